This is an optimization exercise on Yosys and OpenROAD, whose aim is small area, a short achievable clock period and few clock cycles per item, not a production implementation.
RTL that was checked went through simulation tests only; none was proved equivalent to the original.
The runs stand in the order in which they began. Some may have run side by side, so a run need not build on the results above it, and the first need not be the original design.
Not every run is shown, and edits may drop behaviour that the tests do not exercise.
The RTL of runs 2 to 6 was laid out without a check of its function.

$ cat design.v
module matvec8_part3(clk, reset, input_valid, input_ready, input_data, new_matrix, output_valid, output_ready, output_data);
parameter INPUT_LENGTH = 14;
parameter OUTPUT_LENGTH = 28;
parameter MATRIX_LENGTH = 8;
parameter VECTOR_SIZE = MATRIX_LENGTH;
parameter MATRIX_SIZE = MATRIX_LENGTH * MATRIX_LENGTH;
input clk, reset, input_valid, output_ready,new_matrix;
input signed [INPUT_LENGTH-1:0] input_data;
output signed [OUTPUT_LENGTH-1:0] output_data;
output output_valid, input_ready;
wire [$clog2(VECTOR_SIZE)-1:0]wire_addr_x;
wire wire_wr_en_x;
wire [$clog2(MATRIX_SIZE)-1:0]wire_addr_w;
wire wire_wr_en_w;
wire wire_clear_acc;
wire wire_en_acc;
control control_inst(.clk(clk), .reset(reset), .new_matrix(new_matrix), .input_valid(input_valid), .addr_x(wire_addr_x), .wr_en_x(wire_wr_en_x), .addr_w(wire_addr_w), .wr_en_w(wire_wr_en_w), .clear_acc(wire_clear_acc), .en_acc(wire_en_acc), .input_ready(input_ready), .output_valid(output_valid), .output_ready(output_ready));
datapath datapath_inst(.clk(clk), .input_data(input_data), .addr_x(wire_addr_x), .wr_en_x(wire_wr_en_x), .addr_w(wire_addr_w), .wr_en_w(wire_wr_en_w), .clear_acc(wire_clear_acc), .en_acc(wire_en_acc), .output_data(output_data));
endmodule
module datapath(clk, input_data, addr_x, wr_en_x, addr_w, wr_en_w, clear_acc, en_acc, output_data);
parameter INPUT_LENGTH = 14;
parameter OUTPUT_LENGTH = 28;
parameter MATRIX_LENGTH = 8;
parameter MATRIX_SIZE = MATRIX_LENGTH * MATRIX_LENGTH;
parameter VECTOR_SIZE = MATRIX_LENGTH;
input clk, wr_en_x, wr_en_w, clear_acc, en_acc;
input signed [INPUT_LENGTH-1:0] input_data;
input [$clog2(VECTOR_SIZE)-1:0] addr_x ;
input [$clog2(MATRIX_SIZE)-1:0] addr_w;
output logic signed [OUTPUT_LENGTH-1:0] output_data;
   logic [INPUT_LENGTH-1: 0]input_data_holder;                                       
wire [INPUT_LENGTH-1:0] wire_mem_x_data_out;
wire [INPUT_LENGTH-1:0] wire_mem_w_data_out;
wire [OUTPUT_LENGTH-1:0] wire_mult_to_add;
wire [OUTPUT_LENGTH-1:0] wire_add_to_reg28b;
always_ff @(posedge clk)begin
   input_data_holder <= input_data ;
end
memory #(INPUT_LENGTH,MATRIX_SIZE) memoryWInst(.clk(clk), .data_in(input_data_holder), .data_out(wire_mem_w_data_out), .addr(addr_w), .wr_en(wr_en_w));
memory #(INPUT_LENGTH,VECTOR_SIZE) memoryXInst(.clk(clk), .data_in(input_data_holder), .data_out(wire_mem_x_data_out), .addr(addr_x), .wr_en(wr_en_x));
multiplier multiplier_inst(.a_in(wire_mem_x_data_out), .b_in(wire_mem_w_data_out), .mult_out(wire_mult_to_add));
adder adder_inst(.productAB(wire_mult_to_add), .preSum(output_data), .out(wire_add_to_reg28b));
register28b reg28b_add_to_out_inst(.clk(clk), .reset(clear_acc), .en(en_acc), .data(wire_add_to_reg28b), .out(output_data));
endmodule
module control(clk, reset,new_matrix, input_valid, input_ready, output_valid, output_ready, addr_x, wr_en_x, addr_w, wr_en_w, clear_acc, en_acc);
parameter MATRIX_LENGTH = 8;
parameter MATRIX_SIZE = MATRIX_LENGTH * MATRIX_LENGTH;
parameter VECTOR_SIZE = MATRIX_LENGTH;
parameter DATA_SIZE = MATRIX_SIZE + VECTOR_SIZE;
input clk, reset, input_valid, output_ready,new_matrix;
output logic [$clog2(VECTOR_SIZE)-1:0] addr_x;
output logic [$clog2(MATRIX_SIZE)-1:0] addr_w;
output logic wr_en_x, wr_en_w, clear_acc, en_acc, input_ready, output_valid;
logic local_valid, temp_valid, temp_valid2, local_ready,local_wr_en_x, local_wr_en_w; 
logic start_computing,temp_en_acc,temp_clear_acc,continue_next,reset_x_addr,from_loading;          
logic temp_en_accp,temp_en_acc2,came3;
logic unsigned [$clog2(DATA_SIZE)-1:0]count_input_data;                                     
logic unsigned [$clog2(MATRIX_SIZE)-1:0]count_w_addr;
logic unsigned [$clog2(VECTOR_SIZE)-1:0]count_x_addr;
logic unsigned [$clog2(MATRIX_SIZE):0]count_compute;
always_ff @(posedge clk) begin 
    if(reset)begin                                                                          
        local_ready <= 1;                                                                   
        input_ready <= 1;
        local_valid <= 0;
        output_valid <= 0;
        count_input_data <= 0;
        count_w_addr <= 0;
        count_x_addr <= 0;
        count_compute <= 0;
        addr_x <=0;
        addr_w <=0 ;
        local_wr_en_w <= 0;
        local_wr_en_x <= 0;
        wr_en_w <= 0;
        wr_en_x <= 0;
        en_acc <= 0;
        clear_acc <= 1;
        start_computing <= 0;    
        temp_valid <= 0;
        temp_valid2 <= 0;
        temp_en_acc <= 0;
        temp_clear_acc <= 1;
        continue_next <= 0;
        reset_x_addr <= 0;
        from_loading <= 0;
        came3 <= 0;
        temp_en_accp <= 0;
   end 
    else begin
        if(count_input_data != DATA_SIZE &&(!input_valid && !start_computing))begin                 
            if(local_wr_en_w == 1)begin 
                local_wr_en_w <= 0;
                wr_en_w <= 0;
            end
            else if (local_wr_en_x == 1) begin
                local_wr_en_x <= 0;
                wr_en_x <= 0;
            end
        end
        else if((input_valid && local_ready)||count_input_data == DATA_SIZE) begin                  
            if(count_input_data < MATRIX_SIZE) begin                                          
                if(count_input_data == 0)begin
                    if(new_matrix == 1)begin
                        local_wr_en_w <= 1;
                        local_wr_en_x <= 0;
                        wr_en_w <= 1;                                                                 
                        wr_en_x <= 0;
                        count_input_data <= count_input_data +1;
                    end
                    else begin
                        count_input_data <= MATRIX_SIZE+1;
                        local_wr_en_w <= 0;
                        local_wr_en_x <= 1;
                        wr_en_w <= 0;
                        wr_en_x <= 1;
                    end
                end
                else begin
                    local_wr_en_w <= 1;
                    local_wr_en_x <= 0;
                    wr_en_w <= 1;                                                                 
                    wr_en_x <= 0;
                    count_input_data <= count_input_data +1;
                    if(count_input_data != 0 )begin
                        count_w_addr <= count_w_addr +1;
                        addr_w <= count_w_addr +1 ;
                    end
                end
            end
        else if(count_input_data >= MATRIX_SIZE && count_input_data < DATA_SIZE) begin             
            local_wr_en_w <= 0;
            local_wr_en_x <= 1;
            wr_en_w <= 0;
            wr_en_x <= 1;
            count_input_data <= count_input_data +1;                                                
            if(count_input_data != MATRIX_SIZE)begin                                                                  
                count_x_addr <= count_x_addr +1;
                addr_x <= count_x_addr +1 ;
                end
        end                                                                          
	    else if(count_input_data == DATA_SIZE) begin                                                        
            start_computing <= 1;                                                                    
            count_w_addr <= 0;                                                                       
            addr_w <=  0 ;                                                                           
            addr_x <= 0;
            count_x_addr <= 0;
            count_input_data <= 0;
            local_wr_en_x <= 0;
            wr_en_x <= 0;
            temp_en_acc <= 1;
            en_acc <= temp_en_acc ;
            temp_clear_acc <= 0;
            clear_acc <= temp_clear_acc ;
            temp_valid <= 0;
            temp_valid2 <= temp_valid;
            local_valid <= temp_valid2;
            output_valid <= temp_valid2;
            count_compute <= count_compute+1;
		    from_loading <=1;
        end   
	    if(count_input_data +1 == DATA_SIZE)begin                                                               
		    local_ready <= 0 ;                                                                           
            input_ready <= 0;
        end
        end
        else if(start_computing) begin                                                                   
            if( count_compute%MATRIX_LENGTH != 0 || continue_next)begin                                              
		        reset_x_addr <= 0;                                                                       
                continue_next <= 0;
                count_w_addr <= count_w_addr +1;
                addr_w <= count_w_addr +1 ;
                if(reset_x_addr != 1 || from_loading) begin                                              
                    count_x_addr <= count_x_addr +1;
                    addr_x <= count_x_addr +1 ;
		            from_loading <= 0;
                end
                count_compute <= count_compute +1;
                temp_en_acc <= 1;
                en_acc <= temp_en_acc ;
                temp_clear_acc <= 0;
                clear_acc <= temp_clear_acc ;
                if((count_compute +1)%MATRIX_LENGTH == 0)begin                                                           
                    temp_valid <= 1;                                                                         
                    temp_valid2 <= temp_valid;
                    local_valid <= temp_valid2;
                    output_valid <= temp_valid2;
		            temp_en_accp <= 0;
		            came3 <= 1;                                                                             
                end
                else begin                                                                                       
                    temp_valid <= 0;
                    temp_valid2 <= temp_valid;
                    local_valid <= temp_valid2;
                    output_valid <= temp_valid2;
                end
            end
            else if(count_compute%MATRIX_LENGTH == 0) begin                                                                      
                if(count_compute != MATRIX_SIZE) begin 
                    if(output_ready && local_valid)begin                                                               
                        clear_acc <= 1;                                                                                
                        output_valid <= 0;
                        local_valid <= 0;
		                temp_valid <= 0;
		                temp_valid2 <= 0;
		                temp_en_acc <= 0;
                        count_x_addr <= 0;
		                reset_x_addr <= 1;
                        addr_x <= 0 ;
                        continue_next <= 1;
		                en_acc <= 0;
                    end
                    else if(!output_ready && local_valid )begin                                                      
                        en_acc <= 0;
                    end 
                    else if(!local_valid)begin                                                                       
		                if(came3) begin                                                                              
		                    en_acc <= 1;
                            came3<= 0;
                        end
		                 else begin
		                    en_acc <= 0;
                        end
                        temp_valid2 <= temp_valid;                                                                       
                        local_valid <= temp_valid2;
                        output_valid <= temp_valid2;
                    end
                end
                else begin                                                                                               
                    if(output_ready && local_valid)begin                                                                 
                        start_computing <= 0;
                        en_acc <= 0;
                        clear_acc <= 1;
                        local_valid <= 0;
                        output_valid <= 0;
			            temp_valid <= 0;
                        temp_valid2 <= 0;
                        temp_en_acc <= 0;
                        count_compute <= 0;
                        count_w_addr <= 0;
                        count_x_addr <= 0;
                        addr_w <= 0;
                        addr_x <= 0;
                        local_ready <= 1;
                        input_ready<=1;   
                    end
                    else if(!output_ready && local_valid )begin                                                          
                        en_acc <= 0;
                    end 
                    else if(!local_valid)begin                                                                           
		                if(came3) begin
		                    en_acc <= 1;
                            came3<= 0;
                        end
		                else begin
		                    en_acc <= 0;
                        end	
                        temp_valid2 <= temp_valid;
                        local_valid <= temp_valid2;
                        output_valid <= temp_valid2;
                    end
                end
            end
        end
    end
end  
endmodule
module memory(clk, data_in, data_out, addr, wr_en);
parameter WIDTH = 16, SIZE = 64;
localparam LOGSIZE = $clog2(SIZE);
input [WIDTH-1:0] data_in;
output logic [WIDTH-1:0] data_out;
input [LOGSIZE-1:0] addr;
input clk, wr_en;
logic [SIZE-1:0][WIDTH-1:0] mem;
always_ff @(posedge clk) begin
    data_out <= mem[addr];
if (wr_en)
    mem[addr] <= data_in;
end
endmodule
module adder(preSum, productAB, out);
parameter WIDTH = 28;
input signed[WIDTH-1:0] preSum, productAB;
output logic signed[WIDTH-1:0] out;
always_comb begin
    out = productAB + preSum;
    if(preSum>0 && productAB >0 && out<0) begin
        out = signed'(28'b0111111111111111111111111111);
    end
    else if(preSum <0 && productAB <0 && out>0) begin
        out = signed'(28'b1000000000000000000000000000);
    end
end
endmodule
module multiplier(a_in, b_in, mult_out);
parameter WIDTH = 14;
parameter WIDTH2 = 28;
input signed [WIDTH-1:0] a_in, b_in;
output logic signed [WIDTH2-1:0] mult_out;
always_comb begin
    mult_out = a_in * b_in;
end   
endmodule
module register28b(data, en, clk, reset, out);
parameter WIDTH = 28;
input logic signed [WIDTH-1:0] data;
input en, reset, clk ;
output logic signed [WIDTH-1:0] out;
always_ff @(posedge clk) begin
    if (reset) begin
        out <= 0;
    end
    else if (en) begin
        out <= data;
    end
end
endmodule
$ cat run.sh
#!/bin/bash
# synth_recipe.tcl (not shown) runs the flow's synth.tcl, then flattens the netlist and writes it again
# the make line also repeats each setting of config.mk as NAME=value (left out here)
make -C /OpenROAD-flow-scripts/flow DESIGN_CONFIG=/design/flow/config.mk WORK_HOME=/design/flow/orfs CLKGATE_MAP_FILE= SYNTH_SCRIPT=/design/flow/synth_recipe.tcl finish
$ cat config.mk
export PLATFORM = sky130hd
export DESIGN_NAME = matvec8_part3
export DESIGN_NICKNAME = matvec8_part3
export VERILOG_FILES = /design/flow/design.v
export SDC_FILE = /design/flow/constraint.sdc
export NUM_CORES = 4
export LEC_CHECK = 0
export CAP_MARGIN = 20
export CORE_MARGIN = 2
export CORE_UTILIZATION = 40
export SLEW_MARGIN = 20
$ cat constraint.sdc
create_clock -name core_clock -period 10.0 [get_ports {clk}]
set_input_delay 2.0000 -clock core_clock [delete_from_list [all_inputs] [get_ports {clk}]]
set_output_delay 2.0000 -clock core_clock [all_outputs]
set_load 0.01 [all_outputs]
==> flow_summary.toml, run 1 <==
[job]
cap_violations = 0

[layout]
multi_input_area_sq_um = 33600
seqCellArea_sq_um = 32500
synthToLayoutAreaGrowth_pct = 11.8
drive_above_1_share_pct = 14.6
n_fill_cell = 15400
fin_nets = 5998

[floorplan]
dieWidth_um = 416
dieArea_sq_um = 173000
std_cell_rows = 151
core_sq_um = 169000
fp.dieH_um = 416
initial_core_util_pct = 40.2
io_pins = 49

[synth]
syn_area_per_cell_sq_um = 12.0
yosys.area.top_type_share_pct = 44.5
synth_ff_type = "edfxtp_1"
yosysMostFrequentCell = "edfxtp_1"
synth_cells = 5691
seq_area_frac_synth_pct = 47.7
synthTopCellsByArea = "edfxtp_1, mux4_2, a22o_1"
synth_warnings = 7
synth_seq_cells = 1118
yosys-top-cells-count = "edfxtp_1, nand2_1, a22o_1"
synthDistinctLibCells = 96
synth_nets = 6035
syn_area_sq_um = 68100
synth_top_cell_by_area = "edfxtp_1"
synth_edf_count = 1008
async_reset_ff_share_pct = 0

[worst_setup_path]
timing.reg2reg.worst_path_depth = 30
crit_type = "flip-flop to flip-flop"
cp_slowest_cell = "fa_1"
worst-endpoint-arrival_ns = 9.85
reg2reg_from = "datapath_inst.memoryWInst.data_out[2]"
reg2reg_slack_ns = 0.82
cp-startpoint = "datapath_inst.memoryWInst.data_out[2]"
r2r-end = "datapath_inst.reg28b_add_to_out_inst.out[1]"
critPathLaunchType = "flip-flop"
cp_max_fo = 18
end_kind = "flip-flop"
crit_end = "datapath_inst.reg28b_add_to_out_inst.out[1]"
worstPathRequired_ns = 10.67
cp_common_cell = "fa_1"
max_stage_delay_ns = 0.66

[grt]
grt_remaining_overflow = 0
grt_pass1_vias = 50700
busiest_layer = "met2"
grt_first_pass_wirelength_mm = 380
use_met3_pct = 8.97
gr-usage-met1_pct = 40.3
grt_use_total_pct = 30.5
grt_max_degree = 181
grtUsageMet2_pct = 44.7
grt_antenna_before_repair = 15

[status]
status = "complete, no violations"

[timing]
fin_crit_ns = 9.18
slew_viol_final = 0
rsz0062_at_grt = "no"
max_freq_mhz = 109
setup_violations = 0
relSlewSlack_pct = 12.4
tns_ns = 0
post-route-period-util_pct = 91.8
hold_viol_final = 0
worst_pin_slew_ns = 1.31
skew_ns = 0.0588

[routing]
ant_nets = 0
vias = 54300
drc = 0
wl_per_cell_um = 33.8
viasPerCell = 6.81
first_iter_violations = 8873
drt-total-wl_mm = 270
first_pass_iters = 6

[min_path]
holdCritStartpoint = "control_inst.temp_clear_acc"
hold_path.class = "flip-flop to flip-flop"

[clocking]
post-cts-setup-buffers = 0
cts_tree = "built"
path_clk_slew_ns = 0.06
hold_buffers = 0
clockBufferDepth = 3
clkSinkCount = 1118
worstSkewPairLatency_ns = 0.81
numCtsBuffers = 131
cts.repair.resized = 0
cts_max_level = 4
cts-root-buf = "clkbuf_16"

[placed_design]
place.gp.congestion = 0.993
dp_hpwl_mm = 180
port_buffers = 48
-- worst max-delay path, delay by kind of cell (launching register included) --
family	cells	cell delay, ns
adders and majority gates	8	3.85
and+or+nand+nor	11	2.93
AOI/OAI and AO/OA	4	0.98
DFF	1	0.64
buffers and inverters	5	0.36
xor gates and xnor gates	2	0.32
-- per-layer routing --
layer	vias to the layer above	wire, um
li1	22000	-
met1	27500	99100
met3	788	36500
met2	4039	116000
met5	-	129
met4	18	18800
-- metrics by stage --
step           util, %  setup slack [ns]  cell area, sq um  hold slack (ns)  std cells
2_1_floorplan        -              1.80             68100            0.427       5691
3_3_place_gp      42.3             0.951             71600            0.434       7733
3_5_place_dp      42.3             0.778             71700            0.445       7736
4_1_cts           44.9             0.688             76000            0.458       7972
5_1_grt           44.9             0.223             76100            0.479       7975
6_report          44.9             0.822             76100            0.456       7984
-- flip-flops by register name, summed over array words and instances (netlist names), 3 cells and up --
register and cells:
control_inst.count_compute 7, control_inst.count_input_data 7, control_inst.count_w_addr 6, control_inst.count_x_addr 3, datapath_inst.input_data_holder 14, datapath_inst.memoryWInst.data_out 14
datapath_inst.memoryWInst.mem 896, datapath_inst.memoryXInst.data_out 14, datapath_inst.memoryXInst.mem 112, datapath_inst.reg28b_add_to_out_inst.out 28
-- cells in the final DEF (no fill, tap or decap), types with 14 or more instances in the layout --
cell             netlist  layout
ha_1                 120     120
a22o_1               691     691
mux2i_1               20      18
edfxtp_1            1008    1008
nand4_1               15      15
a221o_1               34      34
clkdlybuf4s50_1        0      48
o2bb2ai_1             98      98
o21a_1                15      15
nand2b_1              26      26
a21o_1                31      31
nand2_1              866     864
a311oi_1              14      14
nand3_1               80      80
clkinv_1               3      27
clkbuf_1             347      23
o21ai_0              360     358
mux4_2               338     338
a22oi_1               23      21
a21oi_1              130     127
dfxtp_1              110     104
clkinv_2               0      16
or3_1                 15      15
nor2_1               268     243
a31oi_1               24      20
nor4_1                16      16
and3_1                14      14
xnor2_1               48      45
xor2_1                29      29
nor3_1                55      50
clkbuf_16              0     134
fa_1                 205     205
and2_1                96      96
buf_4                  4     175
mux2_2                17      17
o22ai_1               82      63
inv_1                236     236
a211oi_1              21      17
-- cell type report --
class | count | area share, %
clock buffers | 167 | 4.70
clock inverters | 69 | 0.934
inverters | 240 | 1.19
well taps | 2218 | 3.65
flip-flops and latches | 1118 | 42.7
multi-input cells | 3929 | 44.2
repair buffers | 234 | 2.61
diodes | 9 | 0.0296
-- cell families (layout without fill, tap and decap cells) --
group,after synthesis,after routing,synth area share (%)
XOR/XNOR,81,81,1.12
multiplexers,375,375,11.8
AO/OA/AOI/OAI,1630,1630,17.8
flip-flops,1118,1118,47.7
other,0,9,0
adder cells (fa/ha/maj),325,325,8.24
buffers and inverters,644,710,3.68
AND/OR/NAND/NOR,1518,1518,9.69
-- worst min-delay path by stage --
stage | endpoint | slack [ns] | cells past startpoint
after floorplan | control_inst.temp_clear_acc | 0.43 | 1
after global placement | control_inst.temp_clear_acc | 0.43 | 1
after detailed placement | control_inst.temp_clear_acc | 0.45 | 1
after CTS | control_inst.temp_en_acc | 0.46 | 2
after global routing | control_inst.temp_en_acc | 0.48 | 2
final | control_inst.temp_clear_acc | 0.46 | 1
Testbench counts, summed over its fixed seeds: cycles 34,816, vectors 320.
Power of run 1 is not shown: the default activity estimate is doubtful for this run.
==> inputs of run 2 (changes only) <==
==> design.v (replaced) <==
module matvec8_part3(clk, reset, input_valid, input_ready, input_data, new_matrix, output_valid, output_ready, output_data);
input clk, reset, input_valid, output_ready, new_matrix;
input signed [13:0] input_data;
output signed [27:0] output_data;
output output_valid, input_ready;
reg [2:0] ph;
always @(posedge clk) ph <= reset ? 3'd0 : ph + 3'd1;
reg rdy;
assign input_ready = rdy;
wire xfer = input_valid & rdy;
reg [13:0] in_r;
always @(posedge clk) in_r <= input_data;
reg mid;             
reg isW;             
reg [2:0] row;       
reg [2:0] col;       
wire eW   = mid ? isW : new_matrix;         
wire [2:0] erow = mid ? row : 3'd0;
reg vld;             
reg ldd;             
reg p0d, p1d;        
reg spec;            
reg pvalid;          
reg hfull;           
reg hcap;            
reg hwr;             
reg x0d;             
reg [13:0] H;
reg run, psel, run_a, cmpv, accpend;
reg [2:0] cnt;       
reg ov;
reg [7:0] wW;        
reg wX;              
wire is_x   = xfer & ~eW;
wire x_last = is_x & (col == 3'd7);
wire x0_dir = is_x & (col == 3'd0) & (mid | ~vld);
wire x0_toH = is_x & ~mid & vld;
wire slot_ok = (cnt == 3'd0) & ~accpend;
wire x1_now  = is_x & (col == 3'd1);
wire go_spec = (ph == 3'd1) & slot_ok & (x0d | hwr) & x1_now;
wire go0     = (ph == 3'd1) & slot_ok & vld & ldd & ~p0d & ~spec;
wire go1     = (ph == 3'd1) & slot_ok & vld & ldd & p0d & ~p1d;
reg        mid_n, isW_n, vld_n, ldd_n, p0d_n, p1d_n, spec_n, pvalid_n, hfull_n;
reg [2:0]  row_n, col_n;
always @* begin
  mid_n = mid; isW_n = isW; row_n = row; col_n = col;
  vld_n = vld; ldd_n = ldd; p0d_n = p0d; p1d_n = p1d; spec_n = spec;
  pvalid_n = pvalid; hfull_n = hfull;
  if (xfer) begin
    col_n = col + 3'd1;
    if (!mid) begin
      mid_n = 1'b1;
      isW_n = new_matrix;
    end
    if (eW && col == 3'd7) begin
      row_n = erow + 3'd1;
      if (erow == 3'd7) isW_n = 1'b0;
    end
    if (x_last) mid_n = 1'b0;
  end
  if (x0_toH) hfull_n = 1'b1;
  if (x0_dir || hwr) begin
    vld_n = 1'b1; ldd_n = 1'b0; p0d_n = 1'b0; p1d_n = 1'b0;
  end
  if (hwr) hfull_n = 1'b0;
  if (x_last) ldd_n = 1'b1;
  if (go_spec) begin spec_n = 1'b1; pvalid_n = 1'b1; end
  if (go0) begin p0d_n = 1'b1; pvalid_n = 1'b1; end
  if (go1) begin p1d_n = 1'b1; vld_n = 1'b0; pvalid_n = 1'b1; end
  if (spec && ph != 3'd1) begin
    if (!xfer) pvalid_n = 1'b0;
    if (ph == 3'd7) begin
      spec_n = 1'b0;
      p0d_n = pvalid & xfer;
    end
  end
end
wire [2:0] ph_n = ph + 3'd1;
wire accept_ok =
    !mid_n ? ~(vld_n & ~p0d_n) :
    isW_n  ? (~row_n[2] | ~vld_n) :
    ((col_n == 3'd0) | hfull_n) ? ~vld_n : 1'b1;
always @(posedge clk) begin
  if (reset) begin
    rdy <= 1'b1; mid <= 1'b0; isW <= 1'b0; row <= 3'd0; col <= 3'd0;
    vld <= 1'b0; ldd <= 1'b0; p0d <= 1'b0; p1d <= 1'b0; spec <= 1'b0;
    pvalid <= 1'b0; hfull <= 1'b0; hcap <= 1'b0; hwr <= 1'b0; x0d <= 1'b0;
    wW <= 8'd0; wX <= 1'b0;
    run <= 1'b0; psel <= 1'b0; run_a <= 1'b0; cmpv <= 1'b0;
  end else begin
    mid <= mid_n; isW <= isW_n; row <= row_n; col <= col_n;
    vld <= vld_n; ldd <= ldd_n; p0d <= p0d_n; p1d <= p1d_n; spec <= spec_n;
    pvalid <= pvalid_n; hfull <= hfull_n;
    rdy <= accept_ok & (ph_n == col_n);
    hcap <= x0_toH;
    hwr  <= hfull_n & ~vld_n & (ph_n == 3'd1);
    x0d  <= x0_dir;
    wW   <= (xfer & eW) ? (8'd1 << erow) : 8'd0;
    wX   <= is_x & ~x0_toH;
    if (ph == 3'd1) begin
      run  <= go_spec | go0 | go1;
      psel <= go1;
      cmpv <= run & pvalid;
    end
    run_a <= run;
  end
end
always @(posedge clk) if (hcap) H <= in_r;
reg [7:0][7:0][13:0] R;     
reg [7:0][13:0] X;          
genvar r, j;
generate for (r = 0; r < 8; r = r + 1) begin : wring
  always @(posedge clk) R[r][0] <= wW[r] ? in_r : R[r][7];
  for (j = 1; j < 8; j = j + 1) begin : sh
    always @(posedge clk) R[r][j] <= R[r][j-1];
  end
end endgenerate
always @(posedge clk) X[0] <= hwr ? H : (wX ? in_r : X[7]);
generate for (j = 1; j < 8; j = j + 1) begin : xring
  always @(posedge clk) X[j] <= X[j-1];
end endgenerate
wire signed [13:0] x_op = run ? X[0] : 14'sd0;
wire first = run_a & (ph == 3'd3);
wire cmp   = cmpv & (ph == 3'd3);
reg [3:0][27:0] P;
reg [3:0][27:0] acc;
reg [3:0][27:0] res;
genvar k;
generate for (k = 0; k < 4; k = k + 1) begin : mac
  wire signed [13:0] w_op = psel ? R[k+4][0] : R[k][0];
  wire [27:0] base = first ? 28'd0 : acc[k];
  wire [28:0] s = {base[27], base} + {P[k][27], P[k]};
  wire [27:0] sat = (s[28] != s[27]) ? {s[28], {27{~s[28]}}} : s[27:0];
  always @(posedge clk) begin
    P[k]   <= $signed(w_op) * $signed(x_op);
    acc[k] <= sat;
  end
end endgenerate
wire avail = cmp | accpend;
wire ld    = avail & (cnt == 3'd0);
wire shift = ov & output_ready;
always @(posedge clk) begin
  if (reset) begin
    cnt <= 3'd0; ov <= 1'b0; accpend <= 1'b0;
  end else begin
    accpend <= avail & ~ld;
    if (ld) begin
      cnt <= 3'd4; ov <= 1'b1;
    end else if (shift) begin
      cnt <= cnt - 3'd1; ov <= (cnt != 3'd1);
    end
  end
end
always @(posedge clk) begin
  if (ld) res <= acc;
  else if (shift) res <= {28'd0, res[3:1]};
end
assign output_data  = res[0];
assign output_valid = ov;
endmodule
==> flow_summary.toml, run 2 <==
[status]
status = "complete, no violations"

[floorplan]
fp.dieH_um = 425
dieArea_sq_um = 181000
std_cell_rows = 154
core_sq_um = 176000
io_pins = 49
dieWidth_um = 425
initial_core_util_pct = 40.2

[min_path]
hold_path.class = "flip-flop to flip-flop"
holdCritStartpoint = "R[384]"

[clocking]
cts_tree = "built"
clockBufferDepth = 3
clkSinkCount = 1412
post-cts-setup-buffers = 0
cts_max_level = 4
worstSkewPairLatency_ns = 0.79
numCtsBuffers = 141
cts-root-buf = "clkbuf_16"
hold_buffers = 0
path_clk_slew_ns = 0.06
cts.repair.resized = 0

[worst_setup_path]
end_kind = "flip-flop"
max_stage_delay_ns = 0.91
crit_type = "flip-flop to flip-flop"
cp_slowest_cell = "mux2i_1"
reg2reg_from = "psel"
critPathLaunchType = "flip-flop"
cp_max_fo = 60
worstPathRequired_ns = 10.69
worst-endpoint-arrival_ns = 8.74
cp-startpoint = "psel"

[timing]
tns_ns = 0
fin_crit_ns = 8.04
relSlewSlack_pct = 21.0
hold_viol_final = 0
setup_violations = 0
worst_pin_slew_ns = 1.15
rsz0062_at_grt = "no"
post-route-period-util_pct = 80.4
slew_viol_final = 0
max_freq_mhz = 124
skew_ns = 0.0467

[placed_design]
dp_hpwl_mm = 126
port_buffers = 48
place.gp.congestion = 0.908

[routing]
drt-total-wl_mm = 169
first_iter_violations = 2630
ant_nets = 0
first_pass_iters = 6
drc = 0
wl_per_cell_um = 18.7
viasPerCell = 4.85
vias = 43800

[grt]
busiest_layer = "met2"
grt_use_total_pct = 19.2
grt_pass1_vias = 46700
grt_max_degree = 86
grt_first_pass_wirelength_mm = 267
gr-usage-met1_pct = 25.2
grt_antenna_before_repair = 8
grtUsageMet2_pct = 32.1
grt_remaining_overflow = 0
use_met3_pct = 3.04

[layout]
drive_above_1_share_pct = 8.22
synthToLayoutAreaGrowth_pct = 11.6
final_common_cell = "dfxtp_1"
top_register = "R"
n_fill_cell = 16600
largest_reg_flops = 896
layout_common_cells = "dfxtp_1, inv_1, fa_1, nand2_1, nor2_1"
fin_nets = 7777
utilization_pct = 44.9

[synth]
synthDistinctLibCells = 88
synth_top_cell_by_area = "dfxtp_1"
seq_area_frac_synth_pct = 41.7
synth_warnings = 1
syn_area_per_cell_sq_um = 10.9
yosys-top-cells-count = "dfxtp_1, inv_1, fa_1"
synth_cells = 6520
yosysMostFrequentCell = "dfxtp_1"
synthTopCellsByArea = "dfxtp_1, fa_1, ha_1"
syn_area_sq_um = 70900
synth_ff_type = "dfxtp_1"
synth_seq_cells = 1412
synth_nets = 7720
async_reset_ff_share_pct = 0
synth_edf_count = 126
yosys.area.top_type_share_pct = 36.3

[job]
cap_violations = 0
run 2: cell types whose count changed in the layout (fill, tap and decap cells not counted), moves of 234 or more:
cell / change
edfxtp_1: -882
fa_1: +579
ha_1: +277
a22o_1: -691
nor2_1: +355
inv_1: +719
mux4_2: -338
o21ai_0: -234
dfxtp_1: +1178
run 2: final timing paths:
path / depth (start not counted) / slack (ns) / end
hold / removal: 0 / 0.30 / R[398]
hold reg to reg: 0 / 0.30 / R[398]
setup reg to reg: 25 / 1.96 / P[83]
setup / recovery: 25 / 1.96 / P[83]
run 2: worst max-delay path, delay by kind of cell, from the launching register on:
kind	cells	cell delay (ns)
DFF	1	0.75
adders and majority gates	7	3.21
muxes	1	0.91
buffers and inverters	7	0.72
xor gates and xnor gates	1	0.13
and+or+nand+nor	2	0.24
AOI/OAI and AO/OA	7	1.95
run 2: logic make-up (layout without fill, tap and decap cells):
group,after synthesis,in the layout,synth area share (%)
and+or+nand+nor,1667,1667,10.1
other,0,2,0
DFF,1412,1412,41.7
AOI/OAI and AO/OA,604,604,5.65
muxes,243,243,3.73
adders and majority gates,1223,1223,29.8
xor gates and xnor gates,217,217,2.70
buffers and inverters,1154,1325,6.32
run 2: through the flow:
stage                     hold slack [ns]  area [sq um]  cells  setup slack (ns)
after floorplan                     0.310         70900   6520              2.64
after global placement              0.310         73900   8773              1.64
after detailed placement            0.312         74000   8774              1.64
after CTS                           0.298         79000   9031              1.58
after global routing                0.302         79000   9031              1.50
final                               0.302         79100   9033              1.96
run 2: final cells by class:
type / count / area [sq um] / share of cell area (%)
tap: 2340 / 2930 / 3.70
sequential: 1412 / 29500 / 37.4
antenna: 2 / 5.00 / 0.00633
timing repair buffer: 113 / 981 / 1.24
multi-input combinational: 3954 / 36900 / 46.7
inverter: 955 / 3580 / 4.53
clock buffer: 192 / 4070 / 5.15
clock inverter: 65 / 1000 / 1.27
run 2: routing by layer:
layer / wire, um / vias up
met4: 5950 / 0
met1: 74400 / 21800
met2: 79900 / 1030
met5: 0 / -
li1: - / 20600
met3: 8200 / 319
Power of run 2 is not shown: the default activity estimate is doubtful for this run.
==> inputs of run 3 (changes only) <==
--- a/design.v
+++ b/design.v
@@ -28,3 +28,3 @@
 reg [13:0] H;
-reg run, psel, run_a, cmpv, accpend;
+reg run, psel, ran, cmpv, accpend;
 reg [2:0] cnt;       
@@ -39,3 +39,3 @@
 wire x1_now  = is_x & (col == 3'd1);
-wire go_spec = (ph == 3'd1) & slot_ok & (x0d | hwr) & x1_now;
+wire go_spec = (ph == 3'd1) & slot_ok & (x0d | hwr);
 wire go0     = (ph == 3'd1) & slot_ok & vld & ldd & ~p0d & ~spec;
@@ -66,3 +66,3 @@
   if (x_last) ldd_n = 1'b1;
-  if (go_spec) begin spec_n = 1'b1; pvalid_n = 1'b1; end
+  if (go_spec) begin spec_n = x1_now; pvalid_n = x1_now; end
   if (go0) begin p0d_n = 1'b1; pvalid_n = 1'b1; end
@@ -88,3 +88,3 @@
     wW <= 8'd0; wX <= 1'b0;
-    run <= 1'b0; psel <= 1'b0; run_a <= 1'b0; cmpv <= 1'b0;
+    run <= 1'b0; psel <= 1'b0; ran <= 1'b0; cmpv <= 1'b0;
   end else begin
@@ -103,4 +103,4 @@
       cmpv <= run & pvalid;
+      ran  <= run;
     end
-    run_a <= run;
   end
@@ -121,6 +121,18 @@
 end endgenerate
-wire signed [13:0] x_op = run ? X[0] : 14'sd0;
-wire first = run_a & (ph == 3'd3);
-wire cmp   = cmpv & (ph == 3'd3);
-reg [3:0][27:0] P;
+wire run_n = ~reset & ((ph == 3'd1) ? (go_spec | go0 | go1) : run);
+wire [13:0] x0_n = hwr ? H : (wX ? in_r : X[7]);
+wire [13:0] xg_n = run_n ? x0_n : 14'd0;
+wire [14:0] xe_n = {xg_n, 1'b0};
+reg [6:0] b_one, b_two, b_neg;
+integer d;
+always @(posedge clk) begin
+  for (d = 0; d < 7; d = d + 1) begin
+    b_one[d] <= xe_n[2*d+1] ^ xe_n[2*d];
+    b_two[d] <= (xe_n[2*d+2] & ~xe_n[2*d+1] & ~xe_n[2*d]) | (~xe_n[2*d+2] & xe_n[2*d+1] & xe_n[2*d]);
+    b_neg[d] <= xe_n[2*d+2] & ~(xe_n[2*d+1] & xe_n[2*d]);
+  end
+end
+wire cmp  = cmpv & (ph == 3'd2);
+wire drop = ran & ~cmpv & (ph == 3'd2);    
+reg [3:0][28:0] PS, PC;      
 reg [3:0][27:0] acc;
@@ -129,14 +141,23 @@
 generate for (k = 0; k < 4; k = k + 1) begin : mac
-  wire signed [13:0] w_op = psel ? R[k+4][0] : R[k][0];
-  wire [27:0] base = first ? 28'd0 : acc[k];
-  wire [28:0] s = {base[27], base} + {P[k][27], P[k]};
+  wire [13:0] w_op = psel ? R[k+4][0] : R[k][0];
+  wire [28:0] ps, pc;
+  booth_cs mul(.w(w_op), .one(b_one), .two(b_two), .neg(b_neg), .s(ps), .c(pc));
+  wire [28:0] b29 = {acc[k][27], acc[k]};
+  wire [28:0] u = b29 ^ PS[k] ^ PC[k];
+  wire [28:0] v = {(b29[27:0] & PS[k][27:0]) | (b29[27:0] & PC[k][27:0]) | (PS[k][27:0] & PC[k][27:0]), 1'b0};
+  wire [28:0] s = u + v;
   wire [27:0] sat = (s[28] != s[27]) ? {s[28], {27{~s[28]}}} : s[27:0];
   always @(posedge clk) begin
-    P[k]   <= $signed(w_op) * $signed(x_op);
-    acc[k] <= sat;
+    PS[k]  <= ps;
+    PC[k]  <= pc;
+    acc[k] <= clr ? 28'd0 : sat;
   end
 end endgenerate
-wire avail = cmp | accpend;
-wire ld    = avail & (cnt == 3'd0);
-wire shift = ov & output_ready;
+wire empty  = (cnt == 3'd0);
+wire ld_now  = cmp & empty;
+wire ldp     = accpend & empty;
+reg rst_d;
+always @(posedge clk) rst_d <= reset;
+wire clr     = ld_now | ldp | drop | reset | rst_d;
+wire shift   = ov & output_ready;
 always @(posedge clk) begin
@@ -145,4 +166,4 @@
   end else begin
-    accpend <= avail & ~ld;
-    if (ld) begin
+    accpend <= (cmp | accpend) & ~empty;
+    if (ld_now | ldp) begin
       cnt <= 3'd4; ov <= 1'b1;
@@ -154,3 +175,4 @@
 always @(posedge clk) begin
-  if (ld) res <= acc;
+  if (ld_now) res <= {mac[3].sat, mac[2].sat, mac[1].sat, mac[0].sat};
+  else if (ldp) res <= acc;
   else if (shift) res <= {28'd0, res[3:1]};
@@ -160 +182,589 @@
 endmodule
+module booth_cs(input [13:0] w, input [6:0] one, input [6:0] two, input [6:0] neg, output [28:0] s, output [28:0] c);
+  wire pp0_0;
+  wire pp0_1;
+  wire pp0_2;
+  wire pp0_3;
+  wire pp0_4;
+  wire pp0_5;
+  wire pp0_6;
+  wire pp0_7;
+  wire pp0_8;
+  wire pp0_9;
+  wire pp0_10;
+  wire pp0_11;
+  wire pp0_12;
+  wire pp0_13;
+  wire pp0_14;
+  wire pp0_15;
+  wire pp1_0;
+  wire pp1_1;
+  wire pp1_2;
+  wire pp1_3;
+  wire pp1_4;
+  wire pp1_5;
+  wire pp1_6;
+  wire pp1_7;
+  wire pp1_8;
+  wire pp1_9;
+  wire pp1_10;
+  wire pp1_11;
+  wire pp1_12;
+  wire pp1_13;
+  wire pp1_14;
+  wire pp1_15;
+  wire pp2_0;
+  wire pp2_1;
+  wire pp2_2;
+  wire pp2_3;
+  wire pp2_4;
+  wire pp2_5;
+  wire pp2_6;
+  wire pp2_7;
+  wire pp2_8;
+  wire pp2_9;
+  wire pp2_10;
+  wire pp2_11;
+  wire pp2_12;
+  wire pp2_13;
+  wire pp2_14;
+  wire pp2_15;
+  wire pp3_0;
+  wire pp3_1;
+  wire pp3_2;
+  wire pp3_3;
+  wire pp3_4;
+  wire pp3_5;
+  wire pp3_6;
+  wire pp3_7;
+  wire pp3_8;
+  wire pp3_9;
+  wire pp3_10;
+  wire pp3_11;
+  wire pp3_12;
+  wire pp3_13;
+  wire pp3_14;
+  wire pp3_15;
+  wire pp4_0;
+  wire pp4_1;
+  wire pp4_2;
+  wire pp4_3;
+  wire pp4_4;
+  wire pp4_5;
+  wire pp4_6;
+  wire pp4_7;
+  wire pp4_8;
+  wire pp4_9;
+  wire pp4_10;
+  wire pp4_11;
+  wire pp4_12;
+  wire pp4_13;
+  wire pp4_14;
+  wire pp4_15;
+  wire pp5_0;
+  wire pp5_1;
+  wire pp5_2;
+  wire pp5_3;
+  wire pp5_4;
+  wire pp5_5;
+  wire pp5_6;
+  wire pp5_7;
+  wire pp5_8;
+  wire pp5_9;
+  wire pp5_10;
+  wire pp5_11;
+  wire pp5_12;
+  wire pp5_13;
+  wire pp5_14;
+  wire pp5_15;
+  wire pp6_0;
+  wire pp6_1;
+  wire pp6_2;
+  wire pp6_3;
+  wire pp6_4;
+  wire pp6_5;
+  wire pp6_6;
+  wire pp6_7;
+  wire pp6_8;
+  wire pp6_9;
+  wire pp6_10;
+  wire pp6_11;
+  wire pp6_12;
+  wire pp6_13;
+  wire pp6_14;
+  wire pp6_15;
+  wire hs1;
+  wire hc2;
+  wire hs3;
+  wire hc4;
+  wire fs5;
+  wire fc6;
+  wire hs7;
+  wire hc8;
+  wire fs9;
+  wire fc10;
+  wire hs11;
+  wire hc12;
+  wire fs13;
+  wire fc14;
+  wire hs15;
+  wire hc16;
+  wire fs17;
+  wire fc18;
+  wire fs19;
+  wire fc20;
+  wire fs21;
+  wire fc22;
+  wire hs23;
+  wire hc24;
+  wire fs25;
+  wire fc26;
+  wire hs27;
+  wire hc28;
+  wire hs29;
+  wire hc30;
+  wire hs31;
+  wire hc32;
+  wire fs33;
+  wire fc34;
+  wire hs35;
+  wire hc36;
+  wire fs37;
+  wire fc38;
+  wire hs39;
+  wire hc40;
+  wire fs41;
+  wire fc42;
+  wire fs43;
+  wire fc44;
+  wire fs45;
+  wire fc46;
+  wire fs47;
+  wire fc48;
+  wire fs49;
+  wire fc50;
+  wire fs51;
+  wire fc52;
+  wire fs53;
+  wire fc54;
+  wire fs55;
+  wire fc56;
+  wire fs57;
+  wire fc58;
+  wire fs59;
+  wire fc60;
+  wire fs61;
+  wire fc62;
+  wire fs63;
+  wire fc64;
+  wire fs65;
+  wire fc66;
+  wire fs67;
+  wire fc68;
+  wire fs69;
+  wire fc70;
+  wire fs71;
+  wire fc72;
+  wire fs73;
+  wire fc74;
+  wire fs75;
+  wire fc76;
+  wire fs77;
+  wire fc78;
+  wire fs79;
+  wire fc80;
+  wire fs81;
+  wire fc82;
+  wire hs83;
+  wire hc84;
+  wire fs85;
+  wire fc86;
+  wire hs87;
+  wire hc88;
+  wire hs89;
+  wire hc90;
+  wire hs91;
+  wire hc92;
+  wire fs93;
+  wire fc94;
+  wire fs95;
+  wire fc96;
+  wire fs97;
+  wire fc98;
+  wire fs99;
+  wire fc100;
+  wire fs101;
+  wire fc102;
+  wire fs103;
+  wire fc104;
+  wire fs105;
+  wire fc106;
+  wire fs107;
+  wire fc108;
+  wire fs109;
+  wire fc110;
+  wire fs111;
+  wire fc112;
+  wire fs113;
+  wire fc114;
+  wire fs115;
+  wire fc116;
+  wire fs117;
+  wire fc118;
+  wire fs119;
+  wire fc120;
+  wire fs121;
+  wire fc122;
+  wire fs123;
+  wire fc124;
+  wire fs125;
+  wire fc126;
+  wire fs127;
+  wire fc128;
+  wire hs129;
+  wire hc130;
+  wire hs131;
+  wire hc132;
+  wire hs133;
+  wire hc134;
+  wire fs135;
+  wire fc136;
+  wire fs137;
+  wire fc138;
+  wire fs139;
+  wire fc140;
+  wire fs141;
+  wire fc142;
+  wire fs143;
+  wire fc144;
+  wire fs145;
+  wire fc146;
+  wire fs147;
+  wire fc148;
+  wire fs149;
+  wire fc150;
+  wire fs151;
+  wire fc152;
+  wire fs153;
+  wire fc154;
+  wire fs155;
+  wire fc156;
+  wire fs157;
+  wire fc158;
+  wire fs159;
+  wire fc160;
+  wire fs161;
+  wire fc162;
+  wire fs163;
+  wire fc164;
+  wire fs165;
+  wire fc166;
+  wire fs167;
+  wire fc168;
+  wire fs169;
+  wire fc170;
+  wire fs171;
+  wire fc172;
+  wire fs173;
+  wire fc174;
+  wire fs175;
+  wire fc176;
+  wire fs177;
+  wire fc178;
+  wire hs179;
+  wire hc180;
+  assign pp0_0 = ((one[0] & w[0])) ^ neg[0];
+  assign pp0_1 = ((one[0] & w[1]) | (two[0] & w[0])) ^ neg[0];
+  assign pp0_2 = ((one[0] & w[2]) | (two[0] & w[1])) ^ neg[0];
+  assign pp0_3 = ((one[0] & w[3]) | (two[0] & w[2])) ^ neg[0];
+  assign pp0_4 = ((one[0] & w[4]) | (two[0] & w[3])) ^ neg[0];
+  assign pp0_5 = ((one[0] & w[5]) | (two[0] & w[4])) ^ neg[0];
+  assign pp0_6 = ((one[0] & w[6]) | (two[0] & w[5])) ^ neg[0];
+  assign pp0_7 = ((one[0] & w[7]) | (two[0] & w[6])) ^ neg[0];
+  assign pp0_8 = ((one[0] & w[8]) | (two[0] & w[7])) ^ neg[0];
+  assign pp0_9 = ((one[0] & w[9]) | (two[0] & w[8])) ^ neg[0];
+  assign pp0_10 = ((one[0] & w[10]) | (two[0] & w[9])) ^ neg[0];
+  assign pp0_11 = ((one[0] & w[11]) | (two[0] & w[10])) ^ neg[0];
+  assign pp0_12 = ((one[0] & w[12]) | (two[0] & w[11])) ^ neg[0];
+  assign pp0_13 = ((one[0] & w[13]) | (two[0] & w[12])) ^ neg[0];
+  assign pp0_14 = ((one[0] & w[13]) | (two[0] & w[13])) ^ neg[0];
+  assign pp0_15 = ~(((one[0] & w[13]) | (two[0] & w[13])) ^ neg[0]);
+  assign pp1_0 = ((one[1] & w[0])) ^ neg[1];
+  assign pp1_1 = ((one[1] & w[1]) | (two[1] & w[0])) ^ neg[1];
+  assign pp1_2 = ((one[1] & w[2]) | (two[1] & w[1])) ^ neg[1];
+  assign pp1_3 = ((one[1] & w[3]) | (two[1] & w[2])) ^ neg[1];
+  assign pp1_4 = ((one[1] & w[4]) | (two[1] & w[3])) ^ neg[1];
+  assign pp1_5 = ((one[1] & w[5]) | (two[1] & w[4])) ^ neg[1];
+  assign pp1_6 = ((one[1] & w[6]) | (two[1] & w[5])) ^ neg[1];
+  assign pp1_7 = ((one[1] & w[7]) | (two[1] & w[6])) ^ neg[1];
+  assign pp1_8 = ((one[1] & w[8]) | (two[1] & w[7])) ^ neg[1];
+  assign pp1_9 = ((one[1] & w[9]) | (two[1] & w[8])) ^ neg[1];
+  assign pp1_10 = ((one[1] & w[10]) | (two[1] & w[9])) ^ neg[1];
+  assign pp1_11 = ((one[1] & w[11]) | (two[1] & w[10])) ^ neg[1];
+  assign pp1_12 = ((one[1] & w[12]) | (two[1] & w[11])) ^ neg[1];
+  assign pp1_13 = ((one[1] & w[13]) | (two[1] & w[12])) ^ neg[1];
+  assign pp1_14 = ((one[1] & w[13]) | (two[1] & w[13])) ^ neg[1];
+  assign pp1_15 = ~(((one[1] & w[13]) | (two[1] & w[13])) ^ neg[1]);
+  assign pp2_0 = ((one[2] & w[0])) ^ neg[2];
+  assign pp2_1 = ((one[2] & w[1]) | (two[2] & w[0])) ^ neg[2];
+  assign pp2_2 = ((one[2] & w[2]) | (two[2] & w[1])) ^ neg[2];
+  assign pp2_3 = ((one[2] & w[3]) | (two[2] & w[2])) ^ neg[2];
+  assign pp2_4 = ((one[2] & w[4]) | (two[2] & w[3])) ^ neg[2];
+  assign pp2_5 = ((one[2] & w[5]) | (two[2] & w[4])) ^ neg[2];
+  assign pp2_6 = ((one[2] & w[6]) | (two[2] & w[5])) ^ neg[2];
+  assign pp2_7 = ((one[2] & w[7]) | (two[2] & w[6])) ^ neg[2];
+  assign pp2_8 = ((one[2] & w[8]) | (two[2] & w[7])) ^ neg[2];
+  assign pp2_9 = ((one[2] & w[9]) | (two[2] & w[8])) ^ neg[2];
+  assign pp2_10 = ((one[2] & w[10]) | (two[2] & w[9])) ^ neg[2];
+  assign pp2_11 = ((one[2] & w[11]) | (two[2] & w[10])) ^ neg[2];
+  assign pp2_12 = ((one[2] & w[12]) | (two[2] & w[11])) ^ neg[2];
+  assign pp2_13 = ((one[2] & w[13]) | (two[2] & w[12])) ^ neg[2];
+  assign pp2_14 = ((one[2] & w[13]) | (two[2] & w[13])) ^ neg[2];
+  assign pp2_15 = ~(((one[2] & w[13]) | (two[2] & w[13])) ^ neg[2]);
+  assign pp3_0 = ((one[3] & w[0])) ^ neg[3];
+  assign pp3_1 = ((one[3] & w[1]) | (two[3] & w[0])) ^ neg[3];
+  assign pp3_2 = ((one[3] & w[2]) | (two[3] & w[1])) ^ neg[3];
+  assign pp3_3 = ((one[3] & w[3]) | (two[3] & w[2])) ^ neg[3];
+  assign pp3_4 = ((one[3] & w[4]) | (two[3] & w[3])) ^ neg[3];
+  assign pp3_5 = ((one[3] & w[5]) | (two[3] & w[4])) ^ neg[3];
+  assign pp3_6 = ((one[3] & w[6]) | (two[3] & w[5])) ^ neg[3];
+  assign pp3_7 = ((one[3] & w[7]) | (two[3] & w[6])) ^ neg[3];
+  assign pp3_8 = ((one[3] & w[8]) | (two[3] & w[7])) ^ neg[3];
+  assign pp3_9 = ((one[3] & w[9]) | (two[3] & w[8])) ^ neg[3];
+  assign pp3_10 = ((one[3] & w[10]) | (two[3] & w[9])) ^ neg[3];
+  assign pp3_11 = ((one[3] & w[11]) | (two[3] & w[10])) ^ neg[3];
+  assign pp3_12 = ((one[3] & w[12]) | (two[3] & w[11])) ^ neg[3];
+  assign pp3_13 = ((one[3] & w[13]) | (two[3] & w[12])) ^ neg[3];
+  assign pp3_14 = ((one[3] & w[13]) | (two[3] & w[13])) ^ neg[3];
+  assign pp3_15 = ~(((one[3] & w[13]) | (two[3] & w[13])) ^ neg[3]);
+  assign pp4_0 = ((one[4] & w[0])) ^ neg[4];
+  assign pp4_1 = ((one[4] & w[1]) | (two[4] & w[0])) ^ neg[4];
+  assign pp4_2 = ((one[4] & w[2]) | (two[4] & w[1])) ^ neg[4];
+  assign pp4_3 = ((one[4] & w[3]) | (two[4] & w[2])) ^ neg[4];
+  assign pp4_4 = ((one[4] & w[4]) | (two[4] & w[3])) ^ neg[4];
+  assign pp4_5 = ((one[4] & w[5]) | (two[4] & w[4])) ^ neg[4];
+  assign pp4_6 = ((one[4] & w[6]) | (two[4] & w[5])) ^ neg[4];
+  assign pp4_7 = ((one[4] & w[7]) | (two[4] & w[6])) ^ neg[4];
+  assign pp4_8 = ((one[4] & w[8]) | (two[4] & w[7])) ^ neg[4];
+  assign pp4_9 = ((one[4] & w[9]) | (two[4] & w[8])) ^ neg[4];
+  assign pp4_10 = ((one[4] & w[10]) | (two[4] & w[9])) ^ neg[4];
+  assign pp4_11 = ((one[4] & w[11]) | (two[4] & w[10])) ^ neg[4];
+  assign pp4_12 = ((one[4] & w[12]) | (two[4] & w[11])) ^ neg[4];
+  assign pp4_13 = ((one[4] & w[13]) | (two[4] & w[12])) ^ neg[4];
+  assign pp4_14 = ((one[4] & w[13]) | (two[4] & w[13])) ^ neg[4];
+  assign pp4_15 = ~(((one[4] & w[13]) | (two[4] & w[13])) ^ neg[4]);
+  assign pp5_0 = ((one[5] & w[0])) ^ neg[5];
+  assign pp5_1 = ((one[5] & w[1]) | (two[5] & w[0])) ^ neg[5];
+  assign pp5_2 = ((one[5] & w[2]) | (two[5] & w[1])) ^ neg[5];
+  assign pp5_3 = ((one[5] & w[3]) | (two[5] & w[2])) ^ neg[5];
+  assign pp5_4 = ((one[5] & w[4]) | (two[5] & w[3])) ^ neg[5];
+  assign pp5_5 = ((one[5] & w[5]) | (two[5] & w[4])) ^ neg[5];
+  assign pp5_6 = ((one[5] & w[6]) | (two[5] & w[5])) ^ neg[5];
+  assign pp5_7 = ((one[5] & w[7]) | (two[5] & w[6])) ^ neg[5];
+  assign pp5_8 = ((one[5] & w[8]) | (two[5] & w[7])) ^ neg[5];
+  assign pp5_9 = ((one[5] & w[9]) | (two[5] & w[8])) ^ neg[5];
+  assign pp5_10 = ((one[5] & w[10]) | (two[5] & w[9])) ^ neg[5];
+  assign pp5_11 = ((one[5] & w[11]) | (two[5] & w[10])) ^ neg[5];
+  assign pp5_12 = ((one[5] & w[12]) | (two[5] & w[11])) ^ neg[5];
+  assign pp5_13 = ((one[5] & w[13]) | (two[5] & w[12])) ^ neg[5];
+  assign pp5_14 = ((one[5] & w[13]) | (two[5] & w[13])) ^ neg[5];
+  assign pp5_15 = ~(((one[5] & w[13]) | (two[5] & w[13])) ^ neg[5]);
+  assign pp6_0 = ((one[6] & w[0])) ^ neg[6];
+  assign pp6_1 = ((one[6] & w[1]) | (two[6] & w[0])) ^ neg[6];
+  assign pp6_2 = ((one[6] & w[2]) | (two[6] & w[1])) ^ neg[6];
+  assign pp6_3 = ((one[6] & w[3]) | (two[6] & w[2])) ^ neg[6];
+  assign pp6_4 = ((one[6] & w[4]) | (two[6] & w[3])) ^ neg[6];
+  assign pp6_5 = ((one[6] & w[5]) | (two[6] & w[4])) ^ neg[6];
+  assign pp6_6 = ((one[6] & w[6]) | (two[6] & w[5])) ^ neg[6];
+  assign pp6_7 = ((one[6] & w[7]) | (two[6] & w[6])) ^ neg[6];
+  assign pp6_8 = ((one[6] & w[8]) | (two[6] & w[7])) ^ neg[6];
+  assign pp6_9 = ((one[6] & w[9]) | (two[6] & w[8])) ^ neg[6];
+  assign pp6_10 = ((one[6] & w[10]) | (two[6] & w[9])) ^ neg[6];
+  assign pp6_11 = ((one[6] & w[11]) | (two[6] & w[10])) ^ neg[6];
+  assign pp6_12 = ((one[6] & w[12]) | (two[6] & w[11])) ^ neg[6];
+  assign pp6_13 = ((one[6] & w[13]) | (two[6] & w[12])) ^ neg[6];
+  assign pp6_14 = ((one[6] & w[13]) | (two[6] & w[13])) ^ neg[6];
+  assign pp6_15 = ~(((one[6] & w[13]) | (two[6] & w[13])) ^ neg[6]);
+  assign hs1 = pp0_10 ^ pp1_8;
+  assign hc2 = pp0_10 & pp1_8;
+  assign hs3 = pp0_11 ^ pp1_9;
+  assign hc4 = pp0_11 & pp1_9;
+  assign fs5 = pp0_12 ^ pp1_10 ^ pp2_8;
+  assign fc6 = (pp0_12 & pp1_10) | (pp0_12 & pp2_8) | (pp1_10 & pp2_8);
+  assign hs7 = pp3_6 ^ pp4_4;
+  assign hc8 = pp3_6 & pp4_4;
+  assign fs9 = pp0_13 ^ pp1_11 ^ pp2_9;
+  assign fc10 = (pp0_13 & pp1_11) | (pp0_13 & pp2_9) | (pp1_11 & pp2_9);
+  assign hs11 = pp3_7 ^ pp4_5;
+  assign hc12 = pp3_7 & pp4_5;
+  assign fs13 = pp0_14 ^ pp1_12 ^ pp2_10;
+  assign fc14 = (pp0_14 & pp1_12) | (pp0_14 & pp2_10) | (pp1_12 & pp2_10);
+  assign hs15 = pp3_8 ^ pp4_6;
+  assign hc16 = pp3_8 & pp4_6;
+  assign fs17 = pp0_15 ^ pp1_13 ^ pp2_11;
+  assign fc18 = (pp0_15 & pp1_13) | (pp0_15 & pp2_11) | (pp1_13 & pp2_11);
+  assign fs19 = pp3_9 ^ pp4_7 ^ pp5_5;
+  assign fc20 = (pp3_9 & pp4_7) | (pp3_9 & pp5_5) | (pp4_7 & pp5_5);
+  assign fs21 = pp1_14 ^ pp2_12 ^ pp3_10;
+  assign fc22 = (pp1_14 & pp2_12) | (pp1_14 & pp3_10) | (pp2_12 & pp3_10);
+  assign hs23 = pp4_8 ^ pp5_6;
+  assign hc24 = pp4_8 & pp5_6;
+  assign fs25 = pp1_15 ^ pp2_13 ^ pp3_11;
+  assign fc26 = (pp1_15 & pp2_13) | (pp1_15 & pp3_11) | (pp2_13 & pp3_11);
+  assign hs27 = pp2_14 ^ pp3_12;
+  assign hc28 = pp2_14 & pp3_12;
+  assign hs29 = pp0_6 ^ pp1_4;
+  assign hc30 = pp0_6 & pp1_4;
+  assign hs31 = pp0_7 ^ pp1_5;
+  assign hc32 = pp0_7 & pp1_5;
+  assign fs33 = pp0_8 ^ pp1_6 ^ pp2_4;
+  assign fc34 = (pp0_8 & pp1_6) | (pp0_8 & pp2_4) | (pp1_6 & pp2_4);
+  assign hs35 = pp3_2 ^ pp4_0;
+  assign hc36 = pp3_2 & pp4_0;
+  assign fs37 = pp0_9 ^ pp1_7 ^ pp2_5;
+  assign fc38 = (pp0_9 & pp1_7) | (pp0_9 & pp2_5) | (pp1_7 & pp2_5);
+  assign hs39 = pp3_3 ^ pp4_1;
+  assign hc40 = pp3_3 & pp4_1;
+  assign fs41 = pp2_6 ^ pp3_4 ^ pp4_2;
+  assign fc42 = (pp2_6 & pp3_4) | (pp2_6 & pp4_2) | (pp3_4 & pp4_2);
+  assign fs43 = pp5_0 ^ neg[5] ^ hs1;
+  assign fc44 = (pp5_0 & neg[5]) | (pp5_0 & hs1) | (neg[5] & hs1);
+  assign fs45 = pp2_7 ^ pp3_5 ^ pp4_3;
+  assign fc46 = (pp2_7 & pp3_5) | (pp2_7 & pp4_3) | (pp3_5 & pp4_3);
+  assign fs47 = pp5_1 ^ hc2 ^ hs3;
+  assign fc48 = (pp5_1 & hc2) | (pp5_1 & hs3) | (hc2 & hs3);
+  assign fs49 = pp5_2 ^ pp6_0 ^ neg[6];
+  assign fc50 = (pp5_2 & pp6_0) | (pp5_2 & neg[6]) | (pp6_0 & neg[6]);
+  assign fs51 = hc4 ^ fs5 ^ hs7;
+  assign fc52 = (hc4 & fs5) | (hc4 & hs7) | (fs5 & hs7);
+  assign fs53 = pp5_3 ^ pp6_1 ^ fc6;
+  assign fc54 = (pp5_3 & pp6_1) | (pp5_3 & fc6) | (pp6_1 & fc6);
+  assign fs55 = hc8 ^ fs9 ^ hs11;
+  assign fc56 = (hc8 & fs9) | (hc8 & hs11) | (fs9 & hs11);
+  assign fs57 = pp5_4 ^ pp6_2 ^ fc10;
+  assign fc58 = (pp5_4 & pp6_2) | (pp5_4 & fc10) | (pp6_2 & fc10);
+  assign fs59 = hc12 ^ fs13 ^ hs15;
+  assign fc60 = (hc12 & fs13) | (hc12 & hs15) | (fs13 & hs15);
+  assign fs61 = pp6_3 ^ 1'b1 ^ fc14;
+  assign fc62 = (pp6_3 & 1'b1) | (pp6_3 & fc14) | (1'b1 & fc14);
+  assign fs63 = hc16 ^ fs17 ^ fs19;
+  assign fc64 = (hc16 & fs17) | (hc16 & fs19) | (fs17 & fs19);
+  assign fs65 = pp6_4 ^ 1'b1 ^ fc18;
+  assign fc66 = (pp6_4 & 1'b1) | (pp6_4 & fc18) | (1'b1 & fc18);
+  assign fs67 = fc20 ^ fs21 ^ hs23;
+  assign fc68 = (fc20 & fs21) | (fc20 & hs23) | (fs21 & hs23);
+  assign fs69 = pp4_9 ^ pp5_7 ^ pp6_5;
+  assign fc70 = (pp4_9 & pp5_7) | (pp4_9 & pp6_5) | (pp5_7 & pp6_5);
+  assign fs71 = fc22 ^ hc24 ^ fs25;
+  assign fc72 = (fc22 & hc24) | (fc22 & fs25) | (hc24 & fs25);
+  assign fs73 = pp4_10 ^ pp5_8 ^ pp6_6;
+  assign fc74 = (pp4_10 & pp5_8) | (pp4_10 & pp6_6) | (pp5_8 & pp6_6);
+  assign fs75 = 1'b1 ^ fc26 ^ hs27;
+  assign fc76 = (1'b1 & fc26) | (1'b1 & hs27) | (fc26 & hs27);
+  assign fs77 = pp2_15 ^ pp3_13 ^ pp4_11;
+  assign fc78 = (pp2_15 & pp3_13) | (pp2_15 & pp4_11) | (pp3_13 & pp4_11);
+  assign fs79 = pp5_9 ^ pp6_7 ^ hc28;
+  assign fc80 = (pp5_9 & pp6_7) | (pp5_9 & hc28) | (pp6_7 & hc28);
+  assign fs81 = pp3_14 ^ pp4_12 ^ pp5_10;
+  assign fc82 = (pp3_14 & pp4_12) | (pp3_14 & pp5_10) | (pp4_12 & pp5_10);
+  assign hs83 = pp6_8 ^ 1'b1;
+  assign hc84 = pp6_8 & 1'b1;
+  assign fs85 = pp3_15 ^ pp4_13 ^ pp5_11;
+  assign fc86 = (pp3_15 & pp4_13) | (pp3_15 & pp5_11) | (pp4_13 & pp5_11);
+  assign hs87 = pp4_14 ^ pp5_12;
+  assign hc88 = pp4_14 & pp5_12;
+  assign hs89 = pp0_4 ^ pp1_2;
+  assign hc90 = pp0_4 & pp1_2;
+  assign hs91 = pp0_5 ^ pp1_3;
+  assign hc92 = pp0_5 & pp1_3;
+  assign fs93 = pp2_2 ^ pp3_0 ^ neg[3];
+  assign fc94 = (pp2_2 & pp3_0) | (pp2_2 & neg[3]) | (pp3_0 & neg[3]);
+  assign fs95 = pp2_3 ^ pp3_1 ^ hc30;
+  assign fc96 = (pp2_3 & pp3_1) | (pp2_3 & hc30) | (pp3_1 & hc30);
+  assign fs97 = neg[4] ^ hc32 ^ fs33;
+  assign fc98 = (neg[4] & hc32) | (neg[4] & fs33) | (hc32 & fs33);
+  assign fs99 = fc34 ^ hc36 ^ fs37;
+  assign fc100 = (fc34 & hc36) | (fc34 & fs37) | (hc36 & fs37);
+  assign fs101 = fc38 ^ hc40 ^ fs41;
+  assign fc102 = (fc38 & hc40) | (fc38 & fs41) | (hc40 & fs41);
+  assign fs103 = fc42 ^ fc44 ^ fs45;
+  assign fc104 = (fc42 & fc44) | (fc42 & fs45) | (fc44 & fs45);
+  assign fs105 = fc46 ^ fc48 ^ fs49;
+  assign fc106 = (fc46 & fc48) | (fc46 & fs49) | (fc48 & fs49);
+  assign fs107 = fc50 ^ fc52 ^ fs53;
+  assign fc108 = (fc50 & fc52) | (fc50 & fs53) | (fc52 & fs53);
+  assign fs109 = fc54 ^ fc56 ^ fs57;
+  assign fc110 = (fc54 & fc56) | (fc54 & fs57) | (fc56 & fs57);
+  assign fs111 = fc58 ^ fc60 ^ fs61;
+  assign fc112 = (fc58 & fc60) | (fc58 & fs61) | (fc60 & fs61);
+  assign fs113 = fc62 ^ fc64 ^ fs65;
+  assign fc114 = (fc62 & fc64) | (fc62 & fs65) | (fc64 & fs65);
+  assign fs115 = fc66 ^ fc68 ^ fs69;
+  assign fc116 = (fc66 & fc68) | (fc66 & fs69) | (fc68 & fs69);
+  assign fs117 = fc70 ^ fc72 ^ fs73;
+  assign fc118 = (fc70 & fc72) | (fc70 & fs73) | (fc72 & fs73);
+  assign fs119 = fc74 ^ fc76 ^ fs77;
+  assign fc120 = (fc74 & fc76) | (fc74 & fs77) | (fc76 & fs77);
+  assign fs121 = fc78 ^ fc80 ^ fs81;
+  assign fc122 = (fc78 & fc80) | (fc78 & fs81) | (fc80 & fs81);
+  assign fs123 = pp6_9 ^ fc82 ^ hc84;
+  assign fc124 = (pp6_9 & fc82) | (pp6_9 & hc84) | (fc82 & hc84);
+  assign fs125 = pp6_10 ^ 1'b1 ^ fc86;
+  assign fc126 = (pp6_10 & 1'b1) | (pp6_10 & fc86) | (1'b1 & fc86);
+  assign fs127 = pp4_15 ^ pp5_13 ^ pp6_11;
+  assign fc128 = (pp4_15 & pp5_13) | (pp4_15 & pp6_11) | (pp5_13 & pp6_11);
+  assign hs129 = pp5_14 ^ pp6_12;
+  assign hc130 = pp5_14 & pp6_12;
+  assign hs131 = pp0_2 ^ pp1_0;
+  assign hc132 = pp0_2 & pp1_0;
+  assign hs133 = pp0_3 ^ pp1_1;
+  assign hc134 = pp0_3 & pp1_1;
+  assign fs135 = pp2_0 ^ neg[2] ^ hs89;
+  assign fc136 = (pp2_0 & neg[2]) | (pp2_0 & hs89) | (neg[2] & hs89);
+  assign fs137 = pp2_1 ^ hc90 ^ hs91;
+  assign fc138 = (pp2_1 & hc90) | (pp2_1 & hs91) | (hc90 & hs91);
+  assign fs139 = hs29 ^ hc92 ^ fs93;
+  assign fc140 = (hs29 & hc92) | (hs29 & fs93) | (hc92 & fs93);
+  assign fs141 = hs31 ^ fc94 ^ fs95;
+  assign fc142 = (hs31 & fc94) | (hs31 & fs95) | (fc94 & fs95);
+  assign fs143 = hs35 ^ fc96 ^ fs97;
+  assign fc144 = (hs35 & fc96) | (hs35 & fs97) | (fc96 & fs97);
+  assign fs145 = hs39 ^ fc98 ^ fs99;
+  assign fc146 = (hs39 & fc98) | (hs39 & fs99) | (fc98 & fs99);
+  assign fs147 = fs43 ^ fc100 ^ fs101;
+  assign fc148 = (fs43 & fc100) | (fs43 & fs101) | (fc100 & fs101);
+  assign fs149 = fs47 ^ fc102 ^ fs103;
+  assign fc150 = (fs47 & fc102) | (fs47 & fs103) | (fc102 & fs103);
+  assign fs151 = fs51 ^ fc104 ^ fs105;
+  assign fc152 = (fs51 & fc104) | (fs51 & fs105) | (fc104 & fs105);
+  assign fs153 = fs55 ^ fc106 ^ fs107;
+  assign fc154 = (fs55 & fc106) | (fs55 & fs107) | (fc106 & fs107);
+  assign fs155 = fs59 ^ fc108 ^ fs109;
+  assign fc156 = (fs59 & fc108) | (fs59 & fs109) | (fc108 & fs109);
+  assign fs157 = fs63 ^ fc110 ^ fs111;
+  assign fc158 = (fs63 & fc110) | (fs63 & fs111) | (fc110 & fs111);
+  assign fs159 = fs67 ^ fc112 ^ fs113;
+  assign fc160 = (fs67 & fc112) | (fs67 & fs113) | (fc112 & fs113);
+  assign fs161 = fs71 ^ fc114 ^ fs115;
+  assign fc162 = (fs71 & fc114) | (fs71 & fs115) | (fc114 & fs115);
+  assign fs163 = fs75 ^ fc116 ^ fs117;
+  assign fc164 = (fs75 & fc116) | (fs75 & fs117) | (fc116 & fs117);
+  assign fs165 = fs79 ^ fc118 ^ fs119;
+  assign fc166 = (fs79 & fc118) | (fs79 & fs119) | (fc118 & fs119);
+  assign fs167 = hs83 ^ fc120 ^ fs121;
+  assign fc168 = (hs83 & fc120) | (hs83 & fs121) | (fc120 & fs121);
+  assign fs169 = fs85 ^ fc122 ^ fs123;
+  assign fc170 = (fs85 & fc122) | (fs85 & fs123) | (fc122 & fs123);
+  assign fs171 = hs87 ^ fc124 ^ fs125;
+  assign fc172 = (hs87 & fc124) | (hs87 & fs125) | (fc124 & fs125);
+  assign fs173 = hc88 ^ fc126 ^ fs127;
+  assign fc174 = (hc88 & fc126) | (hc88 & fs127) | (fc126 & fs127);
+  assign fs175 = 1'b1 ^ fc128 ^ hs129;
+  assign fc176 = (1'b1 & fc128) | (1'b1 & hs129) | (fc128 & hs129);
+  assign fs177 = pp5_15 ^ pp6_13 ^ hc130;
+  assign fc178 = (pp5_15 & pp6_13) | (pp5_15 & hc130) | (pp6_13 & hc130);
+  assign hs179 = pp6_14 ^ 1'b1;
+  assign hc180 = pp6_14 & 1'b1;
+  assign s = {1'b1, pp6_15, fc178, fc176, fc174, fc172, fc170, fc168, fc166, fc164, fc162, fc160, fc158, fc156, fc154, fc152, fc150, fc148, fc146, fc144, fc142, fc140, fc138, fc136, hc134, hc132, neg[1], pp0_1, pp0_0};
+  assign c = {1'b0, hc180, hs179, fs177, fs175, fs173, fs171, fs169, fs167, fs165, fs163, fs161, fs159, fs157, fs155, fs153, fs151, fs149, fs147, fs145, fs143, fs141, fs139, fs137, fs135, hs133, hs131, 1'b0, neg[0]};
+endmodule
--- a/config.mk
+++ b/config.mk
@@ -9,3 +9,4 @@
 export CORE_MARGIN = 2
-export CORE_UTILIZATION = 40
+export CORE_UTILIZATION = 60
+export SETUP_SLACK_MARGIN = 5
 export SLEW_MARGIN = 20
==> flow_summary.toml, run 3 <==
[grt]
grt_pass1_vias = 39600
grt_use_total_pct = 30.1
grtUsageMet2_pct = 49.2
gr-usage-met1_pct = 40.6
use_met3_pct = 4.80
grt_antenna_before_repair = 3
grt_max_degree = 77
grt_first_pass_wirelength_mm = 243
busiest_layer = "met2"
grt_remaining_overflow = 0

[layout]
layout_common_cells = "dfxtp_1, a22oi_1, fa_1, inv_1, xnor2_1"
largest_reg_flops = 896
top_register = "R"
fin_area_sq_um = 69100
drive_above_1_share_pct = 11.7
final_common_cell = "dfxtp_1"
synthToLayoutAreaGrowth_pct = 11.3
utilization_pct = 67.1
fin_nets = 5793

[timing]
skew_ns = 0.0359
fin_crit_ns = 4.86
tns_ns = 0
worst_pin_slew_ns = 1.10
layout_setup_ws_ns = 5.14
setup_violations = 0
rsz0062_at_grt = "no"
post-route-period-util_pct = 48.6
max_freq_mhz = 206
slew_viol_final = 0
hold_viol_final = 0
relSlewSlack_pct = 27.0

[worst_setup_path]
crit_type = "flip-flop to flip-flop"
end_kind = "flip-flop"
reg2reg_from = "PC[0]"
path_cells = "inv_4, fa_1, inv_2, ha_4, inv_1, fa_2, nand2b_4, a21oi_4, o41ai_4, nor2b_4, o21a_1, o21ai_2, a21oi_1, o21bai_1, xor2_1, ha_4, clkinvlp_4, nor3_1, nand2_1, o221ai_4, or3_4, a21o_1, a21o_1"
timing.reg2reg.worst_path_depth = 23
cp_max_fo = 6
cp_slowest_cell = "or3_4"
worst-endpoint-arrival_ns = 5.36
crit_cells = 23
worstPathRequired_ns = 10.51
path_delay_family = "compound AO/OA/AOI/OAI gates"
crit_buf_inv = 4
critPathLaunchType = "flip-flop"
cp-startpoint = "PC[0]"
max_stage_delay_ns = 0.50

[status]
status = "complete, no violations"

[synth]
syn_area_per_cell_sq_um = 11.8
async_reset_ff_share_pct = 0
synth_nets = 5847
synth_seq_cells = 1532
synth_ff_type = "dfxtp_1"
synthDistinctLibCells = 81
synth_warnings = 1
synth_edf_count = 126
synth_top_cell_by_area = "dfxtp_1"
yosys-top-cells-count = "dfxtp_1, a22oi_1, fa_1, inv_1, xnor2_1"
yosysMostFrequentCell = "dfxtp_1"
synth_cells = 5243
synthTopCellsByArea = "dfxtp_1, fa_1, edfxtp_1"
yosys.area.top_type_share_pct = 45.3
seq_area_frac_synth_pct = 51.4
syn_area_sq_um = 62100

[clocking]
cts_max_level = 4
worstSkewPairLatency_ns = 0.76
cts-root-buf = "clkbuf_16"
clockBufferDepth = 3
path_clk_slew_ns = 0.06
clkSinkCount = 1532
cts_tree = "built"
numCtsBuffers = 150

[routing]
vias = 38600
first_pass_iters = 6
first_iter_violations = 2967
ant_nets = 0
viasPerCell = 5.76
drc = 0
drt-total-wl_mm = 158
wl_per_cell_um = 23.7

[placed_design]
port_buffers = 48
dp_hpwl_mm = 105
place.gp.congestion = 0.923
place_area_sq_um = 63400
post-place-ws_ns = 3.41

[job]
cap_violations = 0

[floorplan]
std_cell_rows = 118
initial_core_util_pct = 60.3
dieWidth_um = 326
fp.dieH_um = 326
io_pins = 49
dieArea_sq_um = 106000
core_sq_um = 103000

[min_path]
holdCritStartpoint = "R[73]"
whs_path_depth = 0
hold_path.class = "flip-flop to flip-flop"
[run 3: changes by cell type in the layout (fill, tap and decap cells not counted), sizes merged, moves of 162 or more]
| cell | previous run | this run |
|---|---|---|
| fa | 784 | 352 |
| nor2 | 600 | 217 |
| xor2 | 57 | 219 |
| a22oi | 3 | 370 |
| ha | 397 | 233 |
| nand2 | 681 | 134 |
| inv | 971 | 361 |
[run 3: layout make-up]
| type | count | area [sq um] |
|---|---|---|
| clock buffer | 207 | 4260 |
| inverter | 354 | 1360 |
| fill | 7862 | 33900 |
| timing repair buffer | 132 | 1150 |
| clock inverter | 70 | 885 |
| antenna | 2 | 5.00 |
| tap | 1380 | 1730 |
| multi-input combinational | 3018 | 27800 |
| sequential | 1532 | 32000 |
| timing repair inverter | 1 | 5.00 |
[run 3: worst paths after layout]
path,slack (ns),to
min,0.31,R[87]
max reg2reg,5.14,res[38]
min reg2reg,0.31,R[87]
max,5.14,res[38]
[run 3: metal layers]
layer | wire [um] | vias to the layer above
met2 | 74700 | 1329
met3 | 9400 | 335
met4 | 5790 | 0
met5 | 0 | -
li1 | - | 17700
met1 | 68500 | 19200
[run 3: cells by family (layout without fill, tap and decap cells)]
logic type,count (synthesis),in the layout,share of synthesized area [%]
buf+inv,697,764,4.43
other cells,0,2,0
xor+xnor,534,534,7.53
simple gates,642,646,5.00
flops,1532,1532,51.4
fa+ha+maj,610,610,16.4
compound gates,997,997,11.1
mux,231,231,4.09
[run 3: what timing repair did]
item / CTS / global route
resized for setup: 26 / 37
pin swaps: 5 / 17
hold buffers: 0 / 0
hold endpoints to repair: 0 / 0
buffers inserted: 13 / 13
setup endpoints to repair: 159 / 146
gates cloned: 4 / 1
[run 3: metrics by stage]
stage	cells	hold WS [ns]
final	6696	0.306
after global routing	6694	0.311
after CTS	6680	0.301
after detailed placement	6386	0.312
after global placement	6386	0.310
after floorplan	5243	0.310
Power of run 3 is not shown: the default activity estimate is doubtful for this run.
==> inputs of run 4 (changes only) <==
--- a/config.mk
+++ b/config.mk
@@ -7,5 +7,6 @@
 export LEC_CHECK = 0
+export ABC_CLOCK_PERIOD_IN_PS = 4000
 export CAP_MARGIN = 20
 export CORE_MARGIN = 2
-export CORE_UTILIZATION = 60
+export CORE_UTILIZATION = 40
 export SETUP_SLACK_MARGIN = 5
==> flow_summary.toml, run 4 <==
[status]
status = "complete, no violations"

[layout]
top_register = "R"
synthToLayoutAreaGrowth_pct = 13.2
largest_reg_flops = 896
utilization_pct = 45.6
fin_nets = 5817
n_fill_cell = 14000
fin_area_sq_um = 70300
drive_above_1_share_pct = 12.5
layout_common_cells = "dfxtp_1, a22oi_1, fa_1, inv_1, xnor2_1"
final_common_cell = "dfxtp_1"

[grt]
grt_pass1_vias = 40200
grt_max_degree = 80
grt_use_total_pct = 20.6
grt_antenna_before_repair = 7
grt_remaining_overflow = 0
grt_first_pass_wirelength_mm = 248

[synth]
synth_nets = 5847
seq_area_frac_synth_pct = 51.4
synth_ff_type = "dfxtp_1"
yosys.area.top_type_share_pct = 45.3
yosys-top-cells-count = "dfxtp_1, a22oi_1, fa_1, inv_1, xnor2_1"
syn_area_per_cell_sq_um = 11.8
synth_cells = 5243
synth_seq_cells = 1532
synth_edf_count = 126
synthDistinctLibCells = 81
synth_warnings = 1
syn_area_sq_um = 62100
synthTopCellsByArea = "dfxtp_1, fa_1, edfxtp_1"
async_reset_ff_share_pct = 0
synth_top_cell_by_area = "dfxtp_1"
yosysMostFrequentCell = "dfxtp_1"

[clocking]
worstSkewPairLatency_ns = 0.81
clockBufferDepth = 3
cts_tree = "built"
path_clk_slew_ns = 0.06
numCtsBuffers = 151
cts-root-buf = "clkbuf_16"
clkSinkCount = 1532
hold_buffers = 0
cts_max_level = 4

[routing]
first_iter_violations = 3168
vias = 38900
met1_length_mm = 74.3
wl_met2_mm = 73.9
drt-total-wl_mm = 163
ant_nets = 0
wl_per_cell_um = 22.1
drc = 0
top_layer = "met5"
first_pass_iters = 6
route.met3.wl_mm = 10.2
viasPerCell = 5.26

[timing]
worst_pin_slew_ns = 1.15
hold_viol_final = 0
fin_crit_ns = 5.01
rsz0062_at_grt = "yes"
slew_viol_final = 0
tns_ns = 0
setup_violations = 0
whs_ns = 0.301
post-route-period-util_pct = 50.1
skew_ns = 0.0678
max_freq_mhz = 200
relSlewSlack_pct = 23.5

[worst_setup_path]
worst-endpoint-arrival_ns = 5.58
crit_buf_inv = 5
path_delay_family = "compound AO/OA/AOI/OAI gates"
end_kind = "flip-flop"
cp_max_fo = 6
critPathLaunchType = "flip-flop"
path_cells = "clkinvlp_4, buf_4, fa_2, inv_2, ha_4, inv_1, fa_2, nand2b_4, a21oi_4, o41ai_4, nor2b_4, o21a_2, o21ai_2, a21oi_1, o21bai_1, xor2_1, ha_4, clkinvlp_4, nor3_1, nand2_1, o221ai_4, or3_4, a21o_1, a21o_1"
cp_slowest_cell = "or3_4"
worstPathRequired_ns = 10.56
crit_type = "flip-flop to flip-flop"
max_stage_delay_ns = 0.50
reg2reg_slack_ns = 4.99

[floorplan]
std_cell_rows = 144
io_pins = 49
dieArea_sq_um = 158000
initial_core_util_pct = 40.3
dieWidth_um = 398
core_sq_um = 154000
fp.dieH_um = 398

[job]
cap_violations = 0

[placed_design]
dp_hpwl_mm = 108
place.gp.congestion = 0.901
port_buffers = 48
place_area_sq_um = 64300

[min_path]
hold_path.class = "flip-flop to flip-flop"
-- run 4: routing by layer --
metal / global-route usage (%) / up-vias
met5: 0 / -
met4: 6.99 / 2
met3: 3.38 / 294
met2: 32.5 / 1319
met1: 28.7 / 19500
li1: - / 17700
-- run 4: stage by stage --
stage / setup slack [ns] / std cells
floorplan: 5.06 / 5243
global placement: 3.65 / 7055
detailed placement: 3.51 / 7055
CTS: 5.01 / 7356
global route: 4.79 / 7381
finish: 4.99 / 7383
-- run 4: path summary, 6_finish.rpt --
kind / start / end / cells past startpoint
min reg2reg: X[11] / X[25] / 0
min: X[11] / X[25] / 0
max: PC[0] / res[38] / 24
max reg2reg: PC[0] / res[38] / 24
-- run 4: worst reg2reg max path: cells and delay by family, from the launching register on --
kind | cells | cell delay [ns]
DFF | 1 | 0.34
AOI/OAI and AO/OA | 9 | 1.56
and+or+nand+nor | 5 | 1.02
adders and majority gates | 4 | 1.07
buffers and inverters | 5 | 0.55
xor gates and xnor gates | 1 | 0.25
-- run 4: cell type report --
cell class                      count  area [sq um]  share of cell area, %
Antenna cell                        2          5.00                0.00712
Multi-Input combinational cell   3017         27900                   39.7
Timing Repair Buffer              154          1300                   1.86
Timing Repair inverter              3          25.0                 0.0356
Clock buffer                      224          4350                   6.18
Inverter                          354          1360                   1.94
Tap cell                         2044          2560                   3.64
Clock inverter                     53           788                   1.12
Sequential cell                  1532         32000                   45.5
-- run 4: kinds of logic after synthesis --
| group | count (synthesis) | share of synthesized area [%] |
|---|---|---|
| adders and majority gates | 610 | 16.4 |
| buffers and inverters | 697 | 4.43 |
| and+or+nand+nor | 642 | 5.00 |
| muxes | 231 | 4.09 |
| DFF | 1532 | 51.4 |
| AOI/OAI and AO/OA | 997 | 11.1 |
| xor gates and xnor gates | 534 | 7.53 |
-- run 4: timing repair --
item | in CTS | in global routing
setup endpoints to repair | 160 | 149
buffers inserted | 21 | 20
resized for setup | 40 | 68
pin swaps | 12 | 27
cloned | 3 | 5
Power of run 4 is not shown: the default activity estimate is doubtful for this run.
==> inputs of run 5 (changes only) <==
--- a/design.v
+++ b/design.v
@@ -16,4 +16,2 @@
 reg [2:0] col;       
-wire eW   = mid ? isW : new_matrix;         
-wire [2:0] erow = mid ? row : 3'd0;
 reg vld;             
@@ -28,3 +26,3 @@
 reg [13:0] H;
-reg run, psel, ran, cmpv, accpend;
+reg run, psel, run_a, cmpv, accpend;
 reg [2:0] cnt;       
@@ -33,8 +31,3 @@
 reg wX;              
-wire is_x   = xfer & ~eW;
-wire x_last = is_x & (col == 3'd7);
-wire x0_dir = is_x & (col == 3'd0) & (mid | ~vld);
-wire x0_toH = is_x & ~mid & vld;
 wire slot_ok = (cnt == 3'd0) & ~accpend;
-wire x1_now  = is_x & (col == 3'd1);
 wire go_spec = (ph == 3'd1) & slot_ok & (x0d | hwr);
@@ -42,42 +35,19 @@
 wire go1     = (ph == 3'd1) & slot_ok & vld & ldd & p0d & ~p1d;
-reg        mid_n, isW_n, vld_n, ldd_n, p0d_n, p1d_n, spec_n, pvalid_n, hfull_n;
-reg [2:0]  row_n, col_n;
-always @* begin
-  mid_n = mid; isW_n = isW; row_n = row; col_n = col;
-  vld_n = vld; ldd_n = ldd; p0d_n = p0d; p1d_n = p1d; spec_n = spec;
-  pvalid_n = pvalid; hfull_n = hfull;
-  if (xfer) begin
-    col_n = col + 3'd1;
-    if (!mid) begin
-      mid_n = 1'b1;
-      isW_n = new_matrix;
-    end
-    if (eW && col == 3'd7) begin
-      row_n = erow + 3'd1;
-      if (erow == 3'd7) isW_n = 1'b0;
-    end
-    if (x_last) mid_n = 1'b0;
-  end
-  if (x0_toH) hfull_n = 1'b1;
-  if (x0_dir || hwr) begin
-    vld_n = 1'b1; ldd_n = 1'b0; p0d_n = 1'b0; p1d_n = 1'b0;
-  end
-  if (hwr) hfull_n = 1'b0;
-  if (x_last) ldd_n = 1'b1;
-  if (go_spec) begin spec_n = x1_now; pvalid_n = x1_now; end
-  if (go0) begin p0d_n = 1'b1; pvalid_n = 1'b1; end
-  if (go1) begin p1d_n = 1'b1; vld_n = 1'b0; pvalid_n = 1'b1; end
-  if (spec && ph != 3'd1) begin
-    if (!xfer) pvalid_n = 1'b0;
-    if (ph == 3'd7) begin
-      spec_n = 1'b0;
-      p0d_n = pvalid & xfer;
-    end
-  end
-end
-wire [2:0] ph_n = ph + 3'd1;
-wire accept_ok =
-    !mid_n ? ~(vld_n & ~p0d_n) :
-    isW_n  ? (~row_n[2] | ~vld_n) :
-    ((col_n == 3'd0) | hfull_n) ? ~vld_n : 1'b1;
+localparam NXW = 35;
+wire [NXW-1:0] nx0, nx1v, nx1w;
+ctl_nx cn0 (.ph(ph), .mid(mid), .isW(isW), .row(row), .col(col), .vld(vld), .ldd(ldd), .p0d(p0d), .p1d(p1d),
+            .spec(spec), .pvalid(pvalid), .hfull(hfull), .x0d(x0d), .hwr(hwr), .go_spec(go_spec), .go0(go0), .go1(go1),
+            .xf(1'b0), .nm(1'b0), .nx(nx0));
+ctl_nx cn1v(.ph(ph), .mid(mid), .isW(isW), .row(row), .col(col), .vld(vld), .ldd(ldd), .p0d(p0d), .p1d(p1d),
+            .spec(spec), .pvalid(pvalid), .hfull(hfull), .x0d(x0d), .hwr(hwr), .go_spec(go_spec), .go0(go0), .go1(go1),
+            .xf(1'b1), .nm(1'b0), .nx(nx1v));
+ctl_nx cn1w(.ph(ph), .mid(mid), .isW(isW), .row(row), .col(col), .vld(vld), .ldd(ldd), .p0d(p0d), .p1d(p1d),
+            .spec(spec), .pvalid(pvalid), .hfull(hfull), .x0d(x0d), .hwr(hwr), .go_spec(go_spec), .go0(go0), .go1(go1),
+            .xf(1'b1), .nm(1'b1), .nx(nx1w));
+wire [NXW-1:0] nx = ~xfer ? nx0 : (new_matrix ? nx1w : nx1v);
+wire        mid_n, isW_n, vld_n, ldd_n, p0d_n, p1d_n, spec_n, pvalid_n, hfull_n, rdy_n, hcap_n, hwr_n, x0d_n, wX_n;
+wire [2:0]  row_n, col_n;
+wire [7:0]  wW_n;
+assign {mid_n, isW_n, row_n, col_n, vld_n, ldd_n, p0d_n, p1d_n, spec_n, pvalid_n, hfull_n,
+        rdy_n, hcap_n, hwr_n, x0d_n, wW_n, wX_n} = nx;
 always @(posedge clk) begin
@@ -88,3 +58,3 @@
     wW <= 8'd0; wX <= 1'b0;
-    run <= 1'b0; psel <= 1'b0; ran <= 1'b0; cmpv <= 1'b0;
+    run <= 1'b0; psel <= 1'b0; run_a <= 1'b0; cmpv <= 1'b0;
   end else begin
@@ -93,8 +63,3 @@
     pvalid <= pvalid_n; hfull <= hfull_n;
-    rdy <= accept_ok & (ph_n == col_n);
-    hcap <= x0_toH;
-    hwr  <= hfull_n & ~vld_n & (ph_n == 3'd1);
-    x0d  <= x0_dir;
-    wW   <= (xfer & eW) ? (8'd1 << erow) : 8'd0;
-    wX   <= is_x & ~x0_toH;
+    rdy <= rdy_n; hcap <= hcap_n; hwr <= hwr_n; x0d <= x0d_n; wW <= wW_n; wX <= wX_n;
     if (ph == 3'd1) begin
@@ -103,4 +68,4 @@
       cmpv <= run & pvalid;
-      ran  <= run;
     end
+    run_a <= run;
   end
@@ -134,4 +99,4 @@
 end
-wire cmp  = cmpv & (ph == 3'd2);
-wire drop = ran & ~cmpv & (ph == 3'd2);    
+wire first = run_a & (ph == 3'd3);
+wire cmp   = cmpv & (ph == 3'd3);
 reg [3:0][28:0] PS, PC;      
@@ -144,3 +109,4 @@
   booth_cs mul(.w(w_op), .one(b_one), .two(b_two), .neg(b_neg), .s(ps), .c(pc));
-  wire [28:0] b29 = {acc[k][27], acc[k]};
+  wire [27:0] base = first ? 28'd0 : acc[k];
+  wire [28:0] b29 = {base[27], base};
   wire [28:0] u = b29 ^ PS[k] ^ PC[k];
@@ -152,12 +118,8 @@
     PC[k]  <= pc;
-    acc[k] <= clr ? 28'd0 : sat;
+    acc[k] <= sat;
   end
 end endgenerate
-wire empty  = (cnt == 3'd0);
-wire ld_now  = cmp & empty;
-wire ldp     = accpend & empty;
-reg rst_d;
-always @(posedge clk) rst_d <= reset;
-wire clr     = ld_now | ldp | drop | reset | rst_d;
-wire shift   = ov & output_ready;
+wire avail = cmp | accpend;
+wire ld    = avail & (cnt == 3'd0);
+wire shift = ov & output_ready;
 always @(posedge clk) begin
@@ -166,4 +128,4 @@
   end else begin
-    accpend <= (cmp | accpend) & ~empty;
-    if (ld_now | ldp) begin
+    accpend <= avail & ~ld;
+    if (ld) begin
       cnt <= 3'd4; ov <= 1'b1;
@@ -175,4 +137,3 @@
 always @(posedge clk) begin
-  if (ld_now) res <= {mac[3].sat, mac[2].sat, mac[1].sat, mac[0].sat};
-  else if (ldp) res <= acc;
+  if (ld) res <= acc;
   else if (shift) res <= {28'd0, res[3:1]};
@@ -182,2 +143,60 @@
 endmodule
+module ctl_nx(input [2:0] ph, input mid, input isW, input [2:0] row, input [2:0] col,
+              input vld, input ldd, input p0d, input p1d, input spec, input pvalid, input hfull,
+              input x0d, input hwr, input go_spec, input go0, input go1,
+              input xf, input nm, output [34:0] nx);
+wire eW   = mid ? isW : nm;             
+wire [2:0] erow = mid ? row : 3'd0;
+wire is_x   = xf & ~eW;
+wire x_last = is_x & (col == 3'd7);
+wire x0_dir = is_x & (col == 3'd0) & (mid | ~vld);
+wire x0_toH = is_x & ~mid & vld;
+wire x1_now = is_x & (col == 3'd1);
+reg        mid_n, isW_n, vld_n, ldd_n, p0d_n, p1d_n, spec_n, pvalid_n, hfull_n;
+reg [2:0]  row_n, col_n;
+always @* begin
+  mid_n = mid; isW_n = isW; row_n = row; col_n = col;
+  vld_n = vld; ldd_n = ldd; p0d_n = p0d; p1d_n = p1d; spec_n = spec;
+  pvalid_n = pvalid; hfull_n = hfull;
+  if (xf) begin
+    col_n = col + 3'd1;
+    if (!mid) begin
+      mid_n = 1'b1;
+      isW_n = nm;
+    end
+    if (eW && col == 3'd7) begin
+      row_n = erow + 3'd1;
+      if (erow == 3'd7) isW_n = 1'b0;
+    end
+    if (x_last) mid_n = 1'b0;
+  end
+  if (x0_toH) hfull_n = 1'b1;
+  if (x0_dir || hwr) begin
+    vld_n = 1'b1; ldd_n = 1'b0; p0d_n = 1'b0; p1d_n = 1'b0;
+  end
+  if (hwr) hfull_n = 1'b0;
+  if (x_last) ldd_n = 1'b1;
+  if (go_spec) begin spec_n = x1_now; pvalid_n = x1_now; end
+  if (go0) begin p0d_n = 1'b1; pvalid_n = 1'b1; end
+  if (go1) begin p1d_n = 1'b1; vld_n = 1'b0; pvalid_n = 1'b1; end
+  if (spec && ph != 3'd1) begin
+    if (!xf) pvalid_n = 1'b0;
+    if (ph == 3'd7) begin
+      spec_n = 1'b0;
+      p0d_n = pvalid & xf;
+    end
+  end
+end
+wire [2:0] ph_n = ph + 3'd1;
+wire accept_ok =
+    !mid_n ? ~(vld_n & ~p0d_n) :
+    isW_n  ? (~row_n[2] | ~vld_n) :
+    ((col_n == 3'd0) | hfull_n) ? ~vld_n : 1'b1;
+wire rdy_n  = accept_ok & (ph_n == col_n);
+wire hwr_n  = hfull_n & ~vld_n & (ph_n == 3'd1);
+wire [7:0] wW_n = (xf & eW) ? (8'd1 << erow) : 8'd0;
+wire wX_n   = is_x & ~x0_toH;
+assign nx = {mid_n, isW_n, row_n, col_n, vld_n, ldd_n, p0d_n, p1d_n, spec_n, pvalid_n, hfull_n,
+             rdy_n, x0_toH, hwr_n, x0_dir, wW_n, wX_n};
+endmodule
 module booth_cs(input [13:0] w, input [6:0] one, input [6:0] two, input [6:0] neg, output [28:0] s, output [28:0] c);
--- a/config.mk
+++ b/config.mk
@@ -7,3 +7,3 @@
 export LEC_CHECK = 0
-export ABC_CLOCK_PERIOD_IN_PS = 4000
+export ABC_CLOCK_PERIOD_IN_PS = 3000
 export CAP_MARGIN = 20
==> flow_summary.toml, run 5 <==
[timing]
rsz0062_at_grt = "no"
post-route-period-util_pct = 48.1
relSlewSlack_pct = 25.7
fin_crit_ns = 4.81
skew_ns = 0.0354
slew_viol_final = 0
tns_ns = 0
max_freq_mhz = 208
worst_pin_slew_ns = 1.11
layout_setup_ws_ns = 5.19
setup_violations = 0
hold_viol_final = 0

[clocking]
clockBufferDepth = 3
cts_tree = "built"
path_clk_slew_ns = 0.06
numCtsBuffers = 154
clkSinkCount = 1531
worstSkewPairLatency_ns = 0.79
hold_buffers = 0
cts-root-buf = "clkbuf_16"
cts_max_level = 4

[layout]
top_register = "R"
n_fill_cell = 14100
fin_area_sq_um = 70300
final_common_cell = "dfxtp_1"
drive_above_1_share_pct = 10.6
layout_common_cells = "dfxtp_1, inv_1, nand2_1, a22oi_1, fa_1"
fin_nets = 6110
synthToLayoutAreaGrowth_pct = 12.8
largest_reg_flops = 896
utilization_pct = 45.5

[worst_setup_path]
cp_max_fo = 41
max_stage_delay_ns = 0.85
end_kind = "flip-flop"
crit_type = "flip-flop to flip-flop"
worst-endpoint-arrival_ns = 5.46
cp_slowest_cell = "mux2i_1"
cp_common_cell = "fa_1"
path_cells = "buf_4, mux2i_1, nor2_1, xnor2_1, fa_1, fa_1, fa_1, inv_1, fa_1"
critPathLaunchType = "flip-flop"
worstPathRequired_ns = 10.64

[grt]
grt_use_total_pct = 19.3
grt_remaining_overflow = 0
grt_pass1_vias = 39000
grt_first_pass_wirelength_mm = 235
grt_antenna_before_repair = 1
grt_max_degree = 69

[placed_design]
port_buffers = 48
post-place-ws_ns = 3.51
dp_hpwl_mm = 104
place.gp.congestion = 0.885
place_area_sq_um = 64500

[floorplan]
std_cell_rows = 144
fp.dieH_um = 399
initial_core_util_pct = 40.4
dieWidth_um = 399
core_sq_um = 154000
io_pins = 49
dieArea_sq_um = 159000

[synth]
yosys.area.top_type_share_pct = 45.1
synth_nets = 6148
synth_warnings = 2
async_reset_ff_share_pct = 0
synthTopCellsByArea = "dfxtp_1, fa_1, edfxtp_1"
synth_seq_cells = 1531
syn_area_per_cell_sq_um = 11.2
synth_cells = 5544
synth_edf_count = 126
yosys-top-cells-count = "dfxtp_1, inv_1, nand2_1"
synthDistinctLibCells = 74
synth_ff_type = "dfxtp_1"
seq_area_frac_synth_pct = 51.2
synth_top_cell_by_area = "dfxtp_1"
syn_area_sq_um = 62300
yosysMostFrequentCell = "dfxtp_1"

[min_path]
hold_path.class = "flip-flop to flip-flop"

[routing]
viasPerCell = 4.97
drc = 0
first_iter_violations = 2916
first_pass_iters = 6
wl_per_cell_um = 19.8
drt-total-wl_mm = 152
ant_nets = 0
vias = 38200

[status]
status = "complete, no violations"

[job]
cap_violations = 0
run 5: repair_timing:
| item | in CTS | in global routing |
|---|---|---|
| buffers inserted | 4 | 5 |
| pin swaps | 5 | 10 |
| setup endpoints to repair | 111 | 105 |
| gates resized for setup | 31 | 18 |
| gates cloned | 5 | 1 |
run 5: routing by layer:
| layer | up-vias | track usage, % | wire length [um] |
|---|---|---|---|
| met2 | 1281 | 29.9 | 66500 |
| met3 | 293 | 3.98 | 9660 |
| met4 | 2 | 7.28 | 5270 |
| met5 | - | 0 | 7 |
| li1 | 17700 | - | - |
| met1 | 18900 | 26.6 | 70300 |
run 5: critical path, delay by kind of cell (launching register included):
kind | cells | cell delay (ns)
fa+ha+maj | 4 | 1.93
mux | 1 | 0.85
buf+inv | 2 | 0.73
flops | 1 | 0.61
xor+xnor | 1 | 0.36
simple gates | 1 | 0.18
run 5: worst paths after layout:
check                           startpoint  endpoint  slack (ns)  cells past startpoint
worst max-delay path                  psel    PC[73]        5.19                      9
worst min-delay path                 X[68]     X[82]        0.31                      0
worst max register to register        psel    PC[73]        5.19                      9
worst min register to register       X[68]     X[82]        0.31                      0
run 5: cell families (layout without fill, tap and decap cells):
logic type	after synthesis	count (layout)	share of synthesized area, %
flip-flops	1531	1531	51.2
buffers and inverters	1069	1150	6.65
AO/OA/AOI/OAI	790	790	8.69
AND/OR/NAND/NOR	785	789	5.40
adder cells (fa/ha/maj)	632	632	16.9
XOR/XNOR	528	529	7.44
multiplexers	209	209	3.73
other	0	1	0
run 5: cell type report:
cell class,count,area [sq um],share of cell area (%)
well taps,2044,2560,3.64
clock buffers,216,4520,6.43
inverters,765,2870,4.08
flip-flops and latches,1531,32000,45.5
multi-input cells,2949,26600,37.8
repair buffers,105,958,1.36
diodes,1,2.50,0.00356
clock inverters,64,858,1.22
run 5: per-stage QoR:
stage	hold slack, ns	instances
after floorplan	0.310	5544
after global placement	0.310	7379
after detailed placement	0.312	7379
after CTS	0.309	7668
after global routing	0.316	7674
final	0.311	7675
Power of run 5 is not shown: the default activity estimate is doubtful for this run.
==> inputs of run 6 (changes only) <==
==> flow/run.sh (new file) <==
#!/bin/bash
set -e
cp standard.sh standard_sh_copy.txt
cp synth_recipe.tcl synth_recipe_copy.txt
echo "export SETUP_SLACK_MARGIN = ${MARGIN:-7}" >> config.mk
bash standard.sh > standard.log 2>&1
==> standard.sh (new file) <==
#!/bin/bash
# synth_recipe.tcl (not shown) runs the flow's synth.tcl, then flattens the netlist and writes it again
# the make line also repeats each setting of config.mk as NAME=value (left out here)
make -C /OpenROAD-flow-scripts/flow DESIGN_CONFIG=/design/flow/config.mk WORK_HOME=/design/flow/orfs CLKGATE_MAP_FILE= SYNTH_SCRIPT=/design/flow/synth_recipe.tcl "${@:-finish}"
--- a/config.mk
+++ b/config.mk
@@ -11,3 +11,3 @@
 export CORE_UTILIZATION = 40
-export SETUP_SLACK_MARGIN = 5
 export SLEW_MARGIN = 20
+export SETUP_SLACK_MARGIN = 7
removed: run.sh
==> flow_summary.toml, run 6 <==
[worst_setup_path]
path_cells = "ha_4, ha_4, nand2_8, buf_16, buf_8, buf_8, nand2_4, fa_1, inv_2, ha_4, a41oi_4, o221ai_2, a22oi_2, a211oi_2, o21ai_2, mux2i_2, nand3_4, nor2_4, clkbuf_16, o21ai_2"
cp_max_fo = 8
cp_common_cell = "ha_4"
cp-startpoint = "ph[0]"
path_delay_family = "adder cells"
worstPathRequired_ns = 10.68
crit_buf_inv = 5
worst-endpoint-arrival_ns = 5.01
reg2reg_from = "ph[0]"
critPathLaunchType = "flip-flop"
end_kind = "flip-flop"
r2r-end = "acc[26]"
timing.reg2reg.worst_path_depth = 20
reg2reg_slack_ns = 5.67
crit_type = "flip-flop to flip-flop"
max_stage_delay_ns = 0.52
cp_slowest_cell = "fa_1"

[routing]
drc = 0
wl_per_cell_um = 20.6
first_pass_iters = 5
vias = 39400
viasPerCell = 4.93
drt-total-wl_mm = 165
first_iter_violations = 2619
ant_nets = 0

[floorplan]
fp.dieH_um = 399
dieArea_sq_um = 159000
dieWidth_um = 399
std_cell_rows = 144
core_sq_um = 154000
io_pins = 49
initial_core_util_pct = 40.4

[min_path]
hold_path.class = "flip-flop to flip-flop"
whs_path_depth = 0
min_to = "R[642]"
holdCritStartpoint = "R[628]"

[synth]
synth_top_cell_by_area = "dfxtp_1"
synth_cells = 5544
synthDistinctLibCells = 74
syn_area_sq_um = 62300
synth_edf_count = 126
yosysMostFrequentCell = "dfxtp_1"
synth_seq_cells = 1531
synth_nets = 6148
async_reset_ff_share_pct = 0
syn_area_per_cell_sq_um = 11.2
yosys-top-cells-count = "dfxtp_1, inv_1, nand2_1"
synth_warnings = 2
synthTopCellsByArea = "dfxtp_1, fa_1, edfxtp_1"
seq_area_frac_synth_pct = 51.2
yosys.area.top_type_share_pct = 45.1
synth_ff_type = "dfxtp_1"

[job]
cap_violations = 0

[clocking]
worstSkewPairLatency_ns = 0.82
clkSinkCount = 1531
cts_tree = "built"
clockBufferDepth = 3
numCtsBuffers = 149
cts_max_level = 4
path_clk_slew_ns = 0.06
cts-root-buf = "clkbuf_16"

[layout]
largest_reg_flops = 896
fin_nets = 6434
synthToLayoutAreaGrowth_pct = 24.8
n_antenna_cell = 0
top_register = "R"
final_common_cell = "dfxtp_1"
drive_above_1_share_pct = 28.7
layout_common_cells = "dfxtp_1, inv_1, nand2_1, xnor2_1, fa_1"
n_fill_cell = 13400

[grt]
grt_use_total_pct = 20.7
grt_antenna_before_repair = 1
grt_remaining_overflow = 0
grt_max_degree = 113
grt_pass1_vias = 40400
grt_first_pass_wirelength_mm = 250

[timing]
max_freq_mhz = 231
tns_ns = 0
skew_ns = 0.0581
relSlewSlack_pct = 27.1
post-route-period-util_pct = 43.3
setup_violations = 0
fin_crit_ns = 4.33
rsz0062_at_grt = "yes"
worst_pin_slew_ns = 1.09
hold_viol_final = 0
slew_viol_final = 0

[status]
status = "complete, no violations"

[placed_design]
dp_hpwl_mm = 105
place.gp.congestion = 0.903
port_buffers = 48
-- run 6: cell counts after synthesis --
No cell type changed its count.
-- run 6: how the worst max path moves through the flow --
| stage | end | slack, ns | cells after the start |
|---|---|---|---|
| floorplan | acc[62] | 5.97 | 20 |
| global placement | acc[49] | 4.76 | 17 |
| detailed placement | acc[49] | 4.62 | 17 |
| CTS | acc[56] | 5.68 | 18 |
| global route | acc[12] | 5.55 | 20 |
| finish | acc[26] | 5.67 | 20 |
-- run 6: routing by layer --
| layer | global-route usage (%) | vias up | share of wire [%] |
|---|---|---|---|
| met5 | 0 | - | 0 |
| li1 | - | 18400 | - |
| met2 | 32.2 | 1181 | 45 |
| met4 | 7.90 | 0 | 3.6 |
| met1 | 28.8 | 19600 | 46 |
| met3 | 3.51 | 283 | 5.8 |
-- run 6: cell families after synthesis --
group,synth area share [%]
mux,3.73
buf+inv,6.65
simple gates,5.40
compound gates,8.69
flops,51.2
xor+xnor,7.44
fa+ha+maj,16.9
-- run 6: what timing repair did --
action / in CTS / in global routing
setup buffers: 267 / 45
endpoints found under the setup margin: 325 / 425
hold buffers: 0 / 0
gates cloned: 27 / 7
resized for setup: 658 / 311
pin swaps: 256 / 180
-- run 6: area by class of cell --
cell class	count	area [sq um]	area share [%]
Clock buffer	201	4180	5.37
Clock inverter	74	945	1.21
Inverter	765	2870	3.70
Multi-Input combinational cell	2965	30700	39.5
Sequential cell	1531	32000	41.1
Tap cell	2044	2560	3.29
Timing Repair Buffer	418	4560	5.86
-- run 6: metrics by stage --
stage                     hold WS (ns)  setup slack, ns  util, %  area [sq um]  cells
after detailed placement         0.312             4.62     42.8         66100   7377
after global placement           0.310             4.76     42.8         66100   7377
after global routing             0.283             5.55     50.4         77800   7998
after CTS                        0.272             5.68     49.2         76000   7946
after floorplan                  0.310             5.97        -         64800   5544
final                            0.284             5.67     50.4         77800   7998
Power of run 6 is not shown: the default activity estimate is doubtful for this run.

==> separate check: timing with driven ports <==
In the flow no input, the clock included, has a driving cell. The finished layouts below were timed again as built, in two steps.
Step 1 sets driving cells, clkbuf_16 on the clock port and buf_2 on the other inputs (assumed; they add their load-dependent delay and slew).
Step 2 adds t to the input delays and takes it off the output delays; t is the mean of the earliest and latest rising clock arrival at the registers after step 1. Input paths then give back, and output paths get back, about the clock's delay inside the block.
Three values: no drivers, after step 1, after step 2; two values: the first two.
run	t, ns	setup slack, ns	hold WS [ns]	latest minus earliest clock arrival (ns)
run 1	0.856	0.822 / 0.822 / 0.822	0.456 / 0.456 / 0.456	0.073 / 0.074
run 2	0.850	1.956 / 1.956 / 1.956	0.302 / 0.302 / 0.302	0.060 / 0.060
run 3	0.811	5.143 / 5.143 / 5.143	0.306 / 0.306 / 0.306	0.036 / 0.036
run 4	0.852	4.988 / 4.988 / 4.988	0.301 / 0.301 / 0.301	0.068 / 0.068
run 5	0.852	5.187 / 5.187 / 5.187	0.311 / 0.311 / 0.311	0.036 / 0.036
run 6	0.869	5.668 / 5.668 / 5.668	0.284 / 0.284 / 0.284	0.059 / 0.059
After both steps every run listed still meets setup and hold.
